From an optimization exercise on the open Yosys and OpenROAD flow, aimed at a short achievable clock period and few clock cycles; shortcuts taken in it are not production practice. The RTL was checked by simulation tests, not by an equivalence proof against the original design. Order is by start time. A run may have started before the one above it ended, and the first run may already hold edits. The series may have gaps, and a smaller design here may also do less where the tests do not look. No activity file was given, so power comes from the tool's default toggle rates.

File: flow/config.mk
export PLATFORM = sky130hd
export DESIGN_NAME = Pipelined_CPU
export DESIGN_NICKNAME = Pipelined_CPU
export VERILOG_FILES = /design/flow/design.v
export SDC_FILE = /design/flow/constraint.sdc
export NUM_CORES = 4
export LEC_CHECK = 0
export CAP_MARGIN = 20
export CORE_MARGIN = 2
export CORE_UTILIZATION = 45
export PLACE_DENSITY = 0.6
export SLEW_MARGIN = 20
File: flow/constraint.sdc
create_clock -name core_clock -period 8.0 [get_ports {clk}]
set_input_delay 1.6000 -clock core_clock [delete_from_list [all_inputs] [get_ports {clk}]]
set_output_delay 1.6000 -clock core_clock [all_outputs]
set_load 0.01 [all_outputs]
File: flow/design.v
module Add_32(
    input wire [31:0] a,
    input wire [31:0] b,
    output wire [31:0] c
);
    assign c = a + b;
endmodule
module MUX2T1_32(
    input [31:0] I0,
    input [31:0] I1,
    input sel,
    output reg [31:0] O
    );
    always @ (*) begin
      O = sel ? I1 : I0;
    end
endmodule
module MUX4T1_32(
    input [1:0] S,
    input [31:0] I0,
    input [31:0] I1,
    input [31:0] I2,
    input [31:0] I3,
    output reg [31:0] O
);
    always @ (*) begin
        case(S)
            2'b00: O = I0;
            2'b01: O = I1;
            2'b10: O = I2;
            2'b11: O = I3;
            default: O = 31'b0; 
        endcase
    end
endmodule
`timescale 1ns / 1ps
module PC(
    input clk,
    input rst,
    input CE,
    input [31:0] PC_in,
    output reg [31:0] PC_out
    );
    always @ (posedge clk or posedge rst) begin
        if(rst == 1'b1) begin
            PC_out <= 32'b0;
        end else if(CE == 1'b1) begin
            PC_out <= PC_in;
        end
    end
endmodule
`timescale 1ns / 1ps
module Pipeline_IF(
    input wire clk_IF,
    input wire rst_IF,
    input wire en_IF,
    input wire [31:0] PC_in_IF,
    input wire PCSrc,
    output wire [31:0] PC_out_IF
    );
    wire [31:0] MUX2T1_32_0_O;
    wire [31:0] Add_32_0_c;
    wire [31:0] PC_0_PC_out;
    MUX2T1_32 MUX2T1_32_0(
    .I0(Add_32_0_c),
    .I1(PC_in_IF),
    .sel(PCSrc),
    .O(MUX2T1_32_0_O)
    );
    PC PC_0(
    .clk(clk_IF),
    .rst(rst_IF),
    .CE(en_IF),
    .PC_in(MUX2T1_32_0_O),
    .PC_out(PC_0_PC_out)
    );
    Add_32 Add_32_0(
    .a(32'h00000004),
    .b(PC_0_PC_out),
    .c(Add_32_0_c)
    );
    assign PC_out_IF = PC_0_PC_out;
endmodule
`timescale 1ns / 1ps
module IF_reg_ID(
    input wire clk_IFID,
    input wire rst_IFID,
    input wire en_IFID,
    input wire [31:0] PC_in_IFID,
    input wire [31:0] inst_in_IFID,
    input wire NOP_IFID, 
    output reg [31:0] PC_out_IFID,
    output reg [31:0] inst_out_IFID,
    output reg valid_IFID 
    );
    always @ (posedge clk_IFID or posedge rst_IFID) begin
        if(rst_IFID == 1'b1) begin
                PC_out_IFID <= 32'b0; 
                inst_out_IFID <= 32'b0; 
                valid_IFID <= 1'b0;
        end else if(en_IFID == 1'b1) begin
            if(NOP_IFID == 1'b1) begin
                PC_out_IFID <= 32'h00000000;
                inst_out_IFID <= 32'h00000013;
                valid_IFID <= 1'b0;
            end else begin
                PC_out_IFID <= PC_in_IFID;
                inst_out_IFID <= inst_in_IFID;
                valid_IFID <= 1'b1;
            end
        end
    end
endmodule
`timescale 1ns / 1ps
module ImmGen_new(
    input wire [2:0] ImmSel,
    input wire [31:0] inst_field,  
    output reg [31:0] Imm_out 
    );
    always @ * begin
        Imm_out = 32'b0;
        case(ImmSel)
            3'b001:begin Imm_out = {{20{inst_field[31]}},inst_field[31:20]}; end 
            3'b010:begin Imm_out = {{20{inst_field[31]}},inst_field[31:25],inst_field[11:7]}; end 
            3'b011:begin Imm_out = {{19{inst_field[31]}},inst_field[31],inst_field[7],inst_field[30:25],inst_field[11:8],1'b0}; end 
            3'b100:begin Imm_out = {{11{inst_field[31]}},inst_field[31],inst_field[19:12],inst_field[20],inst_field[30:21],1'b0}; end 
            3'b000:begin Imm_out = {inst_field[31:12],12'b000000000000}; end  
        endcase
    end
endmodule
`timescale 1ns / 1ps
module Register_32M32b(
    input clk,
    input rst,
    input RegWrite,
    input [4:0] Rs1_addr,
    input [4:0] Rs2_addr,
    input [4:0] Wt_addr,
    input [31:0] Wt_data,
    output [31:0] Rs1_data,
    output [31:0] Rs2_data
    );
    reg [31:0] register [1:31];
    integer i;
    wire wen = (Wt_addr != 0) && (RegWrite == 1);
    assign Rs1_data = (Rs1_addr == 0) ? 0 : ((wen && Wt_addr == Rs1_addr) ? Wt_data : register[Rs1_addr]);
    assign Rs2_data = (Rs2_addr == 0) ? 0 : ((wen && Wt_addr == Rs2_addr) ? Wt_data : register[Rs2_addr]);
    always @ (posedge clk or posedge rst) begin
        if(rst == 1) begin
            for(i=1;i<32;i=i+1)
                register[i] <= 0;
        end
        else if(wen) begin
            register[Wt_addr] <= Wt_data;
        end
    end
endmodule
`timescale 1ns / 1ps
module SCPU_ctrl_more(
    input wire [4:0] OPcode, 
    input wire [2:0] Fun3, 
    input wire Fun7, 
    input wire MIO_ready, 
    output reg [2:0] ImmSel, 
    output reg ALUSrc_B, 
    output reg [1:0] MemtoReg,
    output reg [1:0] Jump, 
    output reg Branch, 
    output reg BranchN, 
    output reg RegWrite,
    output reg MemRW,
    output reg [3:0] ALU_Control, 
    output reg ill_instr,
    output reg CPU_MIO, 
    output reg is_imm,
    output reg Rs1_used, 
    output reg Rs2_used 
    );
    wire [3:0] Fun;
    reg [1:0] ALUop;
    reg em;
    assign Fun = {Fun3,Fun7};
    always @ * begin
        CPU_MIO = MIO_ready;
        {ImmSel,ALUSrc_B,MemtoReg,Jump,Branch,BranchN,RegWrite,MemRW,ALU_Control,ill_instr,is_imm,Rs1_used,Rs2_used,ALUop,em} = 0;
        case(OPcode)
            5'b01100:begin {ALUSrc_B,MemtoReg,RegWrite,MemRW,Branch,Jump,ALUop,ImmSel,BranchN,em,ill_instr,Rs1_used,Rs2_used} = 18'b000100001000000011;end 
            5'b00000:begin {ALUSrc_B,MemtoReg,RegWrite,MemRW,Branch,Jump,ALUop,ImmSel,BranchN,em,ill_instr,Rs1_used,Rs2_used} = 18'b101100000000100010;end 
            5'b00100:begin {ALUSrc_B,MemtoReg,RegWrite,MemRW,Branch,Jump,ALUop,ImmSel,BranchN,em,ill_instr,Rs1_used,Rs2_used} = 18'b100100001100100010;end 
            5'b11001:begin {ALUSrc_B,MemtoReg,RegWrite,MemRW,Branch,Jump,ALUop,ImmSel,BranchN,em,ill_instr,Rs1_used,Rs2_used} = 18'b110100100000100010;end 
            5'b01000:begin {ALUSrc_B,MemtoReg,RegWrite,MemRW,Branch,Jump,ALUop,ImmSel,BranchN,em,ill_instr,Rs1_used,Rs2_used} = 18'b100010000001000011;end 
            5'b11000:begin {ALUSrc_B,MemtoReg,RegWrite,MemRW,Jump,ALUop,ImmSel,em,ill_instr,Rs1_used,Rs2_used} = 16'b0000000010110011;end 
            5'b01101:begin {ALUSrc_B,MemtoReg,RegWrite,MemRW,Branch,Jump,ALUop,ImmSel,BranchN,em,ill_instr,Rs1_used,Rs2_used} = 18'b100100000000000000;end 
            5'b11011:begin {ALUSrc_B,MemtoReg,RegWrite,MemRW,Branch,Jump,ALUop,ImmSel,BranchN,em,ill_instr,Rs1_used,Rs2_used} = 18'b110100010010000000;end 
            5'b11100:begin {ALUSrc_B,MemtoReg,RegWrite,MemRW,Branch,Jump,ALUop,ImmSel,BranchN,em,ill_instr} = 16'b0000000000000010;end 
            default:begin {ALUSrc_B,MemtoReg,RegWrite,MemRW,Branch,Jump,ALUop,ImmSel,BranchN,em,ill_instr} = 16'b0000000000000001;end  
        endcase
        case(ALUop)
        2'b00:begin ALU_Control = 4'b0010;is_imm = 1'b1;end 
        2'b01:
            case(Fun3)
            3'b000:begin Branch = 1'b1;BranchN = 1'b0;ALU_Control = 4'b0110;is_imm = 1'b0;end 
            3'b001:begin Branch = 1'b0;BranchN = 1'b1;ALU_Control = 4'b0110;is_imm = 1'b0;end 
            default:begin BranchN = 1'b0;ALU_Control = 4'b0000;ill_instr = 1'b1;end
            endcase
        2'b10:
            case({Fun3,Fun7})
            4'b0000:begin ALU_Control = 4'b0010;is_imm = 1'b0;end 
            4'b0001:begin ALU_Control = 4'b0110;is_imm = 1'b0;end 
            4'b0010:begin ALU_Control = 4'b1110;is_imm = 1'b0;end 
            4'b1110:begin ALU_Control = 4'b0000;is_imm = 1'b0;end 
            4'b1100:begin ALU_Control = 4'b0001;is_imm = 1'b0;end 
            4'b1000:begin ALU_Control = 4'b1100;is_imm = 1'b0;end 
            4'b0100:begin ALU_Control = 4'b0111;is_imm = 1'b0;end 
            4'b0110:begin ALU_Control = 4'b1001;is_imm = 1'b0;end 
            4'b1010:begin ALU_Control = 4'b1101;is_imm = 1'b0;end 
            4'b1011:begin ALU_Control = 4'b1111;is_imm = 1'b0;end 
            default:begin ALU_Control = 4'b0000;ill_instr = 1'b1;end
            endcase
        2'b11:
            case(Fun3)
            3'b000:begin ALU_Control = 4'b0010;is_imm = 1'b1;end 
            3'b010:begin ALU_Control = 4'b0111;is_imm = 1'b1;end 
            3'b011:begin ALU_Control = 4'b1001;is_imm = 1'b1;end 
            3'b100:begin ALU_Control = 4'b1100;is_imm = 1'b1;end 
            3'b110:begin ALU_Control = 4'b0001;is_imm = 1'b1;end 
            3'b111:begin ALU_Control = 4'b0000;is_imm = 1'b1;end 
            3'b001:begin ALU_Control = 4'b1110;is_imm = 1'b1;end 
            3'b101:
                case(Fun7)
                1'b0:begin ALU_Control = 4'b1101;is_imm = 1'b1;end 
                1'b1:begin ALU_Control = 4'b1111;is_imm = 1'b1;end 
                endcase
            default:begin ALU_Control = 4'b000;ill_instr = 1'b1;end
            endcase
        endcase
    end
endmodule
`timescale 1ns / 1ps
module Pipeline_ID(
    input wire clk_ID,
    input wire rst_ID,
    input wire RegWrite_in_ID,
    input wire [4:0] Rd_addr_ID,
    input wire [31:0] Wt_data_ID,
    input wire [31:0] Inst_in_ID, 
    output wire [4:0] Rd_addr_out_ID,
    output wire [31:0] Rs1_out_ID,
    output wire [31:0] Rs2_out_ID,
    output wire [31:0] Imm_out_ID,
    output wire ALUSrc_B_ID,
    output wire [3:0] ALU_control_ID,
    output wire Branch_ID,
    output wire BranchN_ID,
    output wire MemRW_ID,
    output wire Jump_ID,
    output wire [1:0] MemtoReg_ID,
    output wire RegWrite_out_ID, 
    output wire [31:0] inst_out_ID,
    output wire is_imm_ID, 
    output wire [4:0] Rs1_addr_ID, 
    output wire [4:0] Rs2_addr_ID, 
    output wire Rs1_used, 
    output wire Rs2_used 
    );
    wire [2:0] SCPU_ctrl_more_0_ImmSel;
    wire [3:0] SCPU_ctrl_more_0_ALU_Control;
    wire [1:0] SCPU_ctrl_more_0_Jump;
    wire SCPU_ctrl_more_0_ill_instr;
    wire SCPU_ctrl_more_0_CPU_MIO;
    wire [31:0] t61;
    wire [31:0] t51;
    wire [31:0] t41;
    wire ALUSrc_B;
    assign Rs1_addr_ID = Inst_in_ID[19:15];
    wire [31:0] Rs1_rf_ID;
    assign Rs1_out_ID = (Inst_in_ID[6:2] == 5'b01101) ? 32'b0 : Rs1_rf_ID;
    assign Rs2_addr_ID = Inst_in_ID[24:20];
    Register_32M32b Register_32M32b_0(
    .clk(clk_ID), 
    .rst(rst_ID),
    .RegWrite(RegWrite_in_ID),
    .Rs1_addr(Inst_in_ID[19:15]),
    .Rs2_addr(Inst_in_ID[24:20]),
    .Wt_addr(Rd_addr_ID),
    .Wt_data(Wt_data_ID), 
    .Rs1_data(Rs1_rf_ID),
    .Rs2_data(Rs2_out_ID)
    );
    assign t61 = {31'b0,ALUSrc_B_ID};
    assign t51 = {28'b0,SCPU_ctrl_more_0_ALU_Control};
    assign t41 = {28'b0,{Inst_in_ID[14:12],Inst_in_ID[30]}};
    assign ALUSrc_B_ID = ALUSrc_B;
    ImmGen_new ImmGen_new_0(
    .ImmSel(SCPU_ctrl_more_0_ImmSel),
    .inst_field(Inst_in_ID),
    .Imm_out(Imm_out_ID)
    );
    SCPU_ctrl_more SCPU_ctrl_more_0(
    .OPcode(Inst_in_ID[6:2]), 
    .Fun3(Inst_in_ID[14:12]), 
    .Fun7(Inst_in_ID[30]), 
    .MIO_ready(1'b0), 
    .ImmSel(SCPU_ctrl_more_0_ImmSel), 
    .ALUSrc_B(ALUSrc_B), 
    .MemtoReg(MemtoReg_ID),
    .Jump(SCPU_ctrl_more_0_Jump), 
    .Branch(Branch_ID), 
    .BranchN(BranchN_ID), 
    .RegWrite(RegWrite_out_ID),
    .MemRW(MemRW_ID),
    .ALU_Control(SCPU_ctrl_more_0_ALU_Control), 
    .ill_instr(SCPU_ctrl_more_0_ill_instr),
    .CPU_MIO(SCPU_ctrl_more_0_CPU_MIO), 
    .is_imm(is_imm_ID),
    .Rs1_used(Rs1_used),
    .Rs2_used(Rs2_used)
    );
    assign Jump_ID =  SCPU_ctrl_more_0_Jump[0];
    assign ALU_control_ID = SCPU_ctrl_more_0_ALU_Control;
    assign Rd_addr_out_ID = Inst_in_ID[11:7];
    assign inst_out_ID = Inst_in_ID;
endmodule
`timescale 1ns / 1ps
module ID_reg_EX(
    input wire clk_IDEX,
    input wire rst_IDEX,
    input wire en_IDEX,
    input wire NOP_IDEX, 
    input wire valid_in_IDEX, 
    input wire [31:0] PC_in_IDEX,
    input wire [4:0] Rd_addr_IDEX,
    input wire [31:0] Rs1_in_IDEX,
    input wire [31:0] Rs2_in_IDEX,
    input wire [31:0] Imm_in_IDEX,
    input wire ALUSrc_B_in_IDEX,
    input wire [3:0] ALU_control_in_IDEX,
    input wire Branch_in_IDEX,
    input wire BranchN_in_IDEX,
    input wire MemRW_in_IDEX,
    input wire Jump_in_IDEX,
    input wire [1:0] MemtoReg_in_IDEX,
    input wire RegWrite_in_IDEX,
    input wire [31:0] inst_in_IDEX,
    input wire is_imm_in_IDEX, 
    output reg [31:0] PC_out_IDEX,
    output reg [4:0] Rd_addr_out_IDEX,
    output reg [31:0] Rs1_out_IDEX,
    output reg [31:0] Rs2_out_IDEX,
    output reg [31:0] Imm_out_IDEX,
    output reg ALUSrc_B_out_IDEX,
    output reg [3:0] ALU_control_out_IDEX,
    output reg Branch_out_IDEX,
    output reg BranchN_out_IDEX,
    output reg MemRW_out_IDEX,
    output reg Jump_out_IDEX,
    output reg [1:0] MemtoReg_out_IDEX,
    output reg RegWrite_out_IDEX, 
    output reg [31:0] inst_out_IDEX,
    output reg is_imm_out_IDEX,
    output reg valid_out_IDEX 
    );
    always @ (posedge clk_IDEX or posedge rst_IDEX) begin
        if(rst_IDEX == 1'b1) begin
                PC_out_IDEX <= 32'b0;
                Rd_addr_out_IDEX <= 5'b0;
                Rs1_out_IDEX <= 32'b0;
                Rs2_out_IDEX <= 32'b0;
                Imm_out_IDEX <= 32'b0;
                ALUSrc_B_out_IDEX <= 1'b0;
                ALU_control_out_IDEX <= 4'b0;
                Branch_out_IDEX <= 1'b0;
                BranchN_out_IDEX <= 1'b0;
                MemRW_out_IDEX <= 1'b0;
                Jump_out_IDEX <= 1'b0;
                MemtoReg_out_IDEX <= 2'b0;
                RegWrite_out_IDEX <= 1'b0;
                inst_out_IDEX <= 32'b0;
                is_imm_out_IDEX <= 1'b0;
                valid_out_IDEX <= 1'b0;
        end else if(en_IDEX == 1'b1) begin
            if(NOP_IDEX == 1'b1) begin
                PC_out_IDEX <= 32'b0;
                Rd_addr_out_IDEX <= 5'b0;
                Rs1_out_IDEX <= 32'b0;
                Rs2_out_IDEX <= 32'b0;
                Imm_out_IDEX <= 32'b0;
                ALUSrc_B_out_IDEX <= 1'b0;
                ALU_control_out_IDEX <= 4'b0;
                Branch_out_IDEX <= 1'b0;
                BranchN_out_IDEX <= 1'b0;
                MemRW_out_IDEX <= 1'b0;
                Jump_out_IDEX <= 1'b0;
                MemtoReg_out_IDEX <= 2'b0;
                RegWrite_out_IDEX <= 1'b0;
                inst_out_IDEX <= 32'h00000013;
                is_imm_out_IDEX <= 1'b0;
                valid_out_IDEX <= 1'b0;
            end else begin
                PC_out_IDEX <= PC_in_IDEX;
                Rd_addr_out_IDEX <= Rd_addr_IDEX;
                Rs1_out_IDEX <= Rs1_in_IDEX;
                Rs2_out_IDEX <= Rs2_in_IDEX;
                Imm_out_IDEX <= Imm_in_IDEX;
                ALUSrc_B_out_IDEX <= ALUSrc_B_in_IDEX;
                ALU_control_out_IDEX <= ALU_control_in_IDEX;
                Branch_out_IDEX <= Branch_in_IDEX;
                BranchN_out_IDEX <= BranchN_in_IDEX;
                MemRW_out_IDEX <= MemRW_in_IDEX;
                Jump_out_IDEX <= Jump_in_IDEX;
                MemtoReg_out_IDEX <= MemtoReg_in_IDEX;
                RegWrite_out_IDEX <= RegWrite_in_IDEX;
                inst_out_IDEX <= inst_in_IDEX;
                is_imm_out_IDEX <= is_imm_in_IDEX;
                valid_out_IDEX <= valid_in_IDEX;
            end
        end
    end
endmodule
`timescale 1ns / 1ps
module MyALU(
    input wire [31:0] A,
    input wire [31:0] B,
    input wire [3:0] operation,
    output reg [31:0] res,
    output wire zero
    );
    always @ (*) begin
        res = 32'b0;
        case(operation)
            4'b0000:begin res = $signed(A) & $signed(B);end 
            4'b0001:begin res = $signed(A) | $signed(B);end 
            4'b0010:begin res = $signed(A) + $signed(B);end 
            4'b0110:begin res = $signed(A) - $signed(B);end 
            4'b0111:begin res = ($signed(A) < $signed(B));end 
            4'b1001:begin res = (A < B);end 
            4'b1100:begin res = $signed(A) ^ $signed(B);end 
            4'b1101:begin res = A >> B[4:0];end 
            4'b1110:begin res = A << B[4:0];end 
            4'b1111:begin res = $signed(A) >>> B[4:0];end 
        endcase
    end
    assign zero = (res == 32'b0);
endmodule
`timescale 1ns / 1ps
module Pipeline_EX(
    input wire [31:0] PC_in_EX,
    input wire [31:0] Rs1_in_EX,
    input wire [31:0] Rs2_in_EX,
    input wire [31:0] Imm_in_EX,
    input wire ALUSrc_B_in_EX,
    input wire [3:0] ALU_control_in_EX,  
    output wire [31:0] PC_out_EX, 
    output wire [31:0] PC4_out_EX,
    output wire zero_out_EX,
    output wire [31:0] ALU_out_EX,
    output wire [31:0] Rs2_out_EX
    );
    wire [31:0] MUX2T1_32_0_O;
    Add_32 Add_32_0(
    .a(32'h00000004),
    .b(PC_in_EX),
    .c(PC4_out_EX)
    );
    Add_32 Add_32_1(
    .a(PC_in_EX),
    .b(Imm_in_EX),
    .c(PC_out_EX)
    );
    MyALU MyALU_0(
    .A(Rs1_in_EX),
    .B(MUX2T1_32_0_O),
    .operation(ALU_control_in_EX),
    .res(ALU_out_EX),
    .zero(zero_out_EX)
    );
    MUX2T1_32 MUX2T1_32_0(
    .I0(Rs2_in_EX),
    .I1(Imm_in_EX),
    .sel(ALUSrc_B_in_EX),
    .O(MUX2T1_32_0_O)
    );
    assign Rs2_out_EX = Rs2_in_EX; 
endmodule
`timescale 1ns / 1ps
module EX_reg_Mem(
    input wire clk_EXMem,
    input wire rst_EXMem,
    input wire en_EXMem,
    input wire valid_in_EXMem, 
    input wire [31:0] PC_in_EXMem,
    input wire [31:0] PC4_in_EXMem,
    input wire [31:0] PC_imm_EXMem, 
    input wire [4:0] Rd_addr_EXMem,
    input wire zero_in_EXMem,
    input wire [31:0] ALU_in_EXMem,
    input wire [31:0] Rs2_in_EXMem,
    input wire Branch_in_EXMem,
    input wire BranchN_in_EXMem,
    input wire MemRW_in_EXMem,
    input wire Jump_in_EXMem,
    input wire [1:0] MemtoReg_in_EXMem,
    input wire RegWrite_in_EXMem,
    input wire [31:0] inst_in_EXMem,
    input wire [31:0] pc_in_EXMem, 
    output reg [31:0] PC_imm_out_EXMem, 
    output reg [31:0] PC_out_EXMem,
    output reg [31:0] PC4_out_EXMem,
    output reg [4:0] Rd_addr_out_EXMem,
    output reg zero_out_EXMem,
    output reg [31:0] ALU_out_EXMem,
    output reg [31:0] Rs2_out_EXMem,
    output reg Branch_out_EXMem,
    output reg BranchN_out_EXMem,
    output reg MemRW_out_EXMem,
    output reg Jump_out_EXMem,
    output reg [1:0] MemtoReg_out_EXMem,
    output reg RegWrite_out_EXMem,
    output reg [31:0] inst_out_EXMem,
    output reg [31:0] pc_out_EXMem,
    output reg valid_out_EXMem 
    );
    always @ (posedge clk_EXMem or posedge rst_EXMem) begin
        if(rst_EXMem == 1'b1) begin
                PC_out_EXMem <= 32'b0;
                PC4_out_EXMem <= 32'b0;
                Rd_addr_out_EXMem <= 5'b0;
                zero_out_EXMem <= 1'b0;
                ALU_out_EXMem <= 32'b0;
                Rs2_out_EXMem <= 32'b0;
                Branch_out_EXMem <= 1'b0;
                BranchN_out_EXMem <= 1'b0;
                MemRW_out_EXMem <= 1'b0;
                Jump_out_EXMem <= 1'b0;
                MemtoReg_out_EXMem <= 2'b0;
                RegWrite_out_EXMem <= 1'b0;
                inst_out_EXMem <= 32'b0;
                pc_out_EXMem <= 32'b0;
                PC_imm_out_EXMem <= 32'b0;
                valid_out_EXMem <= 1'b0;
        end else if(en_EXMem == 1'b1) begin
            begin
                PC_out_EXMem <= PC_in_EXMem;
                PC4_out_EXMem <= PC4_in_EXMem;
                Rd_addr_out_EXMem <= Rd_addr_EXMem;
                zero_out_EXMem <= zero_in_EXMem;
                ALU_out_EXMem <= ALU_in_EXMem;
                Rs2_out_EXMem <= Rs2_in_EXMem;
                Branch_out_EXMem <= Branch_in_EXMem;
                BranchN_out_EXMem <= BranchN_in_EXMem;
                MemRW_out_EXMem <= MemRW_in_EXMem;
                Jump_out_EXMem <= Jump_in_EXMem;
                MemtoReg_out_EXMem <= MemtoReg_in_EXMem;
                RegWrite_out_EXMem <= RegWrite_in_EXMem;
                inst_out_EXMem <= inst_in_EXMem;
                pc_out_EXMem <= pc_in_EXMem;
                PC_imm_out_EXMem <= PC_imm_EXMem;
                valid_out_EXMem <= valid_in_EXMem;
            end
        end
    end
endmodule
module Pipeline_Mem(
    input wire zero_in_Mem,
    input wire Branch_in_Mem,
    input wire BranchN_in_Mem,
    input wire Jump_in_Mem,
    output wire PCSrc
    );
    assign PCSrc = (((~zero_in_Mem) & BranchN_in_Mem) | (Branch_in_Mem & zero_in_Mem)) | Jump_in_Mem;
endmodule
`timescale 1ns / 1ps
module Mem_reg_WB(
    input wire clk_MemWB,
    input wire rst_MemWB,
    input wire en_MemWB,
    input wire valid_in_MemWB, 
    input wire [31:0] PC4_in_MemWB,
    input wire [4:0] Rd_addr_MemWB,
    input wire [31:0] ALU_in_MemWB,
    input wire [31:0] DMem_data_MemWB,
    input wire [1:0] MemtoReg_in_MemWB,
    input wire RegWrite_in_MemWB,
    input wire [31:0] pc_in_MemWB,
    input wire [31:0] inst_in_MemWB, 
    output reg [31:0] PC4_out_MemWB,
    output reg [4:0] Rd_addr_out_MemWB,
    output reg [31:0] ALU_out_MemWB,
    output reg [31:0] DMem_data_out_MemWB,
    output reg [1:0] MemtoReg_out_MemWB,
    output reg RegWrite_out_MemWB,
    output reg [31:0] pc_out_MemWB,
    output reg [31:0] inst_out_MemWB,
    output reg valid_out_MemWB 
    );
    always @ (posedge clk_MemWB or posedge rst_MemWB) begin
        if(rst_MemWB == 1'b1) begin
                PC4_out_MemWB <= 32'b0;
                Rd_addr_out_MemWB <= 5'b0;
                ALU_out_MemWB <= 32'b0;
                DMem_data_out_MemWB <= 32'b0;
                MemtoReg_out_MemWB <= 2'b0;
                RegWrite_out_MemWB <= 1'b0;
                pc_out_MemWB <= 32'b0;
                inst_out_MemWB <= 32'b0;
                valid_out_MemWB <= 1'b0;
        end else if(en_MemWB == 1'b1) begin
            begin
                PC4_out_MemWB <= PC4_in_MemWB;
                Rd_addr_out_MemWB <= Rd_addr_MemWB;
                ALU_out_MemWB <= ALU_in_MemWB;
                DMem_data_out_MemWB <= DMem_data_MemWB;
                MemtoReg_out_MemWB <= MemtoReg_in_MemWB;
                RegWrite_out_MemWB <= RegWrite_in_MemWB;
                pc_out_MemWB <= pc_in_MemWB;
                inst_out_MemWB <= inst_in_MemWB;
                valid_out_MemWB <= valid_in_MemWB;
            end
        end
    end
endmodule
`timescale 1ns / 1ps
module Pipeline_WB(
    input wire [31:0] PC4_in_WB,
    input wire [31:0] ALU_in_WB,
    input wire [31:0] DMem_data_WB,
    input wire [1:0] MemtoReg_in_WB,
    output wire [31:0] Data_out_WB
    );
    MUX4T1_32 MUX4T1_32_0(
    .I0(ALU_in_WB),
    .I1(DMem_data_WB),
    .I2(PC4_in_WB),
    .I3(PC4_in_WB),
    .S(MemtoReg_in_WB),
    .O(Data_out_WB)
    );
endmodule
`timescale 1ns / 1ps
module Pipeline_Stall(
    input wire rst_stall,
    input wire [4:0] Rs1_addr_ID,
    input wire [4:0] Rs2_addr_ID,
    input wire RegWrite_out_IDEX, 
    input wire [4:0] Rd_addr_out_IDEX,
    input wire RegWrite_out_EXMem,
    input wire [4:0] Rd_addr_out_EXMem,
    input wire Rs1_uesd, 
    input wire Rs2_uesd,
    input wire Branch_ID,
    input wire BranchN_ID,
    input wire Jump_ID,
    input wire Branch_out_IDEX,
    input wire BranchN_out_IDEX,
    input wire Jump_out_IDEX,
    input wire Branch_out_EXMem,
    input wire BranchN_out_EXMem,
    input wire Jump_out_EXMem,
    input wire PCSrc_Mem, 
    output wire en_IF, 
    output wire en_IFID,
    output wire NOP_IDEX,
    output wire NOP_IFID
    );
    wire hazard1_l;
    wire hazard2_l;
    wire hazard1_o;
    wire hazard2_o;
    wire Data_stall;
    wire Control_stall;
    assign hazard1_l = (RegWrite_out_EXMem&Rs1_uesd)&(Rs1_addr_ID!=1'b0)&(Rd_addr_out_EXMem==Rs1_addr_ID);
    assign hazard2_l = (RegWrite_out_EXMem&Rs2_uesd)&(Rs2_addr_ID!=1'b0)&(Rd_addr_out_EXMem==Rs2_addr_ID); 
    assign hazard1_o = (RegWrite_out_IDEX&Rs1_uesd)&(Rs1_addr_ID!=1'b0)&(Rd_addr_out_IDEX==Rs1_addr_ID);
    assign hazard2_o = (RegWrite_out_IDEX&Rs2_uesd)&(Rs2_addr_ID!=1'b0)&(Rd_addr_out_IDEX==Rs2_addr_ID);
    assign Data_stall = hazard1_l | hazard2_l | hazard1_o | hazard2_o;
    assign en_IF = (Data_stall == 1'b0) & ((Control_stall == 1'b0) | (PCSrc_Mem == 1'b1)); 
    assign en_IFID = (Data_stall == 1'b0);
    assign NOP_IDEX = !(Data_stall == 1'b0); 
    wire hazard_ID;
    wire hazard_EX;
    wire hazard_Mem;
    assign hazard_ID = ((Branch_ID==1'b1)|(BranchN_ID==1'b1)|(Jump_ID==1'b1));
    assign hazard_EX = ((Branch_out_IDEX==1'b1)|(BranchN_out_IDEX==1'b1)|(Jump_out_IDEX==1'b1));
    assign hazard_Mem = ((Branch_out_EXMem==1'b1)|(BranchN_out_EXMem==1'b1)|(Jump_out_EXMem==1'b1));
    assign Control_stall = hazard_ID | hazard_EX | hazard_Mem;
    assign NOP_IFID = (Control_stall == 1'b1);
endmodule
`timescale 1ns / 1ps
module Pipelined_CPU(
    input wire rst,
    input wire clk,
    input wire [31:0] inst_IF,
    input wire [31:0] Data_in,
    output wire [31:0] PC_out_IF,
    output wire [31:0] Addr_out,
    output wire [31:0] Data_out,
    output wire MemRW_Mem
    );
    wire [31:0] IF_PC_out_IF;
    wire [31:0] ExRegMem_PC_out_ExMem;
    wire [31:0] IFRegID_PC_out_IFID;
    wire [31:0] IFRegID_inst_out_IFID;
    wire [4:0] ID_Rd_addr_out_ID;
    wire [31:0] ID_Rs1_out_ID;
    wire [31:0] ID_Rs2_out_ID;
    wire [31:0] ID_Imm_out_ID;
    wire [3:0] ID_ALU_control_ID;
    wire ID_ALUSrc_B_ID;
    wire ID_Branch_ID;
    wire ID_BranchN_ID;
    wire ID_MemRW_ID;
    wire ID_Jump_ID;
    wire [1:0] ID_MemtoReg_ID;
    wire ID_RegWrite_out_ID;
    wire [31:0] IDRegEX_PC_out_IDEX;
    wire [4:0] IDRegEX_Rd_addr_out_IDEX;
    wire [31:0] IDRegEX_Rs1_out_IDEX;
    wire [31:0] IDRegEX_Rs2_out_IDEX;
    wire [31:0] IDRegEX_Imm_out_IDEX;
    wire IDRegEX_ALUSrc_B_out_IDEX;
    wire [3:0] IDRegEX_ALU_control_out_IDEX;
    wire IDRegEX_Branch_out_IDEX;
    wire IDRegEX_BranchN_out_IDEX;
    wire IDRegEX_MemRW_out_IDEX;
    wire IDRegEX_Jump_out_IDEX;
    wire [1:0] IDRegEX_MemtoReg_out_IDEX;
    wire IDRegEX_RegWrite_out_IDEX;
    wire [31:0] EX_PC_out_EX;
    wire [31:0] EX_PC4_out_EX;
    wire EX_zero_out_EX;
    wire [31:0] EX_ALU_out_EX;
    wire [31:0] EX_Rs2_out_EX;
    wire [31:0] EXRegMem_Pc_out_EXMem;
    wire [31:0] EXRegMem_PC4_out_EXMem;
    wire [4:0] EXRegMem_Rd_addr_out_EXMem;
    wire EXRegMem_zero_out_EXMem;
    wire [31:0] EXRegMem_ALU_out_EXMem;
    wire [31:0] EXRegMem_Rs2_out_EXMem;
    wire EXRegMem_Branch_out_EXMem;
    wire EXRegMem_BranchN_out_EXMem;
    wire EXRegMem_MemRW_out_EXMem;
    wire EXRegMem_Jump_out_EXMem;
    wire [1:0] EXRegMem_MemtoReg_out_EXMem;
    wire EXRegMem_RegWrite_out_EXMem;
    wire Mem_PCSrc;
    wire [31:0] MemRegWB_PC4_out_MemWB;
    wire [4:0] MemRegWB_Rd_addr_out_MemWB;
    wire [31:0] MemRegWB_ALU_out_MemWB;
    wire [31:0] MemRegWB_DMem_data_out_MemWB;
    wire [1:0] MemRegWB_MemtoReg_out_MemWB;
    wire MemRegWB_RegWrite_out_MemWB;
    wire [31:0] WB_Data_out_WB;
    wire [31:0] ID_inst_out_ID;
    wire [31:0] IDRegEX_out_IDEX;
    wire [31:0] IDRegEX_inst_out_IDEX;
    wire ID_is_imm_ID;
    wire IDRegEX_is_imm_IDEX;
    wire [31:0] EXRegMem_inst_out_EXMem;
    wire [31:0] MemRegWB_pc_MemWB;
    wire [31:0] MemRegWB_inst_MemWB;
    wire [31:0] EXRegMem_pc_out_EXMem;
    wire Stall_en_IF;
    wire [31:0] EXRegMem_PC_imm_out_EXMem;
    wire Stall_en_IFID;
    wire Stall_NOP_IFID;
    wire [4:0] ID_Rs1_addr_ID;
    wire [4:0] ID_Rs2_addr_ID;
    wire ID_Rs1_used;
    wire ID_Rs2_used;
    wire Stall_NOP_IDEX;
    wire IFRegID_valid_IFID;
    wire IDRegEX_valid_out_IDEX;
    Pipeline_Stall Stall(
    .rst_stall(rst),
    .Rs1_addr_ID(ID_Rs1_addr_ID),
    .Rs2_addr_ID(ID_Rs2_addr_ID),
    .RegWrite_out_IDEX(IDRegEX_RegWrite_out_IDEX), 
    .Rd_addr_out_IDEX(IDRegEX_Rd_addr_out_IDEX),
    .RegWrite_out_EXMem(EXRegMem_RegWrite_out_EXMem),
    .Rd_addr_out_EXMem(EXRegMem_Rd_addr_out_EXMem),
    .Rs1_uesd(ID_Rs1_used), 
    .Rs2_uesd(ID_Rs2_used),
    .Branch_ID(ID_Branch_ID),
    .BranchN_ID(ID_BranchN_ID),
    .Jump_ID(ID_Jump_ID),
    .Branch_out_IDEX(IDRegEX_Branch_out_IDEX),
    .BranchN_out_IDEX(IDRegEX_BranchN_out_IDEX),
    .Jump_out_IDEX(IDRegEX_Jump_out_IDEX),
    .Branch_out_EXMem(EXRegMem_Branch_out_EXMem),
    .BranchN_out_EXMem(EXRegMem_BranchN_out_EXMem),
    .Jump_out_EXMem(EXRegMem_Jump_out_EXMem), 
    .PCSrc_Mem(Mem_PCSrc),
    .en_IF(Stall_en_IF), 
    .en_IFID(Stall_en_IFID),
    .NOP_IDEX(Stall_NOP_IDEX),
    .NOP_IFID(Stall_NOP_IFID)
    );
    Pipeline_IF IF(
    .clk_IF(clk),
    .rst_IF(rst),
    .en_IF(Stall_en_IF),
    .PC_in_IF(EXRegMem_PC_imm_out_EXMem),
    .PCSrc(Mem_PCSrc), 
    .PC_out_IF(IF_PC_out_IF)
    );
    IF_reg_ID IFRegID(
    .clk_IFID(clk),
    .rst_IFID(rst),
    .en_IFID(Stall_en_IFID), 
    .NOP_IFID(Stall_NOP_IFID), 
    .PC_in_IFID(IF_PC_out_IF),
    .inst_in_IFID(inst_IF), 
    .PC_out_IFID(IFRegID_PC_out_IFID),
    .inst_out_IFID(IFRegID_inst_out_IFID),
    .valid_IFID(IFRegID_valid_IFID)
    );
    wire [31:0] s91;wire [31:0] s101;wire [31:0] s111;wire [31:0] s81;wire [31:0] s71;wire [31:0] s61;wire [31:0] s51;
    wire [31:0] t31;wire [31:0] t41;wire [31:0] t51;wire [31:0] t61;
    Pipeline_ID ID(
    .clk_ID(clk),
    .rst_ID(rst),
    .RegWrite_in_ID(MemRegWB_RegWrite_out_MemWB),
    .Rd_addr_ID(MemRegWB_Rd_addr_out_MemWB),
    .Wt_data_ID(WB_Data_out_WB), 
    .Inst_in_ID(IFRegID_inst_out_IFID), 
    .Rd_addr_out_ID(ID_Rd_addr_out_ID),
    .Rs1_out_ID(ID_Rs1_out_ID),
    .Rs2_out_ID(ID_Rs2_out_ID),
    .Imm_out_ID(ID_Imm_out_ID),
    .ALUSrc_B_ID(ID_ALUSrc_B_ID),
    .ALU_control_ID(ID_ALU_control_ID),
    .Branch_ID(ID_Branch_ID),
    .BranchN_ID(ID_BranchN_ID),
    .MemRW_ID(ID_MemRW_ID),
    .Jump_ID(ID_Jump_ID),
    .MemtoReg_ID(ID_MemtoReg_ID),
    .RegWrite_out_ID(ID_RegWrite_out_ID),
    .inst_out_ID(ID_inst_out_ID),
    .is_imm_ID(ID_is_imm_ID),
    .Rs1_addr_ID(ID_Rs1_addr_ID), 
    .Rs2_addr_ID(ID_Rs2_addr_ID), 
    .Rs1_used(ID_Rs1_used), 
    .Rs2_used(ID_Rs2_used) 
    );
    ID_reg_EX IDRegEX(
    .clk_IDEX(clk),
    .rst_IDEX(rst),
    .en_IDEX(1'b1),
    .NOP_IDEX(Stall_NOP_IDEX), 
    .valid_in_IDEX(IFRegID_valid_IFID), 
    .PC_in_IDEX(IFRegID_PC_out_IFID),
    .Rd_addr_IDEX(ID_Rd_addr_out_ID),
    .Rs1_in_IDEX(ID_Rs1_out_ID),
    .Rs2_in_IDEX(ID_Rs2_out_ID),
    .Imm_in_IDEX(ID_Imm_out_ID),
    .ALUSrc_B_in_IDEX(ID_ALUSrc_B_ID),
    .ALU_control_in_IDEX(ID_ALU_control_ID),
    .Branch_in_IDEX(ID_Branch_ID),
    .BranchN_in_IDEX(ID_BranchN_ID),
    .MemRW_in_IDEX(ID_MemRW_ID),
    .Jump_in_IDEX(ID_Jump_ID),
    .MemtoReg_in_IDEX(ID_MemtoReg_ID),
    .RegWrite_in_IDEX(ID_RegWrite_out_ID),
    .inst_in_IDEX(IFRegID_inst_out_IFID),
    .is_imm_in_IDEX(ID_is_imm_ID), 
    .PC_out_IDEX(IDRegEX_PC_out_IDEX),
    .Rd_addr_out_IDEX(IDRegEX_Rd_addr_out_IDEX),
    .Rs1_out_IDEX(IDRegEX_Rs1_out_IDEX),
    .Rs2_out_IDEX(IDRegEX_Rs2_out_IDEX),
    .Imm_out_IDEX(IDRegEX_Imm_out_IDEX),
    .ALUSrc_B_out_IDEX(IDRegEX_ALUSrc_B_out_IDEX),
    .ALU_control_out_IDEX(IDRegEX_ALU_control_out_IDEX),
    .Branch_out_IDEX(IDRegEX_Branch_out_IDEX),
    .BranchN_out_IDEX(IDRegEX_BranchN_out_IDEX),
    .MemRW_out_IDEX(IDRegEX_MemRW_out_IDEX),
    .Jump_out_IDEX(IDRegEX_Jump_out_IDEX),
    .MemtoReg_out_IDEX(IDRegEX_MemtoReg_out_IDEX),
    .RegWrite_out_IDEX(IDRegEX_RegWrite_out_IDEX), 
    .inst_out_IDEX(IDRegEX_inst_out_IDEX),
    .is_imm_out_IDEX(IDRegEX_is_imm_IDEX),
    .valid_out_IDEX(IDRegEX_valid_out_IDEX) 
    );
    Pipeline_EX EX(
    .PC_in_EX(IDRegEX_PC_out_IDEX),
    .Rs1_in_EX(IDRegEX_Rs1_out_IDEX),
    .Rs2_in_EX(IDRegEX_Rs2_out_IDEX),
    .Imm_in_EX(IDRegEX_Imm_out_IDEX),
    .ALUSrc_B_in_EX(IDRegEX_ALUSrc_B_out_IDEX),
    .ALU_control_in_EX(IDRegEX_ALU_control_out_IDEX), 
    .PC_out_EX(EX_PC_out_EX),
    .PC4_out_EX(EX_PC4_out_EX),
    .zero_out_EX(EX_zero_out_EX),
    .ALU_out_EX(EX_ALU_out_EX),
    .Rs2_out_EX(EX_Rs2_out_EX)
    );
    wire EXRegMem_valid_out_EXMem;
    EX_reg_Mem EXRegMem(
    .clk_EXMem(clk),
    .rst_EXMem(rst),
    .en_EXMem(1'b1),
    .PC_imm_EXMem(EX_PC_out_EX), 
    .valid_in_EXMem(IDRegEX_valid_out_IDEX), 
    .PC_in_EXMem(IDRegEX_PC_out_IDEX),
    .PC4_in_EXMem(EX_PC4_out_EX),
    .Rd_addr_EXMem(IDRegEX_Rd_addr_out_IDEX),
    .zero_in_EXMem(EX_zero_out_EX),
    .ALU_in_EXMem(EX_ALU_out_EX),
    .Rs2_in_EXMem(EX_Rs2_out_EX),
    .Branch_in_EXMem(IDRegEX_Branch_out_IDEX),
    .BranchN_in_EXMem(IDRegEX_BranchN_out_IDEX),
    .MemRW_in_EXMem(IDRegEX_MemRW_out_IDEX),
    .Jump_in_EXMem(IDRegEX_Jump_out_IDEX),
    .MemtoReg_in_EXMem(IDRegEX_MemtoReg_out_IDEX),
    .RegWrite_in_EXMem(IDRegEX_RegWrite_out_IDEX),
    .inst_in_EXMem(IDRegEX_inst_out_IDEX),
    .pc_in_EXMem(IDRegEX_PC_out_IDEX), 
    .PC_out_EXMem(EXRegMem_Pc_out_EXMem),
    .PC4_out_EXMem(EXRegMem_PC4_out_EXMem),
    .valid_out_EXMem(EXRegMem_valid_out_EXMem), 
    .Rd_addr_out_EXMem(EXRegMem_Rd_addr_out_EXMem),
    .zero_out_EXMem(EXRegMem_zero_out_EXMem),
    .ALU_out_EXMem(EXRegMem_ALU_out_EXMem),
    .Rs2_out_EXMem(EXRegMem_Rs2_out_EXMem),
    .Branch_out_EXMem(EXRegMem_Branch_out_EXMem),
    .BranchN_out_EXMem(EXRegMem_BranchN_out_EXMem),
    .MemRW_out_EXMem(EXRegMem_MemRW_out_EXMem),
    .Jump_out_EXMem(EXRegMem_Jump_out_EXMem),
    .MemtoReg_out_EXMem(EXRegMem_MemtoReg_out_EXMem),
    .RegWrite_out_EXMem(EXRegMem_RegWrite_out_EXMem),
    .pc_out_EXMem(EXRegMem_pc_out_EXMem),
    .inst_out_EXMem(EXRegMem_inst_out_EXMem),
    .PC_imm_out_EXMem(EXRegMem_PC_imm_out_EXMem) 
    );
    Pipeline_Mem Mem(
    .zero_in_Mem(EXRegMem_zero_out_EXMem),
    .Branch_in_Mem(EXRegMem_Branch_out_EXMem),
    .BranchN_in_Mem(EXRegMem_BranchN_out_EXMem),
    .Jump_in_Mem(EXRegMem_Jump_out_EXMem),
    .PCSrc(Mem_PCSrc)
    );
    wire MemRegWB_valid_out_MemWB;
    Mem_reg_WB MemRegWB(
    .clk_MemWB(clk),
    .rst_MemWB(rst),
    .en_MemWB(1'b1),
    .PC4_in_MemWB(EXRegMem_PC4_out_EXMem),
    .Rd_addr_MemWB(EXRegMem_Rd_addr_out_EXMem),
    .ALU_in_MemWB(EXRegMem_ALU_out_EXMem),
    .DMem_data_MemWB(Data_in),
    .MemtoReg_in_MemWB(EXRegMem_MemtoReg_out_EXMem),
    .RegWrite_in_MemWB(EXRegMem_RegWrite_out_EXMem),
    .pc_in_MemWB(EXRegMem_pc_out_EXMem), 
    .inst_in_MemWB(EXRegMem_inst_out_EXMem), 
    .valid_in_MemWB(EXRegMem_valid_out_EXMem), 
    .PC4_out_MemWB(MemRegWB_PC4_out_MemWB),
    .Rd_addr_out_MemWB(MemRegWB_Rd_addr_out_MemWB),
    .ALU_out_MemWB(MemRegWB_ALU_out_MemWB),
    .DMem_data_out_MemWB(MemRegWB_DMem_data_out_MemWB),
    .MemtoReg_out_MemWB(MemRegWB_MemtoReg_out_MemWB),
    .RegWrite_out_MemWB(MemRegWB_RegWrite_out_MemWB),
    .pc_out_MemWB(MemRegWB_pc_MemWB), 
    .inst_out_MemWB(MemRegWB_inst_MemWB), 
    .valid_out_MemWB(MemRegWB_valid_out_MemWB) 
    );
    Pipeline_WB WB(
    .PC4_in_WB(MemRegWB_PC4_out_MemWB),
    .ALU_in_WB(MemRegWB_ALU_out_MemWB),
    .DMem_data_WB(MemRegWB_DMem_data_out_MemWB),
    .MemtoReg_in_WB(MemRegWB_MemtoReg_out_MemWB), 
    .Data_out_WB(WB_Data_out_WB)
    );
    assign PC_out_IF = IF_PC_out_IF;
    assign Addr_out = EXRegMem_ALU_out_EXMem;
    assign Data_out = EXRegMem_Rs2_out_EXMem;
    assign MemRW_Mem = EXRegMem_MemRW_out_EXMem;
endmodule
File: flow/run.sh
#!/bin/bash
# synth_recipe.tcl (not shown) runs the flow's synth.tcl, then flattens the netlist and writes it again
# the make line also repeats each setting of config.mk as NAME=value (left out here)
make -C /OpenROAD-flow-scripts/flow DESIGN_CONFIG=/design/flow/config.mk WORK_HOME=/design/flow/orfs CLKGATE_MAP_FILE= SYNTH_SCRIPT=/design/flow/synth_recipe.tcl finish
==> flow_summary.json, run 1 <==
{
  "status": "timing/DRC/antenna clean",
  "relSlewSlack_pct": 15.1,
  "drt-initial-drc-count": 11626,
  "cts.hold.buffers_added": 0,
  "cp.required_ns": 8.73,
  "die_w_um": 410,
  "yosysTopAreaCell": "dfrtp_1",
  "core_um2": 164000,
  "maxSlewViolCount": 0,
  "die_h_um": 410,
  "drv_cap": 0,
  "tightest_slew_ns": 1.27,
  "setup_violations": 0,
  "final_common_cell": "dfrtp_1",
  "drc": 0,
  "power_frac_seq_pct": 42.1,
  "clock-sinks": 1476,
  "placed_area_um2": 78600,
  "place_congestion": 1.00,
  "largest_reg_flops": 992,
  "critPathLaunchType": "flip-flop",
  "cts_made_buffers": 159,
  "post_synth.cell_area_avg_um2": 9.49,
  "postSynthCellCount": 7825,
  "finalSetupTns_ns": 0,
  "cts_tree": "done",
  "hold_viol_final": 0,
  "cts_buffer_depth": 3,
  "synth.area.top_cells": "dfrtp_1 50%, o21ai_0 7.9%, nand2_1 7.3%",
  "synth_flop_cell": "dfrtp_1",
  "synthesis.area_um2": 74300,
  "n_fill_cell": 15131,
  "port_buffers": 160,
  "drtPass1Iterations": 12,
  "overflow": 0,
  "io_pins": 163,
  "p_per_area_nw_per_um2": 299,
  "clk_pin_slew_ns": 0.06,
  "hpwl_um": 216000,
  "yosys_warnings": 12,
  "p_sw_share_pct": 37.7,
  "reg2reg_depth": 12,
  "wl_um": 359000,
  "layout_common_cells": "1,473 x dfrtp_1, 1,432 x nand2_1, 1,168 x o21ai_0, 472 x a221oi_1, 380 x a22o_1",
  "clock_power_share_pct": 30.8,
  "end_kind": "flip-flop",
  "ys_seq_elements": 1476,
  "fin_crit_sh_pct": 79.5,
  "num_vias": 70046,
  "hp-class": "flip-flop to flip-flop",
  "yosys.area.top_type_share_pct": 49.7,
  "power.internal_mw": 15.7,
  "grt_pass1_wl_um": 504000,
  "cts-root-buf": "clkbuf_16",
  "fmax_ghz": 0.157,
  "dp.cells": 9683,
  "leakage_nw": 36.1,
  "seq_area_frac_synth_pct": 49.7,
  "drive_gt1_share_pct": 9.66,
  "final_cell_area_um2": 84100,
  "via_per_inst": 7.01,
  "synthDistinctLibCells": 85,
  "htreeDepth": 4,
  "post_drt_wl_per_cell_um": 35.9,
  "row_count": 149,
  "synth_async_sr_flop_share_pct": 100,
  "grt_max_degree": 156,
  "grt_pass1_vias": 65915,
  "crit_type": "flip-flop to flip-flop",
  "critPathMaxFanout": 35,
  "rsz0062_at_grt": "false",
  "hold_depth": 0,
  "grt_use_total_pct": 42.0,
  "clock_latency_ns": 0.85,
  "regMostFlops": "ID.Register_32M32b_0.register",
  "critPathArrivalTime_ns": 7.09,
  "start_util_pct": 45.2,
  "pwr-share-comb_pct": 27.1,
  "synth-edff-count": 0,
  "peakVddDrop_uv": 250,
  "fin_cells": 9993,
  "skew_ns": 0.0374,
  "finalCriticalPeriod_ns": 6.36,
  "final_util_pct": 51.2,
  "dieArea_um2": 168000,
  "cts-resized-gates": 0,
  "nets": 7858,
  "final_antenna_net_count": 0,
  "antenna_found_initial": 25,
  "area_delta_synth_final_pct": 13.3,
  "p_switching_mw": 9.48,
  "postCtsSetupBuffers": 0
}
cell families (layout without fill, tap and decap cells):
family	after synthesis	count (layout)	share of synthesized area, %
mux	246	246	4.44
other cells	0	11	0
xor+xnor	107	107	1.26
buf+inv	800	768	4.13
fa+ha+maj	137	137	2.34
flops	1476	1476	49.7
compound gates	2729	2729	24.6
simple gates	2330	2330	13.5
critical path, cell delays in order (launching register included):
cell and delay [ns]:
dfrtp_2 0.44, buf_4 0.54, mux2i_4 0.85, nor2_1 0.37, a222oi_1 0.93, a21oi_1 0.16, a211oi_1 0.46, nor2_1 0.25
nor4_1 0.65, or4b_1 0.57, nor4_1 0.62, nand4bb_1 0.19, nor4_2 0.18
final timing paths:
kind,startpoint,to,slack (ns)
min in group asynchronous,rst,ID.Register_32M32b_0.register[4][27],1.23
worst max-delay path,IDRegEX.ALUSrc_B_out_IDEX,EXRegMem.zero_out_EXMem,1.64
worst min register to register,IDRegEX.MemtoReg_out_IDEX[1],EXRegMem.MemtoReg_out_EXMem[1],0.34
worst max register to register,IDRegEX.ALUSrc_B_out_IDEX,EXRegMem.zero_out_EXMem,1.64
worst min-delay path,IDRegEX.MemtoReg_out_IDEX[1],EXRegMem.MemtoReg_out_EXMem[1],0.34
max in group asynchronous,rst,ID.Register_32M32b_0.register[17][15],4.97
per-layer routing:
layer | track usage, % | share of wire (%) | vias up
li1 | - | - | 28503
met1 | 55.7 | 38 | 34260
met2 | 57.6 | 40 | 5595
met3 | 16.2 | 14 | 1660
met4 | 25.1 | 7.6 | 28
met5 | 0.718 | 0.084 | -
stage by stage:
| stage | hold slack, ns | worst slack (ns) | power, mW |
|---|---|---|---|
| 2_1_floorplan | 0.331 | -14.04 | 14.1 |
| 4_1_cts | 0.346 | 1.79 | 24.9 |
| 6_report | 0.335 | 1.64 | 25.1 |
| 5_1_grt | 0.341 | 1.51 | 26.1 |
| 3_3_place_gp | 0.332 | 1.82 | 17.1 |
| 3_5_place_dp | 0.335 | 1.83 | 17.2 |
cell usage after synthesis, types with 33 or more instances:
cell type / instances
and3_1: 58
o22ai_1: 99
clkbuf_1: 625
mux2_2: 68
mux4_2: 58
xnor2_1: 74
a21o_1: 44
buf_1: 35
ha_1: 133
dfrtp_1: 1476
nor2_1: 332
a21oi_1: 226
nor3_1: 42
a22oi_1: 36
nand4_1: 161
xor2_1: 33
inv_1: 115
a221oi_1: 472
o21ai_0: 1170
nand3_1: 91
nand2_1: 1453
nand2b_1: 33
mux2i_1: 118
a22o_1: 380
a222oi_1: 66
power groups by stage:
stage                     registers, mW  logic (mW)  clock network (mW)
after global routing               10.7        7.26                8.06
after detailed placement           10.7        6.56                   0
final                              10.6        6.82                7.74
after global placement             10.6        6.51                   0
after CTS                          10.5        6.59                7.77
after floorplan                    10.1        4.02                   0
layout make-up:
type | count | area [um2] | area share, %
repair buffers | 352 | 3210 | 3.81
clock buffers | 238 | 4690 | 5.57
multi-input cells | 5549 | 35300 | 42.0
diodes | 11 | 27.5 | 0.0327
well taps | 2189 | 2740 | 3.26
clock inverters | 60 | 768 | 0.913
flip-flops and latches | 1476 | 36900 | 43.9
inverters | 118 | 447 | 0.531
Testbench counts, summed over its fixed seeds: cycles 80,372.
==> inputs of run 2 (changes only) <==
==> flow/design.v (replaced) <==
`timescale 1ns / 1ps
module Add_32 #(parameter W = 32, parameter INV = 0) (
    input  wire [W-1:0] a,
    input  wire [W-1:0] b,
    input  wire         ci,
    output wire [W-1:0] s,
    output wire         co
    );
    wire [W-1:0] g, x, c;
    Add_pg #(.W(W), .INV(INV)) u_pg (.a(a), .b(b), .ci(ci), .g(g), .x(x));
    Add_ks #(.W(W)) u_ks (.g(g), .p(x), .c(c));
    Add_sum #(.W(W)) u_sum (.x(x), .c({c[W-2:0], ci}), .s(s));
    assign co = c[W-1];
endmodule
module Add_pg #(parameter W = 32, parameter INV = 0) (
    input  wire [W-1:0] a,
    input  wire [W-1:0] b,
    input  wire         ci,
    output wire [W-1:0] g,
    output wire [W-1:0] x
    );
    wire [W-1:0] bb = INV ? ~b : b;
    assign x = a ^ bb;
    assign g = {a[W-1:1] & bb[W-1:1], (a[0] & bb[0]) | (x[0] & ci)};
endmodule
module Add_ks #(parameter W = 32) (
    input  wire [W-1:0] g,
    input  wire [W-1:0] p,
    output wire [W-1:0] c
    );
    localparam L = (W > 16) ? 5 : (W > 8) ? 4 : (W > 4) ? 3 : (W > 2) ? 2 : 1;
    wire [W-1:0] gg [0:L];
    wire [W-1:0] pp [0:L];
    assign gg[0] = g;
    assign pp[0] = p;
    genvar i, k;
    generate
        for (k = 0; k < L; k = k + 1) begin : lvl
            for (i = 0; i < W; i = i + 1) begin : bit_
                if (i >= (1 << k)) begin : comb
                    assign gg[k+1][i] = gg[k][i] | (pp[k][i] & gg[k][i - (1 << k)]);
                    assign pp[k+1][i] = pp[k][i] & pp[k][i - (1 << k)];
                end else begin : pass
                    assign gg[k+1][i] = gg[k][i];
                    assign pp[k+1][i] = pp[k][i];
                end
            end
        end
    endgenerate
    assign c = gg[L];
endmodule
module Add_sum #(parameter W = 32) (
    input  wire [W-1:0] x,
    input  wire [W-1:0] c,
    output wire [W-1:0] s
    );
    assign s = x ^ c;
endmodule
`timescale 1ns / 1ps
module MUX2T1_32 #(parameter W = 32) (
    input  wire [W-1:0] I0,
    input  wire [W-1:0] I1,
    input  wire         sel,
    output wire [W-1:0] O
    );
    assign O = sel ? I1 : I0;
endmodule
`timescale 1ns / 1ps
module MUX4T1_32 #(parameter W = 32) (
    input  wire [W-1:0] hi,
    input  wire [W-1:0] inc,
    input  wire [W-1:0] dec,
    input  wire         sign,
    input  wire         c,
    output wire [W-1:0] y
    );
    assign y = (sign ^ c) ? (c ? inc : dec) : hi;
endmodule
`timescale 1ns / 1ps
module Pipeline_IF (
    input  wire [31:0] ex_npc,
    input  wire [31:0] pc,
    input  wire [31:0] jt,
    input  wire [31:0] bt,
    input  wire [31:0] pc4,
    input  wire        s_mis,
    input  wire        s_hold,
    input  wire        s_jt,
    input  wire        s_bt,
    input  wire        s_4,
    output wire [31:0] npc
    );
    assign npc = ({32{s_mis}} & ex_npc) | ({32{s_hold}} & pc) | ({32{s_jt}} & jt)
               | ({32{s_bt}} & bt) | ({32{s_4}} & pc4);
endmodule
`timescale 1ns / 1ps
module Register_32M32b (
    input  wire [4:0]        addr,
    input  wire [32*31-1:0]  regs,    
    output wire [31:0]       data
    );
    wire [3:0] dh;
    wire [7:0] dl;
    genvar i;
    generate
        for (i = 0; i < 4; i = i + 1) begin : gh
            assign dh[i] = (addr[4:3] == i);
        end
        for (i = 0; i < 8; i = i + 1) begin : gl
            assign dl[i] = (addr[2:0] == i);
        end
    endgenerate
    wire [31:0] t [0:31];
    assign t[0] = 32'b0;
    generate
        for (i = 1; i < 32; i = i + 1) begin : g
            assign t[i] = t[i-1] | ({32{dh[i/8] & dl[i%8]}} & regs[32*i-1 -: 32]);
        end
    endgenerate
    assign data = t[31];
endmodule
`timescale 1ns / 1ps
module SCPU_ctrl_more (
    input  wire [31:0] ins,
    input  wire [4:0]  ex_rd,
    input  wire        ex_we,
    input  wire        ex_ld,
    input  wire [4:0]  m_rd,
    input  wire        m_we,
    input  wire        z_ok,      
    input  wire        z_ex,      
    input  wire        ex_mis,    
    output wire        stall,
    output wire        pred_br,
    output wire        s_mis, s_hold, s_jt, s_bt, s_4,
    output wire        a_alu, a_wb, a_rf, a_pc,
    output wire        b_alu, b_wb, b_rf, b_k,
    output wire        s_alu, s_wb, s_rf
    );
    wire [6:0] opc = ins[6:0];
    wire [2:0] f3  = ins[14:12];
    wire [4:0] rs1 = ins[19:15];
    wire [4:0] rs2 = ins[24:20];
    wire is_r   = (opc == 7'b0110011);
    wire is_i   = (opc == 7'b0010011);
    wire is_ld  = (opc == 7'b0000011);
    wire is_st  = (opc == 7'b0100011);
    wire is_br  = (opc == 7'b1100011);
    wire is_jal = (opc == 7'b1101111);
    wire use1 = is_r | is_i | is_ld | is_st | is_br;
    wire use2 = is_r | is_st | is_br;
    wire use_b = is_r | is_br;
    wire hit1  = ex_we && ex_rd == rs1;      
    wire hit2  = ex_we && ex_rd == rs2;
    wire hitm1 = m_we  && m_rd  == rs1;      
    wire hitm2 = m_we  && m_rd  == rs2;
    assign stall = ex_ld & ((use1 & hit1) | (use2 & hit2));
    wire br_z1 = (rs1 == 5'd0);
    wire br_z2 = (rs2 == 5'd0);
    wire br_exact = (br_z1 & br_z2) | (z_ok & ((br_z2 & hit1) | (br_z1 & hit2)));
    wire br_zero  = (br_z1 & br_z2) | z_ex;
    assign pred_br = is_br & (br_exact ? (f3[0] ^ br_zero)
                                       : (f3[0] ? (rs1 != rs2) : ((rs1 == rs2) | ins[31])));
    assign s_mis  = ex_mis;
    assign s_hold = !ex_mis & stall;
    assign s_jt   = !ex_mis & !stall & is_jal;
    assign s_bt   = !ex_mis & !stall & !is_jal & pred_br;
    assign s_4    = !ex_mis & !stall & !is_jal & !pred_br;
    assign a_alu = use1 & hit1;
    assign a_wb  = use1 & !hit1 & hitm1;
    assign a_rf  = use1 & !hit1 & !hitm1;
    assign a_pc  = is_jal;
    assign b_alu = use_b & hit2;
    assign b_wb  = use_b & !hit2 & hitm2;
    assign b_rf  = use_b & !hit2 & !hitm2;
    assign b_k   = !use_b;
    assign s_alu = hit2;
    assign s_wb  = !hit2 & hitm2;
    assign s_rf  = !hit2 & !hitm2;
endmodule
`timescale 1ns / 1ps
module Pipeline_ID (
    input  wire [31:0] alu,
    input  wire [31:0] wb,
    input  wire [31:0] rf,
    input  wire [31:0] k,
    input  wire        s_alu,
    input  wire        s_wb,
    input  wire        s_rf,
    input  wire        s_k,
    output wire [31:0] y
    );
    assign y = ({32{s_alu}} & alu) | ({32{s_wb}} & wb) | ({32{s_rf}} & rf) | ({32{s_k}} & k);
endmodule
`timescale 1ns / 1ps
module MyALU_shift (
    input  wire [31:0] a,
    input  wire [4:0]  sh,
    input  wire        s_sll,
    input  wire        s_srl,
    input  wire        s_sra,
    output wire [31:0] y
    );
    wire [31:0] sll_r = a << sh;
    wire [31:0] srl_r = a >> sh;
    wire [31:0] sra_r = $signed(a) >>> sh;
    assign y = ({32{s_sll}} & sll_r) | ({32{s_srl}} & srl_r) | ({32{s_sra}} & sra_r);
endmodule
module MyALU_oth (
    input  wire [31:0] a,
    input  wire [31:0] b,
    input  wire [31:0] shr,
    input  wire        s_xor,
    input  wire        s_or,
    input  wire        s_and,
    output wire [31:0] y
    );
    assign y = ({32{s_xor}} & (a ^ b)) | ({32{s_or}} & (a | b)) | ({32{s_and}} & (a & b)) | shr;
endmodule
module MyALU (
    input  wire [31:0] sum,
    input  wire [31:0] dif,
    input  wire        dif_co,
    input  wire        a31,
    input  wire        b31,
    input  wire [31:0] oth,
    input  wire        s_add,
    input  wire        s_sub,
    input  wire        s_slt,
    input  wire        s_sltu,
    output wire [31:0] res
    );
    wire lt  = (a31 ^ b31) ? a31 : dif[31];
    wire ltu = !dif_co;
    assign res[31:1] = ({31{s_add}} & sum[31:1]) | ({31{s_sub}} & dif[31:1]) | oth[31:1];
    assign res[0] = (s_add & sum[0]) | (s_sub & dif[0]) | oth[0] | (s_slt & lt) | (s_sltu & ltu);
endmodule
`timescale 1ns / 1ps
module Pipelined_CPU(
    input wire rst,
    input wire clk,
    input wire [31:0] inst_IF,
    input wire [31:0] Data_in,
    output wire [31:0] PC_out_IF,
    output wire [31:0] Addr_out,
    output wire [31:0] Data_out,
    output wire MemRW_Mem
    );
    reg [31:0] pc;
    reg [32*31-1:0] rf;    
    reg        ex_we;       
    reg        ex_ld;
    reg        ex_st;
    reg        ex_br;
    reg        ex_bne;
    reg        ex_pred;     
    reg [4:0]  ex_rd;
    reg        ex_s_add, ex_s_sub, ex_s_slt, ex_s_sltu, ex_s_xor, ex_s_or,
               ex_s_and, ex_s_sll, ex_s_srl, ex_s_sra;
    reg [31:0] ex_a;
    reg [31:0] ex_b;
    reg [31:0] ex_s;        
    reg [31:0] ex_npc;      
    reg        m_we;
    reg        m_ld;
    reg        m_st;
    reg [4:0]  m_rd;
    reg [31:0] m_res;       
    reg [31:0] m_addr;      
    reg [31:0] m_sd;
    wire [31:0] a = ex_a;
    wire [31:0] b = ex_b;
    wire [31:0] sum, dif, shr, oth, alu_r;
    wire        sum_co, dif_co;
    Add_32 #(.W(32), .INV(0)) u_add (.a(a), .b(b), .ci(1'b0), .s(sum), .co(sum_co));
    Add_32 #(.W(32), .INV(1)) u_sub (.a(a), .b(b), .ci(1'b1), .s(dif), .co(dif_co));
    MyALU_shift u_sh (.a(a), .sh(b[4:0]), .s_sll(ex_s_sll), .s_srl(ex_s_srl), .s_sra(ex_s_sra), .y(shr));
    MyALU_oth u_oth (.a(a), .b(b), .shr(shr), .s_xor(ex_s_xor), .s_or(ex_s_or), .s_and(ex_s_and), .y(oth));
    MyALU u_res (.sum(sum), .dif(dif), .dif_co(dif_co), .a31(a[31]), .b31(b[31]), .oth(oth),
                 .s_add(ex_s_add), .s_sub(ex_s_sub), .s_slt(ex_s_slt), .s_sltu(ex_s_sltu), .res(alu_r));
    wire ex_eq  = (a == b);
    wire ex_mis = ex_br & (ex_eq ^ ex_bne ^ ex_pred);
    wire z_add = ((a ^ b) == {a[30:0] | b[30:0], 1'b0});
    wire z_ok  = ex_s_add | ex_s_sub;            
    wire z_ex  = ex_s_sub ? ex_eq : z_add;
    wire [31:0] m_wb = m_ld ? Data_in : m_res;
    assign Addr_out  = m_addr;
    assign Data_out  = m_sd;
    assign MemRW_Mem = m_st;
    wire [31:0] ins = inst_IF;
    wire [6:0] opc = ins[6:0];
    wire [2:0] f3  = ins[14:12];
    wire [4:0] rs1 = ins[19:15];
    wire [4:0] rs2 = ins[24:20];
    wire [4:0] rd  = ins[11:7];
    wire is_r   = (opc == 7'b0110011);
    wire is_i   = (opc == 7'b0010011);
    wire is_lui = (opc == 7'b0110111);
    wire is_ld  = (opc == 7'b0000011);
    wire is_st  = (opc == 7'b0100011);
    wire is_br  = (opc == 7'b1100011);
    wire is_jal = (opc == 7'b1101111);
    wire is_op  = is_r | is_i;
    wire use1 = is_r | is_i | is_ld | is_st | is_br;
    wire use2 = is_r | is_st | is_br;
    wire wr   = (is_r | is_i | is_lui | is_ld | is_jal) & (rd != 5'd0);
    wire [31:0] imm_i = {{20{ins[31]}}, ins[31:20]};
    wire [31:0] imm_s = {{20{ins[31]}}, ins[31:25], ins[11:7]};
    wire [31:0] imm_b = {{20{ins[31]}}, ins[7], ins[30:25], ins[11:8], 1'b0};
    wire [31:0] imm_j = {{12{ins[31]}}, ins[19:12], ins[20], ins[30:21], 1'b0};
    wire [31:0] imm_u = {ins[31:12], 12'b0};
    wire [31:0] rf1, rf2;
    Register_32M32b u_rf1 (.addr(rs1), .regs(rf), .data(rf1));
    Register_32M32b u_rf2 (.addr(rs2), .regs(rf), .data(rf2));
    wire stall, pred_br, s_mis, s_hold, s_jt, s_bt, s_4;
    wire a_alu, a_wb, a_rf, a_pc, b_alu, b_wb, b_rf, b_k, s_alu, s_wb, s_rf;
    SCPU_ctrl_more u_ctl (.ins(ins), .ex_rd(ex_rd), .ex_we(ex_we), .ex_ld(ex_ld),
                          .m_rd(m_rd), .m_we(m_we), .z_ok(z_ok), .z_ex(z_ex), .ex_mis(ex_mis),
                          .stall(stall), .pred_br(pred_br),
                          .s_mis(s_mis), .s_hold(s_hold), .s_jt(s_jt), .s_bt(s_bt), .s_4(s_4),
                          .a_alu(a_alu), .a_wb(a_wb), .a_rf(a_rf), .a_pc(a_pc),
                          .b_alu(b_alu), .b_wb(b_wb), .b_rf(b_rf), .b_k(b_k),
                          .s_alu(s_alu), .s_wb(s_wb), .s_rf(s_rf));
    wire [31:0] pc4;
    wire        pc4_c;
    Add_32 #(30) u_pc4 (.a(pc[31:2]), .b(30'd0), .ci(1'b1), .s(pc4[31:2]), .co(pc4_c));
    assign pc4[1:0] = pc[1:0];
    wire [12:0] bt_lo;
    wire        bt_c;
    Add_32 #(13) u_bt (.a(pc[12:0]), .b(imm_b[12:0]), .ci(1'b0), .s(bt_lo), .co(bt_c));
    wire [18:0] bt_inc, bt_dec, bt_hi;
    wire        bt_ic, bt_dc;
    Add_32 #(19) u_bti (.a(pc[31:13]), .b(19'd0), .ci(1'b1), .s(bt_inc), .co(bt_ic));
    Add_32 #(19) u_btd (.a(pc[31:13]), .b({19{1'b1}}), .ci(1'b0), .s(bt_dec), .co(bt_dc));
    MUX4T1_32 #(19) u_bth (.hi(pc[31:13]), .inc(bt_inc), .dec(bt_dec), .sign(imm_b[31]), .c(bt_c), .y(bt_hi));
    wire [31:0] bt = {bt_hi, bt_lo};
    wire [20:0] jt_lo;
    wire        jt_c;
    Add_32 #(21) u_jt (.a(pc[20:0]), .b(imm_j[20:0]), .ci(1'b0), .s(jt_lo), .co(jt_c));
    wire [10:0] jt_inc, jt_dec, jt_hi;
    wire        jt_ic, jt_dc;
    Add_32 #(11) u_jti (.a(pc[31:21]), .b(11'd0), .ci(1'b1), .s(jt_inc), .co(jt_ic));
    Add_32 #(11) u_jtd (.a(pc[31:21]), .b({11{1'b1}}), .ci(1'b0), .s(jt_dec), .co(jt_dc));
    MUX4T1_32 #(11) u_jth (.hi(pc[31:21]), .inc(jt_inc), .dec(jt_dec), .sign(imm_j[31]), .c(jt_c), .y(jt_hi));
    wire [31:0] jt = {jt_hi, jt_lo};
    wire [31:0] imm = is_st  ? imm_s :
                      is_lui ? imm_u :
                      is_jal ? 32'b0 : imm_i;
    wire [31:0] op_a, op_b, op_s;
    Pipeline_ID u_opa (.alu(alu_r), .wb(m_wb), .rf(rf1), .k(pc4),
                       .s_alu(a_alu), .s_wb(a_wb), .s_rf(a_rf), .s_k(a_pc), .y(op_a));
    Pipeline_ID u_opb (.alu(alu_r), .wb(m_wb), .rf(rf2), .k(imm),
                       .s_alu(b_alu), .s_wb(b_wb), .s_rf(b_rf), .s_k(b_k), .y(op_b));
    Pipeline_ID u_ops (.alu(alu_r), .wb(m_wb), .rf(rf2), .k(32'b0),
                       .s_alu(s_alu), .s_wb(s_wb), .s_rf(s_rf), .s_k(1'b0), .y(op_s));
    wire go = !ex_mis && !stall;    
    wire [31:0] npc;
    Pipeline_IF u_npc (.ex_npc(ex_npc), .pc(pc), .jt(jt), .bt(bt), .pc4(pc4),
                       .s_mis(s_mis), .s_hold(s_hold), .s_jt(s_jt), .s_bt(s_bt),
                       .s_4(s_4), .npc(npc));
    wire alt = ins[30] & (is_r | (f3 == 3'b101));
    wire d_add  = !is_op | (f3 == 3'b000 & !(is_r & ins[30]));
    wire d_sub  = is_op & (f3 == 3'b000) & is_r & ins[30];
    wire d_sll  = is_op & (f3 == 3'b001);
    wire d_slt  = is_op & (f3 == 3'b010);
    wire d_sltu = is_op & (f3 == 3'b011);
    wire d_xor  = is_op & (f3 == 3'b100);
    wire d_srl  = is_op & (f3 == 3'b101) & !alt;
    wire d_sra  = is_op & (f3 == 3'b101) & alt;
    wire d_or   = is_op & (f3 == 3'b110);
    wire d_and  = is_op & (f3 == 3'b111);
    always @(posedge clk or posedge rst) begin
        if (rst) begin
            pc <= 32'b0;
        end else begin
            pc <= npc;
        end
    end
    assign PC_out_IF = pc;
    always @(posedge clk or posedge rst) begin
        if (rst) begin
            ex_we <= 1'b0; ex_ld <= 1'b0; ex_st <= 1'b0; ex_br <= 1'b0;
            m_we <= 1'b0; m_ld <= 1'b0; m_st <= 1'b0;
        end else begin
            ex_we   <= go & wr;
            ex_ld   <= go & is_ld;
            ex_st   <= go & is_st;
            ex_br   <= go & is_br;
            m_we    <= ex_we;
            m_ld    <= ex_ld;
            m_st    <= ex_st;
        end
    end
    always @(posedge clk) begin
        ex_bne    <= f3[0];
        ex_pred   <= pred_br;
        ex_rd     <= rd;
        ex_s_add  <= d_add;
        ex_s_sub  <= d_sub;
        ex_s_slt  <= d_slt;
        ex_s_sltu <= d_sltu;
        ex_s_xor  <= d_xor;
        ex_s_or   <= d_or;
        ex_s_and  <= d_and;
        ex_s_sll  <= d_sll;
        ex_s_srl  <= d_srl;
        ex_s_sra  <= d_sra;
        ex_a      <= op_a;
        ex_b      <= op_b;
        ex_s      <= op_s;    
        ex_npc    <= pred_br ? pc4 : bt;
        m_rd      <= ex_rd;
        m_res     <= alu_r;
        m_addr    <= sum;
        m_sd      <= ex_s;
    end
    genvar gi;
    generate
        for (gi = 1; gi < 32; gi = gi + 1) begin : g_rf
            always @(posedge clk or posedge rst) begin
                if (rst) begin
                    rf[32*gi-1 -: 32] <= 32'b0;
                end else if (m_we && m_rd == gi) begin
                    rf[32*gi-1 -: 32] <= m_wb;
                end
            end
        end
    endgenerate
endmodule
--- a/flow/config.mk
+++ b/flow/config.mk
@@ -7,6 +7,10 @@
 export LEC_CHECK = 0
+export ABC_CLOCK_PERIOD_IN_PS = 2500
 export CAP_MARGIN = 20
 export CORE_MARGIN = 2
-export CORE_UTILIZATION = 45
-export PLACE_DENSITY = 0.6
+export CORE_UTILIZATION = 40
+export GPL_TIMING_DRIVEN = 1
+export PLACE_DENSITY = 0.55
+export SETUP_SLACK_MARGIN = 5
 export SLEW_MARGIN = 20
+export SYNTH_HIERARCHICAL = 1
==> run 2 against run 1 <==
Global-route usage down 1.7 points. Sequential share of layout area down 13 points. Die area up 15%. Register-to-register slack better by 2.8 ns. Total power down 8.2%.
==> flow_summary.json, run 2 <==
{
  "final_cell_area_um2": 100000,
  "p_switching_mw": 8.53,
  "clock_power_share_pct": 30.6,
  "post_synth.cell_area_avg_um2": 9.01,
  "synthesis.area_um2": 76300,
  "placed_area_um2": 81100,
  "hp-class": "flip-flop to flip-flop",
  "clock_latency_ns": 0.87,
  "critPathArrivalTime_ns": 4.31,
  "core_um2": 190000,
  "postSynthCellCount": 8472,
  "nets": 9427,
  "power.internal_mw": 14.6,
  "grt_pass1_vias": 72468,
  "critPathLaunchType": "primary input",
  "status": "timing/DRC/antenna clean",
  "place_congestion": 0.983,
  "p_per_area_nw_per_um2": 230,
  "finalWorstSetupSlack_ns": 4.41,
  "critPathMaxFanout": 5,
  "layout_common_cells": "998 x dfrtp_1, 921 x nand2_1, 648 x a21oi_1, 636 x nor2_1, 573 x o21ai_0",
  "hold_viol_final": 0,
  "grt_pass1_wl_um": 557000,
  "fmax_ghz": 0.279,
  "yosys_warnings": 14,
  "final_antenna_net_count": 0,
  "leakage_nw": 43.8,
  "cts.hold.buffers_added": 0,
  "end_kind": "flip-flop",
  "power_frac_seq_pct": 32.5,
  "die_h_um": 441,
  "htreeDepth": 4,
  "tightest_slew_ns": 1.20,
  "start_util_pct": 40.2,
  "crit_type": "primary input to flip-flop",
  "setup_violations": 0,
  "place_ws_ns": 2.37,
  "final_common_cell": "dfrtp_1",
  "io_pins": 163,
  "multi_input_area_um2": 48000,
  "clock-sinks": 1277,
  "cts-root-buf": "clkbuf_16",
  "die_w_um": 441,
  "drive_gt1_share_pct": 25.2,
  "regMostFlops": "rf",
  "largest_reg_flops": 992,
  "register_area_um2": 30900,
  "cts_tree": "done",
  "grt_use_met2_pct": 56.8,
  "dieArea_um2": 194000,
  "n_fill_cell": 17059,
  "post_drt_wl_per_cell_um": 34.7,
  "area_delta_synth_final_pct": 31.6,
  "row_count": 160,
  "wl_um": 408000,
  "gr-max-usage-layer": "met2",
  "grt_use_total_pct": 40.2,
  "clk_pin_slew_ns": 0.06,
  "use_met3_pct": 15.7,
  "relSlewSlack_pct": 18.2,
  "drc": 0,
  "via_per_inst": 6.67,
  "finalCriticalPeriod_ns": 3.59,
  "cts_buffer_depth": 3,
  "port_buffers": 162,
  "p_sw_share_pct": 36.9,
  "overflow": 0,
  "peakVddDrop_uv": 257,
  "met1_usage_pct": 48.9,
  "num_vias": 78414,
  "fin_crit_sh_pct": 44.9,
  "drv_cap": 0,
  "rsz0062_at_grt": "true",
  "cp.required_ns": 8.72,
  "pwr-share-comb_pct": 36.9,
  "skew_ns": 0.0464,
  "cts_made_buffers": 148,
  "drtPass1Iterations": 11,
  "grt_max_degree": 160,
  "antenna_found_initial": 47,
  "drt-initial-drc-count": 12347,
  "maxSlewViolCount": 0,
  "hpwl_um": 228000
}
## run 2: worst paths after layout
| check | end | depth (start not counted) | slack [ns] | start |
|---|---|---|---|---|
| max | ex_s[23] | 11 | 4.41 | inst_IF[24] |
| max in group asynchronous | m_ld | 5 | 5.00 | rst |
| max reg2reg | ex_a[22] | 15 | 4.45 | ex_b[0] |
| min | m_sd[25] | 0 | 0.33 | ex_s[25] |
| min in group asynchronous | rf[334] | 2 | 1.60 | rst |
| min reg2reg | m_sd[25] | 0 | 0.33 | ex_s[25] |
## run 2: worst max-delay path, stage by stage
cell       delay [ns]
buf_16           0.15
buf_16           0.15
and2_4           0.25
buf_6            0.16
buf_16           0.13
and3_4           0.17
a2111oi_4        0.28
nand4_1          0.36
or4_4            0.74
a22oi_2          0.20
nand2_1          0.08
## run 2: power groups by stage
stage | combinational, mW | clock [mW] | sequential, mW
finish | 8.52 | 7.07 | 7.50
global route | 8.94 | 7.35 | 7.54
CTS | 7.81 | 7.07 | 7.47
detailed placement | 6.58 | 0 | 7.77
global placement | 6.49 | 0 | 7.75
floorplan | 4.38 | 0 | 7.55
## run 2: final cells by class
type,instances,share of cell area (%)
timing repair inverter,1,0.00498
sequential,1277,30.8
tap,2511,3.13
clock buffer,221,4.39
clock inverter,49,0.513
antenna,45,0.112
timing repair buffer,972,12.3
inverter,246,0.941
multi-input combinational,6432,47.8
## run 2: through the flow
stage	power (mW)	cells	setup TNS [ns]	utilization, %	hold WS (ns)
CTS	22.3	11532	0	51.0	0.326
global placement	14.2	10809	0	42.7	0.316
detailed placement	14.4	10810	0	42.7	0.313
global route	23.8	11728	0	52.9	0.330
finish	23.1	11754	0	52.9	0.328
floorplan	11.9	8617	-8054.02	-	0.310
## run 2: what timing repair did
action	CTS	global route
resized for setup	1589	375
setup buffers	340	143
pin swaps	461	270
gates cloned	112	28
endpoints found under the setup margin	699	555
## run 2: metal layers
layer / up-vias / share of wire [%]
li1: 32289 / -
met2: 6015 / 40
met3: 1914 / 13
met4: 43 / 10
met1: 38153 / 36
met5: - / 0.10
Testbench counts for the RTL of run 2, summed over its fixed seeds: cycles 42,698.
==> inputs of run 3 (changes only) <==
--- a/flow/design.v
+++ b/flow/design.v
@@ -79,2 +79,13 @@
 `timescale 1ns / 1ps
+module REG_32 (
+    input  wire [7:0]     sel,
+    input  wire [8*32-1:0] r,
+    output wire [31:0]    y
+    );
+    assign y = ({32{sel[0]}} & r[ 31:  0]) | ({32{sel[1]}} & r[ 63: 32])
+             | ({32{sel[2]}} & r[ 95: 64]) | ({32{sel[3]}} & r[127: 96])
+             | ({32{sel[4]}} & r[159:128]) | ({32{sel[5]}} & r[191:160])
+             | ({32{sel[6]}} & r[223:192]) | ({32{sel[7]}} & r[255:224]);
+endmodule
+`timescale 1ns / 1ps
 module Pipeline_IF (
@@ -92,4 +103,6 @@
     );
-    assign npc = ({32{s_mis}} & ex_npc) | ({32{s_hold}} & pc) | ({32{s_jt}} & jt)
-               | ({32{s_bt}} & bt) | ({32{s_4}} & pc4);
+    wire [31:0] rest = ({32{s_mis}} & ex_npc) | ({32{s_hold}} & pc) | ({32{s_4}} & pc4);
+    wire [31:0] m1;
+    MUX2T1_32 #(32) u_mj (.I0(rest), .I1(jt), .sel(s_jt), .O(m1));
+    MUX2T1_32 #(32) u_mb (.I0(m1),   .I1(bt), .sel(s_bt), .O(npc));
 endmodule
@@ -101,21 +114,11 @@
     );
-    wire [3:0] dh;
-    wire [7:0] dl;
-    genvar i;
-    generate
-        for (i = 0; i < 4; i = i + 1) begin : gh
-            assign dh[i] = (addr[4:3] == i);
-        end
-        for (i = 0; i < 8; i = i + 1) begin : gl
-            assign dl[i] = (addr[2:0] == i);
-        end
-    endgenerate
-    wire [31:0] t [0:31];
-    assign t[0] = 32'b0;
-    generate
-        for (i = 1; i < 32; i = i + 1) begin : g
-            assign t[i] = t[i-1] | ({32{dh[i/8] & dl[i%8]}} & regs[32*i-1 -: 32]);
-        end
-    endgenerate
-    assign data = t[31];
+    wire [7:0] dl = 8'b1 << addr[2:0];
+    wire [3:0] dh = 4'b1 << addr[4:3];
+    wire [32*32-1:0] r = {regs, 32'b0};    
+    wire [31:0] y0, y1, y2, y3;
+    REG_32 u_g0 (.sel(dl), .r(r[ 255:  0]), .y(y0));
+    REG_32 u_g1 (.sel(dl), .r(r[ 511:256]), .y(y1));
+    REG_32 u_g2 (.sel(dl), .r(r[ 767:512]), .y(y2));
+    REG_32 u_g3 (.sel(dl), .r(r[1023:768]), .y(y3));
+    assign data = ({32{dh[0]}} & y0) | ({32{dh[1]}} & y1) | ({32{dh[2]}} & y2) | ({32{dh[3]}} & y3);
 endmodule
@@ -166,4 +169,4 @@
     assign s_jt   = !ex_mis & !stall & is_jal;
-    assign s_bt   = !ex_mis & !stall & !is_jal & pred_br;
-    assign s_4    = !ex_mis & !stall & !is_jal & !pred_br;
+    assign s_bt   = !ex_mis & !stall & pred_br;
+    assign s_4    = !ex_mis & !stall;     
     assign a_alu = use1 & hit1;
@@ -232,3 +235,3 @@
     );
-    wire lt  = (a31 ^ b31) ? a31 : dif[31];
+    wire lt  = (a31 ^ b31) ? a31 : !dif_co;
     wire ltu = !dif_co;
@@ -262,3 +265,4 @@
     reg [31:0] ex_s;        
-    reg [31:0] ex_npc;      
+    reg [31:0] ex_pc4;      
+    reg [31:0] ex_bt;       
     reg        m_we;
@@ -282,2 +286,3 @@
     wire ex_mis = ex_br & (ex_eq ^ ex_bne ^ ex_pred);
+    wire [31:0] ex_npc = ex_pred ? ex_pc4 : ex_bt;
     wire z_add = ((a ^ b) == {a[30:0] | b[30:0], 1'b0});
@@ -410,3 +415,4 @@
         ex_s      <= op_s;    
-        ex_npc    <= pred_br ? pc4 : bt;
+        ex_pc4    <= pc4;
+        ex_bt     <= bt;
         m_rd      <= ex_rd;
--- a/flow/config.mk
+++ b/flow/config.mk
@@ -7,8 +7,7 @@
 export LEC_CHECK = 0
-export ABC_CLOCK_PERIOD_IN_PS = 2500
 export CAP_MARGIN = 20
 export CORE_MARGIN = 2
-export CORE_UTILIZATION = 40
+export CORE_UTILIZATION = 30
 export GPL_TIMING_DRIVEN = 1
-export PLACE_DENSITY = 0.55
+export PLACE_DENSITY = 0.42
 export SETUP_SLACK_MARGIN = 5
==> run 3 against run 2 <==
Sequential share of layout area rose by 1.4 points. Clock power rose by 2%. First-iteration DRC count fell by 33%. Sequential power rose by 3.1%. Hold slack got worse by 0.0027 ns. Clock skew fell by 0.013 ns. Via count fell by 8.5%. Die area rose by 33%. Clock-buffer cell count rose by 6. Largest cell class unchanged. Highest routed layer unchanged. Global-route usage fell by 10 points. Critical path depth rose by 2.
==> flow_summary.json, run 3 <==
{
  "status": "timing/DRC/antenna clean",
  "final_cell_area_um2": 98100,
  "p_per_area_nw_per_um2": 249,
  "path_cells": "inv_2, ha_4, nor4_4, nand4_1, nor4_2, and3b_2, buf_6, o21ba_4, buf_8, and4_4, buf_6, buf_12, mux2_4",
  "hold_viol_final": 0,
  "place_ws_ns": 1.89,
  "drv_cap": 0,
  "io_pins": 163,
  "htreeDepth": 4,
  "cts_buffer_depth": 3,
  "drtPass1Iterations": 6,
  "regMostFlops": "rf",
  "clk_pin_slew_ns": 0.06,
  "relSlewSlack_pct": 16.3,
  "die_w_um": 508,
  "tightest_slew_ns": 1.25,
  "grt_pass1_vias": 68750,
  "crit_slowest_cell": "nor4_4",
  "grt_pass1_wl_um": 547000,
  "skew_ns": 0.0333,
  "grt_use_total_pct": 29.8,
  "cts.hold.buffers_added": 0,
  "layout_common_cells": "998 x dfrtp_1, 983 x a22oi_1, 780 x nand2_1, 596 x nor2_1, 592 x a21oi_1",
  "hold_depth": 0,
  "clock_latency_ns": 0.85,
  "hpwl_um": 213000,
  "fmax_ghz": 0.284,
  "start_util_pct": 30.2,
  "final_common_cell": "dfrtp_1",
  "end_kind": "flip-flop",
  "crit_type": "flip-flop to flip-flop",
  "leakage_nw": 40.2,
  "cp.required_ns": 8.70,
  "hp-class": "flip-flop to flip-flop",
  "finalPower_mw": 24.4,
  "finalSetupTns_ns": 0,
  "cts_made_buffers": 156,
  "final_antenna_net_count": 0,
  "register_area_um2": 31600,
  "setup_violations": 0,
  "reg2reg_depth": 13,
  "num_vias": 71751,
  "post_drt_wl_per_cell_um": 32.7,
  "cts_tree": "done",
  "core_um2": 252000,
  "crit_top_cell": "buf_6",
  "critPathTopFamily": "simple AND/OR/NAND/NOR gates",
  "yosys_warnings": 13,
  "antenna_found_initial": 19,
  "finalCriticalPeriod_ns": 3.52,
  "postSynthCellCount": 8072,
  "place_congestion": 0.931,
  "critPathLaunchType": "flip-flop",
  "peakVddDrop_uv": 248,
  "multi_input_area_um2": 45300,
  "cts-root-buf": "clkbuf_16",
  "overflow": 0,
  "critPathBufInv": 5,
  "finalWorstSetupSlack_ns": 4.48,
  "drc": 0,
  "clock-sinks": 1309,
  "path_depth": 13,
  "slowest_delay_ns": 0.45,
  "post_synth.cell_area_avg_um2": 9.43,
  "row_count": 184,
  "critPathMaxFanout": 6,
  "port_buffers": 162,
  "die_h_um": 508,
  "rsz0062_at_grt": "true",
  "fin_crit_sh_pct": 44.0,
  "final_util_pct": 39.0,
  "grt_max_degree": 165,
  "dieArea_um2": 258000,
  "via_per_inst": 5.91,
  "nets": 9005,
  "placed_area_um2": 81500,
  "n_fill_cell": 24913,
  "largest_reg_flops": 992,
  "maxSlewViolCount": 0,
  "drive_gt1_share_pct": 24.8,
  "critPathArrivalTime_ns": 4.22,
  "area_delta_synth_final_pct": 28.9,
  "drt-initial-drc-count": 8226,
  "wl_um": 397000,
  "synthesis.area_um2": 76100
}
==> run 3: repair_timing <==
| action | 4_1_cts | 5_1_grt |
|---|---|---|
| endpoints found under the setup margin | 597 | 441 |
| setup buffers | 315 | 94 |
| gates resized for setup | 1487 | 264 |
| pin swaps | 388 | 158 |
| cloned | 103 | 13 |
==> run 3: final timing paths <==
check                         start  slack, ns  endpoint
min                        ex_s[13]       0.32  m_sd[13]
max reg2reg                ex_b[24]       4.48    pc[22]
max                        ex_b[24]       4.48    pc[22]
max in group asynchronous       rst       5.27   rf[215]
min in group asynchronous       rst       1.46     pc[6]
min reg2reg                ex_s[13]       0.32  m_sd[13]
==> run 3: cell type report <==
cell class	count	area share (%)
sequential	1309	32.2
clock inverter	53	0.668
inverter	269	1.05
timing repair buffer	851	11.2
antenna	12	0.0306
multi-input combinational	6068	46.1
timing repair inverter	1	0.00510
tap	3348	4.27
clock buffer	227	4.47
==> run 3: metal layers <==
layer / GRT usage [%] / vias up / part of all wire, %
li1: - / 30940 / -
met1: 37.6 / 36154 / 40
met2: 47.2 / 3678 / 45
met3: 6.05 / 969 / 8.0
met4: 16.9 / 10 / 6.8
met5: 0 / - / 0.017
==> run 3: metrics by stage <==
step	instances	hold slack, ns
6_report	12138	0.325
5_1_grt	12134	0.329
4_1_cts	12015	0.324
3_5_place_dp	11317	0.312
3_3_place_gp	11310	0.315
2_1_floorplan	8279	0.310
==> run 3: power by group <==
group	switching, mW	internal [mW]	total, mW
clock	3.13	4.07	7.20
combinational	5.42	4.09	9.52
sequential	0.463	7.27	7.73
Testbench counts for the RTL of run 3, summed over its fixed seeds: cycles 42,698.
==> inputs of run 4 (changes only) <==
--- a/flow/design.v
+++ b/flow/design.v
@@ -103,6 +103,4 @@
     );
-    wire [31:0] rest = ({32{s_mis}} & ex_npc) | ({32{s_hold}} & pc) | ({32{s_4}} & pc4);
-    wire [31:0] m1;
-    MUX2T1_32 #(32) u_mj (.I0(rest), .I1(jt), .sel(s_jt), .O(m1));
-    MUX2T1_32 #(32) u_mb (.I0(m1),   .I1(bt), .sel(s_bt), .O(npc));
+    wire [31:0] fd = ({32{s_4}} & pc4) | ({32{s_hold}} & pc) | ({32{s_jt}} & jt) | ({32{s_bt}} & bt);
+    MUX2T1_32 #(32) u_mm (.I0(fd), .I1(ex_npc), .sel(s_mis), .O(npc));
 endmodule
@@ -135,2 +133,4 @@
     input  wire        ex_mis,    
+    input  wire        ex_add,    
+    input  wire        ex_sub,    
     output wire        stall,
@@ -138,5 +138,5 @@
     output wire        s_mis, s_hold, s_jt, s_bt, s_4,
-    output wire        a_alu, a_wb, a_rf, a_pc,
-    output wire        b_alu, b_wb, b_rf, b_k,
-    output wire        s_alu, s_wb, s_rf
+    output wire        a_sum, a_dif, a_oth, a_wb, a_rf, a_pc,
+    output wire        b_sum, b_dif, b_oth, b_wb, b_rf, b_k,
+    output wire        s_sum, s_dif, s_oth, s_wb, s_rf
     );
@@ -167,7 +167,11 @@
     assign s_mis  = ex_mis;
-    assign s_hold = !ex_mis & stall;
-    assign s_jt   = !ex_mis & !stall & is_jal;
-    assign s_bt   = !ex_mis & !stall & pred_br;
-    assign s_4    = !ex_mis & !stall;     
-    assign a_alu = use1 & hit1;
+    assign s_hold = stall;
+    assign s_jt   = !stall & is_jal;
+    assign s_bt   = !stall & pred_br;
+    assign s_4    = !stall & !is_jal & !pred_br;
+    wire ex_oth = !ex_add & !ex_sub;
+    wire a_alu = use1 & hit1;
+    assign a_sum = a_alu & ex_add;
+    assign a_dif = a_alu & ex_sub;
+    assign a_oth = a_alu & ex_oth;
     assign a_wb  = use1 & !hit1 & hitm1;
@@ -175,3 +179,6 @@
     assign a_pc  = is_jal;
-    assign b_alu = use_b & hit2;
+    wire b_alu = use_b & hit2;
+    assign b_sum = b_alu & ex_add;
+    assign b_dif = b_alu & ex_sub;
+    assign b_oth = b_alu & ex_oth;
     assign b_wb  = use_b & !hit2 & hitm2;
@@ -179,3 +186,5 @@
     assign b_k   = !use_b;
-    assign s_alu = hit2;
+    assign s_sum = hit2 & ex_add;
+    assign s_dif = hit2 & ex_sub;
+    assign s_oth = hit2 & ex_oth;
     assign s_wb  = !hit2 & hitm2;
@@ -185,3 +194,5 @@
 module Pipeline_ID (
-    input  wire [31:0] alu,
+    input  wire [31:0] sum,
+    input  wire [31:0] dif,
+    input  wire [31:0] oth,
     input  wire [31:0] wb,
@@ -189,3 +200,5 @@
     input  wire [31:0] k,
-    input  wire        s_alu,
+    input  wire        s_sum,
+    input  wire        s_dif,
+    input  wire        s_oth,
     input  wire        s_wb,
@@ -195,3 +208,4 @@
     );
-    assign y = ({32{s_alu}} & alu) | ({32{s_wb}} & wb) | ({32{s_rf}} & rf) | ({32{s_k}} & k);
+    assign y = ({32{s_sum}} & sum) | ({32{s_dif}} & dif) | ({32{s_oth}} & oth)
+             | ({32{s_wb}} & wb) | ({32{s_rf}} & rf) | ({32{s_k}} & k);
 endmodule
@@ -233,3 +247,4 @@
     input  wire        s_sltu,
-    output wire [31:0] res
+    output wire [31:0] res,
+    output wire [31:0] res_o    
     );
@@ -237,4 +252,4 @@
     wire ltu = !dif_co;
-    assign res[31:1] = ({31{s_add}} & sum[31:1]) | ({31{s_sub}} & dif[31:1]) | oth[31:1];
-    assign res[0] = (s_add & sum[0]) | (s_sub & dif[0]) | oth[0] | (s_slt & lt) | (s_sltu & ltu);
+    assign res_o = {oth[31:1], oth[0] | (s_slt & lt) | (s_sltu & ltu)};
+    assign res   = ({32{s_add}} & sum) | ({32{s_sub}} & dif) | res_o;
 endmodule
@@ -276,3 +291,3 @@
     wire [31:0] b = ex_b;
-    wire [31:0] sum, dif, shr, oth, alu_r;
+    wire [31:0] sum, dif, shr, oth, alu_r, alu_o;
     wire        sum_co, dif_co;
@@ -283,3 +298,4 @@
     MyALU u_res (.sum(sum), .dif(dif), .dif_co(dif_co), .a31(a[31]), .b31(b[31]), .oth(oth),
-                 .s_add(ex_s_add), .s_sub(ex_s_sub), .s_slt(ex_s_slt), .s_sltu(ex_s_sltu), .res(alu_r));
+                 .s_add(ex_s_add), .s_sub(ex_s_sub), .s_slt(ex_s_slt), .s_sltu(ex_s_sltu), .res(alu_r),
+                 .res_o(alu_o));
     wire ex_eq  = (a == b);
@@ -320,10 +336,12 @@
     wire stall, pred_br, s_mis, s_hold, s_jt, s_bt, s_4;
-    wire a_alu, a_wb, a_rf, a_pc, b_alu, b_wb, b_rf, b_k, s_alu, s_wb, s_rf;
+    wire a_sum, a_dif, a_oth, a_wb, a_rf, a_pc, b_sum, b_dif, b_oth, b_wb, b_rf, b_k;
+    wire s_sum, s_dif, s_oth, s_wb, s_rf;
     SCPU_ctrl_more u_ctl (.ins(ins), .ex_rd(ex_rd), .ex_we(ex_we), .ex_ld(ex_ld),
                           .m_rd(m_rd), .m_we(m_we), .z_ok(z_ok), .z_ex(z_ex), .ex_mis(ex_mis),
+                          .ex_add(ex_s_add), .ex_sub(ex_s_sub),
                           .stall(stall), .pred_br(pred_br),
                           .s_mis(s_mis), .s_hold(s_hold), .s_jt(s_jt), .s_bt(s_bt), .s_4(s_4),
-                          .a_alu(a_alu), .a_wb(a_wb), .a_rf(a_rf), .a_pc(a_pc),
-                          .b_alu(b_alu), .b_wb(b_wb), .b_rf(b_rf), .b_k(b_k),
-                          .s_alu(s_alu), .s_wb(s_wb), .s_rf(s_rf));
+                          .a_sum(a_sum), .a_dif(a_dif), .a_oth(a_oth), .a_wb(a_wb), .a_rf(a_rf), .a_pc(a_pc),
+                          .b_sum(b_sum), .b_dif(b_dif), .b_oth(b_oth), .b_wb(b_wb), .b_rf(b_rf), .b_k(b_k),
+                          .s_sum(s_sum), .s_dif(s_dif), .s_oth(s_oth), .s_wb(s_wb), .s_rf(s_rf));
     wire [31:0] pc4;
@@ -354,8 +372,8 @@
     wire [31:0] op_a, op_b, op_s;
-    Pipeline_ID u_opa (.alu(alu_r), .wb(m_wb), .rf(rf1), .k(pc4),
-                       .s_alu(a_alu), .s_wb(a_wb), .s_rf(a_rf), .s_k(a_pc), .y(op_a));
-    Pipeline_ID u_opb (.alu(alu_r), .wb(m_wb), .rf(rf2), .k(imm),
-                       .s_alu(b_alu), .s_wb(b_wb), .s_rf(b_rf), .s_k(b_k), .y(op_b));
-    Pipeline_ID u_ops (.alu(alu_r), .wb(m_wb), .rf(rf2), .k(32'b0),
-                       .s_alu(s_alu), .s_wb(s_wb), .s_rf(s_rf), .s_k(1'b0), .y(op_s));
+    Pipeline_ID u_opa (.sum(sum), .dif(dif), .oth(alu_o), .wb(m_wb), .rf(rf1), .k(pc4),
+                       .s_sum(a_sum), .s_dif(a_dif), .s_oth(a_oth), .s_wb(a_wb), .s_rf(a_rf), .s_k(a_pc), .y(op_a));
+    Pipeline_ID u_opb (.sum(sum), .dif(dif), .oth(alu_o), .wb(m_wb), .rf(rf2), .k(imm),
+                       .s_sum(b_sum), .s_dif(b_dif), .s_oth(b_oth), .s_wb(b_wb), .s_rf(b_rf), .s_k(b_k), .y(op_b));
+    Pipeline_ID u_ops (.sum(sum), .dif(dif), .oth(alu_o), .wb(m_wb), .rf(rf2), .k(32'b0),
+                       .s_sum(s_sum), .s_dif(s_dif), .s_oth(s_oth), .s_wb(s_wb), .s_rf(s_rf), .s_k(1'b0), .y(op_s));
     wire go = !ex_mis && !stall;    
==> run 4 against run 3 <==
Still clean on timing, DRC and antenna. Synthesized cell count is 1.9% higher. Clock-buffer cell count fell by 3. Global-route usage up 2.2 points. Sequential power grew 1%. Utilization increased by 1.3 points. Sequential share of layout area is 1.3 points lower. Cell count increased by 1.3%.
==> flow_summary.json, run 4 <==
{
  "clock-sinks": 1309,
  "peakVddDrop_uv": 218,
  "start_util_pct": 30.2,
  "final_common_cell": "dfrtp_1",
  "fmax_ghz": 0.291,
  "drive_gt1_share_pct": 27.3,
  "clock_latency_ns": 0.86,
  "end_kind": "flip-flop",
  "final_antenna_net_count": 0,
  "port_buffers": 162,
  "cts_buffer_depth": 3,
  "yosys_warnings": 13,
  "via_per_inst": 6.10,
  "finalPower_mw": 25.0,
  "placed_area_um2": 81900,
  "htreeDepth": 4,
  "n_fill_cell": 24847,
  "drv_cap": 0,
  "drt-initial-drc-count": 9205,
  "critPathLaunchType": "primary input",
  "postSynthCellCount": 8224,
  "leakage_nw": 41.4,
  "holdWs_ns": 0.325,
  "rsz0062_at_grt": "true",
  "post_synth.cell_area_avg_um2": 9.36,
  "r2r_slack_ns": 4.60,
  "grt_use_total_pct": 32.0,
  "nets": 9139,
  "relSlewSlack_pct": 18.5,
  "grt_max_degree": 147,
  "status": "timing/DRC/antenna clean",
  "dp.cells": 11411,
  "hp-class": "flip-flop to flip-flop",
  "clk_pin_slew_ns": 0.06,
  "setup_violations": 0,
  "fin_cells": 12299,
  "grt_pass1_vias": 71421,
  "die_w_um": 510,
  "cts_tree": "done",
  "layout_common_cells": "998 x dfrtp_1, 878 x a22oi_1, 727 x nand2_1, 600 x a21oi_1, 598 x nor2_1",
  "critPathLaunch": "inst_IF[19]",
  "worstHoldStart": "ex_s[26]",
  "p_per_area_nw_per_um2": 244,
  "maxSlewViolCount": 0,
  "tightest_slew_ns": 1.22,
  "fin_crit_sh_pct": 42.9,
  "hpwl_um": 224000,
  "power_frac_seq_pct": 31.3,
  "cts_made_buffers": 158,
  "drc": 0,
  "rr_startpoint": "ex_b[20]",
  "p_sw_share_pct": 37.2,
  "cts-root-buf": "clkbuf_16",
  "cp.required_ns": 8.72,
  "largest_reg_flops": 992,
  "final_cell_area_um2": 102000,
  "path_cells": "buf_16, buf_16, or4_4, nor4_4, a31oi_1, a21boi_4, mux2i_4, buf_6, nor2b_4, buf_12, clkbuf_16, a22oi_1, nand2_1, mux2_4",
  "grt_pass1_wl_um": 588000,
  "post_drt_wl_per_cell_um": 35.5,
  "drtPass1Iterations": 8,
  "skew_ns": 0.0400,
  "antenna_found_initial": 26,
  "pwr-share-comb_pct": 38.1,
  "area_delta_synth_final_pct": 33.1,
  "critPathBufInv": 5,
  "critPathTopFamily": "simple AND/OR/NAND/NOR gates",
  "critPathMaxFanout": 8,
  "num_vias": 75012,
  "power.internal_mw": 15.7,
  "crit_slowest_cell": "or4_4",
  "regMostFlops": "rf",
  "finalCriticalPeriod_ns": 3.43,
  "row_count": 185,
  "dieArea_um2": 261000,
  "crit_top_cell": "buf_16",
  "cts.hold.buffers_added": 0,
  "crit_type": "primary input to flip-flop",
  "multi_input_area_um2": 47600,
  "die_h_um": 510,
  "critPathArrivalTime_ns": 4.15,
  "hold_viol_final": 0,
  "wl_um": 437000,
  "p_switching_mw": 9.28,
  "synthesis.area_um2": 77000,
  "register_area_um2": 31600,
  "place_congestion": 0.910,
  "slowest_delay_ns": 0.53,
  "overflow": 0,
  "clock_power_share_pct": 30.5,
  "core_um2": 255000,
  "io_pins": 163
}
## run 4: cell count changes in the layout (fill, tap and decap cells not counted), sizes merged, moves of 7 or more
cell and delta:
a22oi +160, nand3 +97, nand2 -67, a222oi -32, mux2 -32, inv -26
buf +19, clkinv +9, clkbuf +8, and3b +7
## run 4: cell type report
| class | count | area share (%) |
|---|---|---|
| repair buffers | 877 | 12.4 |
| well taps | 3366 | 4.11 |
| clock inverters | 67 | 0.716 |
| inverters | 240 | 0.893 |
| clock buffers | 224 | 4.56 |
| multi-input cells | 6204 | 46.5 |
| flip-flops and latches | 1309 | 30.9 |
| diodes | 12 | 0.0293 |
## run 4: what timing repair did
action	in CTS	in global routing
setup endpoints to repair	575	892
pin swaps	401	306
resized for setup	1688	408
gates cloned	157	33
buffers inserted	318	76
## run 4: power groups by stage
stage	Clock, mW	Combinational, mW	Sequential, mW
6_report	7.63	9.52	7.81
5_1_grt	7.99	10.0	7.87
4_1_cts	7.72	8.97	7.79
3_5_place_dp	0	7.15	8.08
3_3_place_gp	0	7.08	8.07
2_1_floorplan	0	4.62	7.81
## run 4: final timing paths
kind / endpoint / cells after the start
max: pc[7] / 14
min: m_sd[26] / 0
max reg2reg: pc[7] / 17
min reg2reg: m_sd[26] / 0
max in group asynchronous: rf[453] / 4
min in group asynchronous: rf[811] / 2
## run 4: per-layer routing
layer	part of all wire [%]	GRT usage (%)	up-vias	routed length, um
met5	0.027	0	-	119
met1	38	39.6	37711	168000
met4	8.5	21.1	14	37200
li1	-	-	31623	-
met2	44	50.3	4340	194000
met3	8.6	6.60	1324	37400
## run 4: through the flow
step | setup TNS, ns | util, % | setup WS, ns
floorplan | -8054.02 | - | -7.81
global placement | 0 | 32.1 | 2.13
detailed placement | 0 | 32.2 | 2.03
CTS | 0 | 38.9 | 4.62
global route | 0 | 40.2 | 4.50
finish | 0 | 40.2 | 4.57
Testbench counts for the RTL of run 4, summed over its fixed seeds: cycles 42,698.

## static timing again, ports no longer ideal
Ports are ideal in the flow. The routed layouts listed here were re-timed in OpenROAD. Step 1 sets driving cells, clkbuf_16 on the clock port and buf_2 on the other inputs (assumed; they add their load-dependent delay and slew). Step 2 also shifts input and output timing later by t, the mid clock arrival at the registers, as if the neighbouring blocks saw the same clock. a / b / c = ideal / step 1 / step 2; a / b = the first two.
run	t, ns	setup slack, ns	cell pins on the clock port's net
run 1	0.923	1.639 / 1.639 / 1.639	1
run 2	0.920	4.410 / 4.207 / 3.286	1
run 3	0.935	4.478 / 4.478 / 3.676	1
run 4	0.928	4.568 / 4.518 / 3.590	1
After both steps setup and hold are still met in every run listed. For run 2, which loses most, drivers alone change the setup slack by -0.203 ns; drivers and shift together by -1.124 ns.
